This design comes from an exercise in tuning for small area and a short achievable clock period on the open sky130 flow, not from production work. The RTL was checked by simulation tests, not by an equivalence proof against the original design. The runs stand in the order in which they began. Some may have run side by side, so a run need not build on the results above it, and the first need not be the original design. Not every run is shown, and edits may drop behaviour that the tests do not exercise. Power and IR drop assume default switching activity.

==> flow/design.v <==
module processing_element #(
        parameter DATA_WIDTH = 8,
        parameter ACC_WIDTH = 32
)(
        input logic clk,
        input logic rst_n,
        input logic [DATA_WIDTH-1:0] data_in,
        input logic [DATA_WIDTH-1:0] weight_in,
        input logic [ACC_WIDTH-1:0] partial_sum_in,
        input logic valid_in,
        input logic accumulate_en,
        input logic clear_acc,
        input logic use_partial_sum,
        output logic [DATA_WIDTH-1:0] data_out,
        output logic [DATA_WIDTH-1:0] weight_out,
        output logic [ACC_WIDTH-1:0] partial_sum_out,
        output logic valid_out
);
        logic [ACC_WIDTH-1:0] accumulator;
        logic [DATA_WIDTH-1:0] data_reg;
        logic [DATA_WIDTH-1:0] weight_reg;
        logic [2*DATA_WIDTH-1:0] product;
        logic [ACC_WIDTH-1:0] sum;
        logic valid_reg;
        always_ff @(posedge clk or negedge rst_n) begin
                if (!rst_n) begin
                        product <= '0;
                        data_reg <= '0;
                        weight_reg <= '0;
                        valid_reg <= '0;
                end else begin
                        if (valid_in) begin
                                product <= data_in * weight_in;
                                data_reg <= data_in;
                                weight_reg <= weight_in;
                        end
                        valid_reg <= valid_in;
                end
        end
        always_ff @(posedge clk or negedge rst_n) begin
                if (!rst_n) begin
                        accumulator <= '0;
                end else if (clear_acc) begin
                        accumulator <= '0;
                end else if (valid_reg) begin
                        if (accumulate_en) begin
                                accumulator <= accumulator + ACC_WIDTH'(product);
                        end else begin
                                accumulator <= ACC_WIDTH'(product);
                        end
                end
        end
        always_comb begin
                if (use_partial_sum) begin
                        sum = partial_sum_in + accumulator;
                end else begin
                        sum = accumulator;
                end
        end
        always_ff @(posedge clk or negedge rst_n) begin
                if (!rst_n) begin
                        partial_sum_out <= '0;
                        data_out <= '0;
                        weight_out <= '0;
                        valid_out <= '0;
                end else begin
                        partial_sum_out <= sum;
                        data_out <= data_reg;
                        weight_out <= weight_reg;
                        valid_out <= valid_reg;
                end
        end
endmodule
==> flow/run.sh <==
#!/bin/bash
# synth_recipe.tcl (not shown) runs the flow's synth.tcl, then flattens the netlist and writes it again
# the make line also repeats each setting of config.mk as NAME=value (left out here)
make -C /OpenROAD-flow-scripts/flow DESIGN_CONFIG=/design/flow/config.mk WORK_HOME=/design/flow/orfs CLKGATE_MAP_FILE= SYNTH_SCRIPT=/design/flow/synth_recipe.tcl finish
==> flow/config.mk <==
export PLATFORM = sky130hd
export DESIGN_NAME = processing_element
export DESIGN_NICKNAME = processing_element
export VERILOG_FILES = /design/flow/design.v
export SDC_FILE = /design/flow/constraint.sdc
export NUM_CORES = 4
export LEC_CHECK = 0
export CAP_MARGIN = 20
export CORE_MARGIN = 2
export CORE_UTILIZATION = 40
export SLEW_MARGIN = 20
==> flow/constraint.sdc <==
create_clock -name core_clock -period 5.5 [get_ports {clk}]
set_input_delay 1.1000 -clock core_clock [delete_from_list [all_inputs] [get_ports {clk}]]
set_output_delay 1.1000 -clock core_clock [all_outputs]
set_load 0.01 [all_outputs]
==> notes.md, run 1 <==
* Warnings from Yosys at 1
* TritonRoute pass-1 iters at 5
* Routability Congestion at 0.850
* Kind of path behind the tightest hold check: flop to flop
* GRT Total Usage at 17.5%
* Worst setup SP type: input pin
* Syn_nets at 1,064
* Most frequent cells in the layout: dfrtp_1, clkdlybuf4s50_1, ha_1
* Total CTS buffers at 17
* Status: timing/DRC/antenna clean
* Clk sinks at 114
* Synth Flop Type: dfrtp_1
* FF-to-FF End: accumulator[30]
* Largest net degree at the start of global routing at 62
* P_leak at between 5 and 6 nW
* Seq cells post-synth at 114
* Fin. Hold Viols at 0
* Core outline area at 21,800 sq um
* Post-Syn Area at 8810 sq um
* Die W at ~150 um
* Initial antenna violation count at 0
* Slew HR at 32.0%
* Worst flop-to-flop path startpoint: accumulator[1]
* R2R Setup Slk at 2550 ps
* Critical path endpoint category: flop
* Post-Syn Area per Cell at 9.91 sq um
* Clk buf depth at 2
* Async set-or-reset flop fraction in the synthesized netlist at 100%
* Vias/cell at 5.15
* Highest routed metal layer: met4
* Starting DRT DRC Count at between 300 and 400
* P_int at ~2.6 mW
* Cells after synthesis at 889
* Met1 WL at between 9 and 10 mm
* Number of synthesized flops with an enable pin at 0
* Die Y at 152 um
* WS Path Type: input pin to flop
* Peak Freq at 0.191 GHz
* Fin nets at 1,199
* Synth Area in Compound Gates at 15.4%
* Hold Path Stages at 0
* Tmin final at ~5200 ps
* Critical path, cell by cell: clkdlybuf4s50_1 -> and2_1 -> fa_1 -> fa_1 -> ha_1 -> inv_1 -> fa_1 -> inv_1 -> ha_1 -> nor2b_1 -> o21ai_1 -> a21boi_1 -> o21ai_1 -> a21oi_2 -> a41oi_1 -> nor2b_1 -> xnor2_1 -> mux2_2
* Layout cell share with drive strength beyond 1 at between 10% and 20%
* Hpwl dp at 14.7 mm
* Synth cell types at 75
* CP max FO at 6
* Reg2Reg Depth at 11
* Clock power share at 29.6%
* First-pass GRT wire length at 33.3 mm
* Part of the power in combinational logic at 43.3%
* Max-cap viol count at 0
* Clock transition at the registers of the reported paths at about 50 ps
* Wire length per cell at around 15 um
* Crit path DAT at roughly 5500 ps
* Initial core utilization at 40.5%
* Most frequent CP cell: fa_1
* PD cells at approximately 360 nW/um^2
* CTS HTree Levels at 4
* Post-synthesis xor/xnor area fraction at 4.57%
* Vias in the first global route at 6,644
* Critical Path RT at approximately 5800 ps
* Diodes inserted at 0
* Sequential power share at 27.1%
* DIE AREA at 23,200 sq um
* Via count at 6,785
* Std cell rows at 54
* Synth Area in Adders at between 20% and 30%
* Synth-to-layout area growth at 24.9%
* Top flop regs: accumulator x32, partial_sum_out x32, product x16
* Detailed Route WL at 19.4 mm
* Final Non-Filler Cells at 1,317
* Number of I/O pins at 103
* # port buffers at 102
* DR DRC count at 0
* Hold Path End: weight_out[0]
* Peak supply drop at around 0.23 mV
* Post-synthesis sequential area ratio at 32.4%
* Setup bufs post-CTS at 0
* Max Slew Vio Count at 0
* Largest family of logic cells by synthesized area: adder cells
* Psw at 1.33 mW
* Slowest stage cell, crit path: fa_1
* Mux contribution to synthesized area at 7.77%
* Worst Hold Launch: weight_reg[0]
* Placed insts at between 1,000 and 1,500
* Measured slew at the worst slew-check pin at slightly above 1000 ps
* CTS tree: done
* Final global-route overflow total at 0
* Commonest non-fill, non-tap cell in the layout: dfrtp_1
* Post-route ant nets at 0
* Worst-Skew Late Latency at 420 ps
* Final setup fails at 0
* Post-synthesis simple-gate area fraction at between 10% and 20%
* Delay of the slowest critical-path stage at 550 ps
* Sw frac at 33.4%
* Utilization after layout at between 50% and 60%
* Clk_skew at about 9.5 ps
* Clk root buf: clkbuf_16
* Crit share post-route at 95.1%
* Metal2 WL at 8.67 mm
* WL met3 at 859 um
## final cells by class
cell class	count	area, sq um
clock buffer	22	464
clock inverter	10	156
fill	2025	10700
inverter	69	259
multi-input combinational	679	5590
sequential	114	2850
tap	280	350
timing repair buffer	143	1340
## cell usage after synthesis, types with 3 or more instances
cell / number / area [sq um]
dfrtp_1: 114 / 2850
ha_1: 83 / 1040
inv_1: 69 / 259
a21oi_1: 55 / 275
nand2_1: 53 / 199
and2_1: 52 / 325
mux2_2: 51 / 574
nor2_1: 47 / 176
fa_1: 38 / 761
o21ai_0: 35 / 175
xnor2_1: 33 / 289
nand3_1: 18 / 90.1
a211oi_1: 16 / 120
clkbuf_1: 16 / 60.1
a21o_1: 15 / 113
nor3_1: 13 / 65.1
xor2_1: 13 / 114
o211ai_1: 12 / 90.1
mux2i_1: 11 / 110
nand4_1: 10 / 62.6
a31oi_1: 9 / 56.3
nor2b_1: 9 / 56.3
o21a_1: 7 / 52.6
o21bai_1: 7 / 52.6
buf_1: 6 / 22.5
or4_1: 6 / 45.0
and3_1: 5 / 31.3
nand3b_1: 5 / 37.5
or3_1: 5 / 31.3
nand2b_1: 4 / 25.0
o21ai_1: 4 / 20.0
o22ai_1: 4 / 25.0
a211o_1: 3 / 26.3
a21boi_0: 3 / 22.5
a311oi_1: 3 / 26.3
and3_2: 3 / 22.5
o311a_1: 3 / 30.0
or2_2: 3 / 18.8
## kinds of logic (layout without fill, tap and decap cells)
logic type	count (synthesis)	count (layout)
compound gates	200	200
xor+xnor	46	46
fa+ha+maj	121	121
buf+inv	96	244
flops	114	114
mux	62	62
simple gates	250	250
## stage by stage
step | hold slack [ps] | power (mW) | area (sq um) | setup slack (ps) | setup TNS (ps)
after floorplan | 350 | 2.30 | 8810 | 543 | 0
after global placement | 354 | 2.78 | 10400 | -219 | -770
after detailed placement | 361 | 2.80 | 10400 | -309 | -1200
after CTS | 374 | 4.01 | 11000 | 127 | 0
after global routing | 378 | 4.28 | 11000 | -22.0 | -22.0
final | 368 | 3.98 | 11000 | 269 | 0
## routing by layer
metal  track usage, %  vias up
met5                0        -
met4             4.50        0
met3             3.67       10
met2             27.6      126
met1             24.8     3236
li1                 -     3413
## worst max-delay path, delay by kind of cell
family	cells	cell delay, ps
XOR/XNOR	1	80
AND/OR/NAND/NOR	3	560
adder cells (fa/ha/maj)	5	2090
multiplexers	1	260
AO/OA/AOI/OAI	5	830
buffers and inverters	3	620
## how the worst max path moves through the flow
stage | from | end | slack, ps
2_1_floorplan | data_in[1] | product[13] | 540
3_3_place_gp | data_in[2] | product[13] | -220
3_5_place_dp | data_in[1] | product[13] | -310
4_1_cts | data_in[0] | product[13] | 130
5_1_grt | weight_in[3] | product[13] | -20
6_report | weight_in[4] | product[13] | 270
## repair_timing
item	CTS	global route
hold buffers	0	0
setup endpoints to repair	0	4
resized for setup	0	10
## power by group through the flow
stage / Combinational (mW) / Clock [mW] / Sequential, mW
finish: 1.72 / 1.18 / 1.08
CTS: 1.72 / 1.21 / 1.08
detailed placement: 1.71 / 0 / 1.09
global route: 1.94 / 1.25 / 1.10
floorplan: 1.20 / 0 / 1.09
global placement: 1.69 / 0 / 1.09
==> run 2: changes to the inputs <==
==> flow/design.v (replaced) <==
module processing_element #(
        parameter DATA_WIDTH = 8,
        parameter ACC_WIDTH = 32
)(
        input logic clk,
        input logic rst_n,
        input logic [DATA_WIDTH-1:0] data_in,
        input logic [DATA_WIDTH-1:0] weight_in,
        input logic [ACC_WIDTH-1:0] partial_sum_in,
        input logic valid_in,
        input logic accumulate_en,
        input logic clear_acc,
        input logic use_partial_sum,
        output logic [DATA_WIDTH-1:0] data_out,
        output logic [DATA_WIDTH-1:0] weight_out,
        output logic [ACC_WIDTH-1:0] partial_sum_out,
        output logic valid_out
);
        logic [ACC_WIDTH-1:0] accumulator;
        logic [DATA_WIDTH-1:0] data_reg;
        logic [DATA_WIDTH-1:0] weight_reg;
        logic valid_reg;
        wire pp0_0 = data_in[0] & weight_in[0];
        wire pp0_1 = data_in[0] & weight_in[1];
        wire pp0_2 = data_in[0] & weight_in[2];
        wire pp0_3 = data_in[0] & weight_in[3];
        wire pp0_4 = data_in[0] & weight_in[4];
        wire pp0_5 = data_in[0] & weight_in[5];
        wire pp0_6 = data_in[0] & weight_in[6];
        wire pp0_7 = data_in[0] & weight_in[7];
        wire pp1_0 = data_in[1] & weight_in[0];
        wire pp1_1 = data_in[1] & weight_in[1];
        wire pp1_2 = data_in[1] & weight_in[2];
        wire pp1_3 = data_in[1] & weight_in[3];
        wire pp1_4 = data_in[1] & weight_in[4];
        wire pp1_5 = data_in[1] & weight_in[5];
        wire pp1_6 = data_in[1] & weight_in[6];
        wire pp1_7 = data_in[1] & weight_in[7];
        wire pp2_0 = data_in[2] & weight_in[0];
        wire pp2_1 = data_in[2] & weight_in[1];
        wire pp2_2 = data_in[2] & weight_in[2];
        wire pp2_3 = data_in[2] & weight_in[3];
        wire pp2_4 = data_in[2] & weight_in[4];
        wire pp2_5 = data_in[2] & weight_in[5];
        wire pp2_6 = data_in[2] & weight_in[6];
        wire pp2_7 = data_in[2] & weight_in[7];
        wire pp3_0 = data_in[3] & weight_in[0];
        wire pp3_1 = data_in[3] & weight_in[1];
        wire pp3_2 = data_in[3] & weight_in[2];
        wire pp3_3 = data_in[3] & weight_in[3];
        wire pp3_4 = data_in[3] & weight_in[4];
        wire pp3_5 = data_in[3] & weight_in[5];
        wire pp3_6 = data_in[3] & weight_in[6];
        wire pp3_7 = data_in[3] & weight_in[7];
        wire pp4_0 = data_in[4] & weight_in[0];
        wire pp4_1 = data_in[4] & weight_in[1];
        wire pp4_2 = data_in[4] & weight_in[2];
        wire pp4_3 = data_in[4] & weight_in[3];
        wire pp4_4 = data_in[4] & weight_in[4];
        wire pp4_5 = data_in[4] & weight_in[5];
        wire pp4_6 = data_in[4] & weight_in[6];
        wire pp4_7 = data_in[4] & weight_in[7];
        wire pp5_0 = data_in[5] & weight_in[0];
        wire pp5_1 = data_in[5] & weight_in[1];
        wire pp5_2 = data_in[5] & weight_in[2];
        wire pp5_3 = data_in[5] & weight_in[3];
        wire pp5_4 = data_in[5] & weight_in[4];
        wire pp5_5 = data_in[5] & weight_in[5];
        wire pp5_6 = data_in[5] & weight_in[6];
        wire pp5_7 = data_in[5] & weight_in[7];
        wire pp6_0 = data_in[6] & weight_in[0];
        wire pp6_1 = data_in[6] & weight_in[1];
        wire pp6_2 = data_in[6] & weight_in[2];
        wire pp6_3 = data_in[6] & weight_in[3];
        wire pp6_4 = data_in[6] & weight_in[4];
        wire pp6_5 = data_in[6] & weight_in[5];
        wire pp6_6 = data_in[6] & weight_in[6];
        wire pp6_7 = data_in[6] & weight_in[7];
        wire pp7_0 = data_in[7] & weight_in[0];
        wire pp7_1 = data_in[7] & weight_in[1];
        wire pp7_2 = data_in[7] & weight_in[2];
        wire pp7_3 = data_in[7] & weight_in[3];
        wire pp7_4 = data_in[7] & weight_in[4];
        wire pp7_5 = data_in[7] & weight_in[5];
        wire pp7_6 = data_in[7] & weight_in[6];
        wire pp7_7 = data_in[7] & weight_in[7];
        wire hs1 = pp0_6 ^ pp1_5;
        wire hc2 = pp0_6 & pp1_5;
        wire fs3 = pp0_7 ^ pp1_6 ^ pp2_5;
        wire fc4 = (pp0_7 & pp1_6) | (pp0_7 & pp2_5) | (pp1_6 & pp2_5);
        wire hs5 = pp3_4 ^ pp4_3;
        wire hc6 = pp3_4 & pp4_3;
        wire fs7 = pp1_7 ^ pp2_6 ^ pp3_5;
        wire fc8 = (pp1_7 & pp2_6) | (pp1_7 & pp3_5) | (pp2_6 & pp3_5);
        wire hs9 = pp4_4 ^ pp5_3;
        wire hc10 = pp4_4 & pp5_3;
        wire fs11 = pp2_7 ^ pp3_6 ^ pp4_5;
        wire fc12 = (pp2_7 & pp3_6) | (pp2_7 & pp4_5) | (pp3_6 & pp4_5);
        wire hs13 = pp0_4 ^ pp1_3;
        wire hc14 = pp0_4 & pp1_3;
        wire fs15 = pp0_5 ^ pp1_4 ^ pp2_3;
        wire fc16 = (pp0_5 & pp1_4) | (pp0_5 & pp2_3) | (pp1_4 & pp2_3);
        wire hs17 = pp3_2 ^ pp4_1;
        wire hc18 = pp3_2 & pp4_1;
        wire fs19 = hs1 ^ pp2_4 ^ pp3_3;
        wire fc20 = (hs1 & pp2_4) | (hs1 & pp3_3) | (pp2_4 & pp3_3);
        wire fs21 = pp4_2 ^ pp5_1 ^ pp6_0;
        wire fc22 = (pp4_2 & pp5_1) | (pp4_2 & pp6_0) | (pp5_1 & pp6_0);
        wire fs23 = hc2 ^ fs3 ^ hs5;
        wire fc24 = (hc2 & fs3) | (hc2 & hs5) | (fs3 & hs5);
        wire fs25 = pp5_2 ^ pp6_1 ^ pp7_0;
        wire fc26 = (pp5_2 & pp6_1) | (pp5_2 & pp7_0) | (pp6_1 & pp7_0);
        wire fs27 = fc4 ^ hc6 ^ fs7;
        wire fc28 = (fc4 & hc6) | (fc4 & fs7) | (hc6 & fs7);
        wire fs29 = hs9 ^ pp6_2 ^ pp7_1;
        wire fc30 = (hs9 & pp6_2) | (hs9 & pp7_1) | (pp6_2 & pp7_1);
        wire fs31 = fc8 ^ hc10 ^ fs11;
        wire fc32 = (fc8 & hc10) | (fc8 & fs11) | (hc10 & fs11);
        wire fs33 = pp5_4 ^ pp6_3 ^ pp7_2;
        wire fc34 = (pp5_4 & pp6_3) | (pp5_4 & pp7_2) | (pp6_3 & pp7_2);
        wire fs35 = fc12 ^ pp3_7 ^ pp4_6;
        wire fc36 = (fc12 & pp3_7) | (fc12 & pp4_6) | (pp3_7 & pp4_6);
        wire fs37 = pp5_5 ^ pp6_4 ^ pp7_3;
        wire fc38 = (pp5_5 & pp6_4) | (pp5_5 & pp7_3) | (pp6_4 & pp7_3);
        wire fs39 = pp4_7 ^ pp5_6 ^ pp6_5;
        wire fc40 = (pp4_7 & pp5_6) | (pp4_7 & pp6_5) | (pp5_6 & pp6_5);
        wire hs41 = pp0_3 ^ pp1_2;
        wire hc42 = pp0_3 & pp1_2;
        wire fs43 = hs13 ^ pp2_2 ^ pp3_1;
        wire fc44 = (hs13 & pp2_2) | (hs13 & pp3_1) | (pp2_2 & pp3_1);
        wire fs45 = hc14 ^ fs15 ^ hs17;
        wire fc46 = (hc14 & fs15) | (hc14 & hs17) | (fs15 & hs17);
        wire fs47 = fc16 ^ hc18 ^ fs19;
        wire fc48 = (fc16 & hc18) | (fc16 & fs19) | (hc18 & fs19);
        wire fs49 = fc20 ^ fc22 ^ fs23;
        wire fc50 = (fc20 & fc22) | (fc20 & fs23) | (fc22 & fs23);
        wire fs51 = fc24 ^ fc26 ^ fs27;
        wire fc52 = (fc24 & fc26) | (fc24 & fs27) | (fc26 & fs27);
        wire fs53 = fc28 ^ fc30 ^ fs31;
        wire fc54 = (fc28 & fc30) | (fc28 & fs31) | (fc30 & fs31);
        wire fs55 = fc32 ^ fc34 ^ fs35;
        wire fc56 = (fc32 & fc34) | (fc32 & fs35) | (fc34 & fs35);
        wire fs57 = fc36 ^ fc38 ^ fs39;
        wire fc58 = (fc36 & fc38) | (fc36 & fs39) | (fc38 & fs39);
        wire fs59 = fc40 ^ pp5_7 ^ pp6_6;
        wire fc60 = (fc40 & pp5_7) | (fc40 & pp6_6) | (pp5_7 & pp6_6);
        wire hs61 = pp0_2 ^ pp1_1;
        wire hc62 = pp0_2 & pp1_1;
        wire fs63 = hs41 ^ pp2_1 ^ pp3_0;
        wire fc64 = (hs41 & pp2_1) | (hs41 & pp3_0) | (pp2_1 & pp3_0);
        wire fs65 = hc42 ^ fs43 ^ pp4_0;
        wire fc66 = (hc42 & fs43) | (hc42 & pp4_0) | (fs43 & pp4_0);
        wire fs67 = fc44 ^ fs45 ^ pp5_0;
        wire fc68 = (fc44 & fs45) | (fc44 & pp5_0) | (fs45 & pp5_0);
        wire fs69 = fc46 ^ fs47 ^ fs21;
        wire fc70 = (fc46 & fs47) | (fc46 & fs21) | (fs47 & fs21);
        wire fs71 = fc48 ^ fs49 ^ fs25;
        wire fc72 = (fc48 & fs49) | (fc48 & fs25) | (fs49 & fs25);
        wire fs73 = fc50 ^ fs51 ^ fs29;
        wire fc74 = (fc50 & fs51) | (fc50 & fs29) | (fs51 & fs29);
        wire fs75 = fc52 ^ fs53 ^ fs33;
        wire fc76 = (fc52 & fs53) | (fc52 & fs33) | (fs53 & fs33);
        wire fs77 = fc54 ^ fs55 ^ fs37;
        wire fc78 = (fc54 & fs55) | (fc54 & fs37) | (fs55 & fs37);
        wire fs79 = fc56 ^ fs57 ^ pp7_4;
        wire fc80 = (fc56 & fs57) | (fc56 & pp7_4) | (fs57 & pp7_4);
        wire fs81 = fc58 ^ fs59 ^ pp7_5;
        wire fc82 = (fc58 & fs59) | (fc58 & pp7_5) | (fs59 & pp7_5);
        wire fs83 = fc60 ^ pp6_7 ^ pp7_6;
        wire fc84 = (fc60 & pp6_7) | (fc60 & pp7_6) | (pp6_7 & pp7_6);
        logic [28:0] prod_cs;
        wire [28:0] prod_cs_d;
        assign prod_cs_d[0] = pp0_0;
        assign prod_cs_d[1] = pp0_1;
        assign prod_cs_d[2] = pp1_0;
        assign prod_cs_d[3] = hs61;
        assign prod_cs_d[4] = pp2_0;
        assign prod_cs_d[5] = hc62;
        assign prod_cs_d[6] = fs63;
        assign prod_cs_d[7] = fc64;
        assign prod_cs_d[8] = fs65;
        assign prod_cs_d[9] = fc66;
        assign prod_cs_d[10] = fs67;
        assign prod_cs_d[11] = fc68;
        assign prod_cs_d[12] = fs69;
        assign prod_cs_d[13] = fc70;
        assign prod_cs_d[14] = fs71;
        assign prod_cs_d[15] = fc72;
        assign prod_cs_d[16] = fs73;
        assign prod_cs_d[17] = fc74;
        assign prod_cs_d[18] = fs75;
        assign prod_cs_d[19] = fc76;
        assign prod_cs_d[20] = fs77;
        assign prod_cs_d[21] = fc78;
        assign prod_cs_d[22] = fs79;
        assign prod_cs_d[23] = fc80;
        assign prod_cs_d[24] = fs81;
        assign prod_cs_d[25] = fc82;
        assign prod_cs_d[26] = fs83;
        assign prod_cs_d[27] = fc84;
        assign prod_cs_d[28] = pp7_7;
        always_ff @(posedge clk or negedge rst_n) begin
                if (!rst_n) begin
                        data_reg <= '0;
                        weight_reg <= '0;
                        valid_reg <= '0;
                end else begin
                        if (valid_in) begin
                                data_reg <= data_in;
                                weight_reg <= weight_in;
                        end
                        valid_reg <= valid_in;
                end
        end
        always_ff @(posedge clk) begin
                prod_cs <= prod_cs_d;
        end
        wire [15:0] pa_a = {1'b0, prod_cs[27], prod_cs[25], prod_cs[23], prod_cs[21], prod_cs[19], prod_cs[17], prod_cs[15], prod_cs[13], prod_cs[11], prod_cs[9], prod_cs[7], prod_cs[5], prod_cs[3], prod_cs[1], prod_cs[0]};
        wire [15:0] pa_b = {1'b0, prod_cs[28], prod_cs[26], prod_cs[24], prod_cs[22], prod_cs[20], prod_cs[18], prod_cs[16], prod_cs[14], prod_cs[12], prod_cs[10], prod_cs[8], prod_cs[6], prod_cs[4], prod_cs[2], 1'b0};
        wire [15:0] pa_s = pa_a + pa_b;
        wire hs85 = accumulator[0] ^ prod_cs[0];
        wire hc86 = accumulator[0] & prod_cs[0];
        wire fs87 = accumulator[1] ^ prod_cs[1] ^ prod_cs[2];
        wire fc88 = (accumulator[1] & prod_cs[1]) | (accumulator[1] & prod_cs[2]) | (prod_cs[1] & prod_cs[2]);
        wire fs89 = accumulator[2] ^ prod_cs[3] ^ prod_cs[4];
        wire fc90 = (accumulator[2] & prod_cs[3]) | (accumulator[2] & prod_cs[4]) | (prod_cs[3] & prod_cs[4]);
        wire fs91 = accumulator[3] ^ prod_cs[5] ^ prod_cs[6];
        wire fc92 = (accumulator[3] & prod_cs[5]) | (accumulator[3] & prod_cs[6]) | (prod_cs[5] & prod_cs[6]);
        wire fs93 = accumulator[4] ^ prod_cs[7] ^ prod_cs[8];
        wire fc94 = (accumulator[4] & prod_cs[7]) | (accumulator[4] & prod_cs[8]) | (prod_cs[7] & prod_cs[8]);
        wire fs95 = accumulator[5] ^ prod_cs[9] ^ prod_cs[10];
        wire fc96 = (accumulator[5] & prod_cs[9]) | (accumulator[5] & prod_cs[10]) | (prod_cs[9] & prod_cs[10]);
        wire fs97 = accumulator[6] ^ prod_cs[11] ^ prod_cs[12];
        wire fc98 = (accumulator[6] & prod_cs[11]) | (accumulator[6] & prod_cs[12]) | (prod_cs[11] & prod_cs[12]);
        wire fs99 = accumulator[7] ^ prod_cs[13] ^ prod_cs[14];
        wire fc100 = (accumulator[7] & prod_cs[13]) | (accumulator[7] & prod_cs[14]) | (prod_cs[13] & prod_cs[14]);
        wire fs101 = accumulator[8] ^ prod_cs[15] ^ prod_cs[16];
        wire fc102 = (accumulator[8] & prod_cs[15]) | (accumulator[8] & prod_cs[16]) | (prod_cs[15] & prod_cs[16]);
        wire fs103 = accumulator[9] ^ prod_cs[17] ^ prod_cs[18];
        wire fc104 = (accumulator[9] & prod_cs[17]) | (accumulator[9] & prod_cs[18]) | (prod_cs[17] & prod_cs[18]);
        wire fs105 = accumulator[10] ^ prod_cs[19] ^ prod_cs[20];
        wire fc106 = (accumulator[10] & prod_cs[19]) | (accumulator[10] & prod_cs[20]) | (prod_cs[19] & prod_cs[20]);
        wire fs107 = accumulator[11] ^ prod_cs[21] ^ prod_cs[22];
        wire fc108 = (accumulator[11] & prod_cs[21]) | (accumulator[11] & prod_cs[22]) | (prod_cs[21] & prod_cs[22]);
        wire fs109 = accumulator[12] ^ prod_cs[23] ^ prod_cs[24];
        wire fc110 = (accumulator[12] & prod_cs[23]) | (accumulator[12] & prod_cs[24]) | (prod_cs[23] & prod_cs[24]);
        wire fs111 = accumulator[13] ^ prod_cs[25] ^ prod_cs[26];
        wire fc112 = (accumulator[13] & prod_cs[25]) | (accumulator[13] & prod_cs[26]) | (prod_cs[25] & prod_cs[26]);
        wire fs113 = accumulator[14] ^ prod_cs[27] ^ prod_cs[28];
        wire fc114 = (accumulator[14] & prod_cs[27]) | (accumulator[14] & prod_cs[28]) | (prod_cs[27] & prod_cs[28]);
        wire [31:0] aa_a = {accumulator[31], accumulator[30], accumulator[29], accumulator[28], accumulator[27], accumulator[26], accumulator[25], accumulator[24], accumulator[23], accumulator[22], accumulator[21], accumulator[20], accumulator[19], accumulator[18], accumulator[17], accumulator[16], accumulator[15], fs113, fs111, fs109, fs107, fs105, fs103, fs101, fs99, fs97, fs95, fs93, fs91, fs89, fs87, hs85};
        wire [31:0] aa_b = {1'b0, 1'b0, 1'b0, 1'b0, 1'b0, 1'b0, 1'b0, 1'b0, 1'b0, 1'b0, 1'b0, 1'b0, 1'b0, 1'b0, 1'b0, 1'b0, fc114, fc112, fc110, fc108, fc106, fc104, fc102, fc100, fc98, fc96, fc94, fc92, fc90, fc88, hc86, 1'b0};
        wire [31:0] aa_s = aa_a + aa_b;
        wire [31:0] acc_sum = {aa_s[31], aa_s[30], aa_s[29], aa_s[28], aa_s[27], aa_s[26], aa_s[25], aa_s[24], aa_s[23], aa_s[22], aa_s[21], aa_s[20], aa_s[19], aa_s[18], aa_s[17], aa_s[16], aa_s[15], aa_s[14], aa_s[13], aa_s[12], aa_s[11], aa_s[10], aa_s[9], aa_s[8], aa_s[7], aa_s[6], aa_s[5], aa_s[4], aa_s[3], aa_s[2], aa_s[1], aa_s[0]};
        wire [31:0] prod_ext = {16'b0, pa_s[15], pa_s[14], pa_s[13], pa_s[12], pa_s[11], pa_s[10], pa_s[9], pa_s[8], pa_s[7], pa_s[6], pa_s[5], pa_s[4], pa_s[3], pa_s[2], pa_s[1], pa_s[0]};
        wire [31:0] acc_next = !valid_reg ? accumulator : accumulate_en ? acc_sum : prod_ext;
        always_ff @(posedge clk or negedge rst_n) begin
                if (!rst_n)
                        accumulator <= '0;
                else
                        accumulator <= clear_acc ? '0 : acc_next;
        end
        wire [31:0] oa_a = {(partial_sum_in[31] & use_partial_sum), (partial_sum_in[30] & use_partial_sum), (partial_sum_in[29] & use_partial_sum), (partial_sum_in[28] & use_partial_sum), (partial_sum_in[27] & use_partial_sum), (partial_sum_in[26] & use_partial_sum), (partial_sum_in[25] & use_partial_sum), (partial_sum_in[24] & use_partial_sum), (partial_sum_in[23] & use_partial_sum), (partial_sum_in[22] & use_partial_sum), (partial_sum_in[21] & use_partial_sum), (partial_sum_in[20] & use_partial_sum), (partial_sum_in[19] & use_partial_sum), (partial_sum_in[18] & use_partial_sum), (partial_sum_in[17] & use_partial_sum), (partial_sum_in[16] & use_partial_sum), (partial_sum_in[15] & use_partial_sum), (partial_sum_in[14] & use_partial_sum), (partial_sum_in[13] & use_partial_sum), (partial_sum_in[12] & use_partial_sum), (partial_sum_in[11] & use_partial_sum), (partial_sum_in[10] & use_partial_sum), (partial_sum_in[9] & use_partial_sum), (partial_sum_in[8] & use_partial_sum), (partial_sum_in[7] & use_partial_sum), (partial_sum_in[6] & use_partial_sum), (partial_sum_in[5] & use_partial_sum), (partial_sum_in[4] & use_partial_sum), (partial_sum_in[3] & use_partial_sum), (partial_sum_in[2] & use_partial_sum), (partial_sum_in[1] & use_partial_sum), (partial_sum_in[0] & use_partial_sum)};
        wire [31:0] oa_b = {accumulator[31], accumulator[30], accumulator[29], accumulator[28], accumulator[27], accumulator[26], accumulator[25], accumulator[24], accumulator[23], accumulator[22], accumulator[21], accumulator[20], accumulator[19], accumulator[18], accumulator[17], accumulator[16], accumulator[15], accumulator[14], accumulator[13], accumulator[12], accumulator[11], accumulator[10], accumulator[9], accumulator[8], accumulator[7], accumulator[6], accumulator[5], accumulator[4], accumulator[3], accumulator[2], accumulator[1], accumulator[0]};
        wire [31:0] oa_s = oa_a + oa_b;
        wire [31:0] psum_next = {oa_s[31], oa_s[30], oa_s[29], oa_s[28], oa_s[27], oa_s[26], oa_s[25], oa_s[24], oa_s[23], oa_s[22], oa_s[21], oa_s[20], oa_s[19], oa_s[18], oa_s[17], oa_s[16], oa_s[15], oa_s[14], oa_s[13], oa_s[12], oa_s[11], oa_s[10], oa_s[9], oa_s[8], oa_s[7], oa_s[6], oa_s[5], oa_s[4], oa_s[3], oa_s[2], oa_s[1], oa_s[0]};
        always_ff @(posedge clk or negedge rst_n) begin
                if (!rst_n) begin
                        partial_sum_out <= '0;
                        data_out <= '0;
                        weight_out <= '0;
                        valid_out <= '0;
                end else begin
                        partial_sum_out <= psum_next;
                        data_out <= data_reg;
                        weight_out <= weight_reg;
                        valid_out <= valid_reg;
                end
        end
endmodule
==> flow/flow/run.sh (new file) <==
#!/bin/bash
# Layout flow: the standard ORFS flow (standard.sh), with the port
# buffers made from plain buffers instead of the delay buffers
# buffer_ports picks on its own, and power (and area) recovery on
# paths with slack after global routing.
set -euo pipefail
cd "$(dirname "$0")/.."
bash standard.sh finish \
  "BUFFER_PORTS_ARGS=-buffer_cell sky130_fd_sc_hd__buf_2" \
  > flow_standard.log 2>&1
==> flow/standard.sh (new file) <==
#!/bin/bash
# synth_recipe.tcl (not shown) runs the flow's synth.tcl, then flattens the netlist and writes it again
# the make line also repeats each setting of config.mk as NAME=value (left out here)
make -C /OpenROAD-flow-scripts/flow DESIGN_CONFIG=/design/flow/config.mk WORK_HOME=/design/flow/orfs CLKGATE_MAP_FILE= SYNTH_SCRIPT=/design/flow/synth_recipe.tcl "${@:-finish}"
--- a/flow/config.mk
+++ b/flow/config.mk
@@ -8,4 +8,5 @@
 export CAP_MARGIN = 20
 export CORE_MARGIN = 2
 export CORE_UTILIZATION = 40
+export SETUP_SLACK_MARGIN = 2.5
 export SLEW_MARGIN = 20
removed: flow/run.sh
==> run 2 against run 1 <==
  * Core utilization decreased by 0.80 points
  * Non-clock buffer count fell by 19
  * Sequential share of layout area grew 2.0 points
  * Sequential cell count is 13 higher
  * Sequential power increased by 11%
  * Clock power is 8% lower
  * Clock-buffer cell count decreased by 5
  * Critical endpoint is now prod_cs[18]
  * Largest power group unchanged
  * Highest routed layer unchanged
==> notes.md, run 2 <==
* Fin. Hold Viols at 0 (unchanged)
* DR DRC count at 0 (unchanged)
* Overall power at 4.24 mW (+6.6%)
* Synth cell types at 68 (-9.3%)
* Warnings from Yosys at 1 (unchanged)
* Hpwl dp at 15.6 mm (+6.3%)
* Number of I/O pins at 103 (unchanged)
* Synth-to-layout area growth at 22.4%
* Post-synthesis sequential area ratio at 34.2% (+1.8 points)
* Hold Slack at 369 ps (+1.31 ps)
* GRT Total Usage at 18.1% (+0.52 points)
* Slew HR at 40.5% (+8.6 points)
* Critical path endpoint category: flop
* Routability Congestion at 0.861 (+1.2%)
* # port buffers at 102 (unchanged)
* Top cells by area, synth: dfrtp_1, fa_1, ha_1
* Top flop regs: accumulator x32, partial_sum_out x32, prod_cs x29
* Peak Freq at 0.330 GHz (+73%)
* Status: timing/DRC/antenna clean
* Async set-or-reset flop fraction in the synthesized netlist at 77.2% (-23 points)
* Area after DPL at 9780 sq um (-5.6%)
* Clk_skew at 12.3 ps (+2.84 ps)
* Place WS at 1720 ps (+2030 ps)
* Die W at 153 um (+0.38%)
* Number of synthesized flops with an enable pin at 0 (unchanged)
* Seq cells post-synth at 127 (+11%)
* Worst-Skew Late Latency at 430 ps (about the same)
* Measured slew at the worst slew-check pin at 892 ps (-125 ps)
* Final setup TNS at 0 ps (unchanged)
* Top post-synthesis cells by count: dfrtp_1, and2_1, ha_1
* Total CTS buffers at 17 (unchanged)
* Kind of path behind the tightest hold check: flop to flop
* Post-Syn Area per Cell at 9.86 sq um (-0.56%)
* Peak supply drop at 0.299 mV (+30%)
* Cells after synthesis at 901 (+1.3%)
* Critical Path RT at 5860 ps (+60 ps)
* TritonRoute pass-1 iters at 4 (-1)
* Tmin final at 3030 ps (-2200 ps)
* Std cell rows at 54 (unchanged)
* Commonest non-fill, non-tap cell in the layout: dfrtp_1
* Final global-route overflow total at 0 (unchanged)
* Delay of the slowest critical-path stage at 510 ps (-40 ps)
* Final Non-Filler Cells at 1,312 (-0.38%)
* Worst setup SP type: input pin
* Crit path DAT at 3390 ps (-2140 ps)
* Starting DRT DRC Count at 257 (-16%)
* Layout cell share with drive strength beyond 1 at 25.1% (+10 points)
* Post-route ant nets at 0 (unchanged)
* Clk root buf: clkbuf_16
* WS Path Type: input pin to flop
* Vias/cell at 5.34 (+3.6%)
* Critical path, cell by cell: buf_6 -> and2_4 -> fa_2 -> fa_1 -> inv_1 -> fa_1 -> inv_1 -> fa_2
* Crit path max-delay family: adder cells
* Detailed Route WL at 21.0 mm (+8.3%)
* Vias in the first global route at 6,871 (+3.4%)
* Initial antenna violation count at 0 (unchanged)
* Syn_nets at 1,075 (+1.0%)
* Clk sinks at 127 (+11%)
* Wire length per cell at 16.0 um (+8.8%)
* Final setup fails at 0 (unchanged)
* Diodes inserted at 0 (unchanged)
* Slowest stage cell, crit path: fa_2
* Most numerous cell in the Yosys netlist: dfrtp_1
* CP bufs+invs at 3 (unchanged)
* PD cells at 390 nW/um^2 (+7.9%)
* P_leak at 5.05 nW (-1.8%)
* Clock transition at the registers of the reported paths at 70 ps (+20 ps)
* Synth Flop Type: dfrtp_1
* Crit share post-route at 55.0% (-40 points)
* Post-synth top area cell: dfrtp_1
* CTS tree: done
* Die Y at 153 um (+0.38%)
* Max Slew Vio Count at 0 (unchanged)
* Via count at 7,003 (+3.2%)
* Max-cap viol count at 0 (unchanged)
* Most frequent cells in the layout: dfrtp_1, buf_2, and2_1
* Hold_buf cts at 0 (unchanged)
* Post-Syn Area at 8880 sq um (+0.78%)
* Initial core utilization at 40.7% (+0.19 points)
* Core outline area at 21,800 sq um (+0.31%)
* First-pass GRT wire length at 34.3 mm (+2.9%)
* Synth top area share at 27.6% (-4.8 points)
* CP max FO at 9 (+3)
* CTS HTree Levels at 4 (unchanged)
* RSZ-0062 raised after global routing: true
* Placed insts at 1,260 (-1.9%)
* Clk buf depth at 2 (unchanged)
* Fin nets at 1,193 (-0.50%)
* DIE AREA at 23,400 sq um (+0.76%)
* Final worst setup slack at 2470 ps (+2200 ps)
* Utilization after layout at 49.8% (-0.80 points)
* Design area at 10,900 sq um (-1.3%)
* Largest net degree at the start of global routing at 69 (+11%)
==> run 2: changes by cell type in the layout (fill, tap and decap cells not counted), sizes merged, moves of 14 or more <==
| cell | delta |
|---|---|
| inv | -15 |
| dfrtp | -16 |
| buf | +80 |
| a21oi | -14 |
| and2 | +31 |
| fa | +14 |
| ha | -15 |
| clkdlybuf4s50 | -97 |
| dfxtp | +29 |
| mux2 | -35 |
==> run 2: worst reg2reg max path: stages, from the launching register on <==
cell and delay, ps:
dfrtp_2 420, fa_1 440, ha_2 200, fa_2 360
a211oi_2 240, o21bai_2 140, a221oi_4 390, buf_6 170
o31ai_4 60, xnor2_1 150, nand2_1 60, a32o_1 270
==> run 2: area by class of cell <==
class / instances / area [sq um]
Clock inverter: 15 / 144
Fill cell: 2029 / 11000
Inverter: 45 / 169
Multi-Input combinational cell: 704 / 5930
Sequential cell: 127 / 3040
Tap cell: 280 / 350
Timing Repair Buffer: 124 / 817
Clock buffer: 17 / 425
==> run 2: logic make-up after synthesis <==
logic type	synth area share (%)
adder cells (fa/ha/maj)	21.3
XOR/XNOR	4.54
flip-flops	34.2
AO/OA/AOI/OAI	17.2
AND/OR/NAND/NOR	17.3
buffers and inverters	2.99
multiplexers	2.59
==> run 2: what timing repair did <==
action                     in CTS  in global routing
setup endpoints to repair      39                 32
pin swaps                      22                 29
cloned                          0                  2
hold endpoints to repair        0                  0
buffers inserted               10                  7
gates resized for setup        39                 49
==> run 2: routing by layer <==
metal / part of all wire, % / vias up / global-route usage (%)
met1: 48 / 3379 / 25.7
met4: 1.2 / 0 / 5.07
li1: - / 3445 / -
met3: 4.3 / 15 / 3.20
met2: 46 / 164 / 28.5
met5: 0 / - / 0
==> run 2: where the power goes <==
| group | leakage, nW | total [mW] | internal (mW) | switching, mW |
|---|---|---|---|---|
| clock | 0.274 | 1.09 | 0.599 | 0.494 |
| combinational | 3.30 | 1.94 | 0.875 | 1.07 |
| sequential | 1.47 | 1.20 | 1.09 | 0.115 |
| total | 5.05 | 4.24 | 2.56 | 1.68 |
==> run 2: final timing paths <==
| path | from | to | slack (ps) | cells after the start |
|---|---|---|---|---|
| worst max-delay path | weight_in[6] | prod_cs[18] | 2470 | 8 |
| worst min-delay path | data_reg[0] | data_out[0] | 370 | 0 |
| worst max register to register | accumulator[1] | accumulator[15] | 2500 | 11 |
| worst min register to register | data_reg[0] | data_out[0] | 370 | 0 |
| max in group asynchronous | rst_n | partial_sum_out[21] | 3850 | 2 |
| min in group asynchronous | rst_n | accumulator[2] | 770 | 1 |
==> run 3: changes to the inputs <==
--- a/flow/design.v
+++ b/flow/design.v
@@ -102,72 +102,72 @@
         wire fc16 = (pp0_5 & pp1_4) | (pp0_5 & pp2_3) | (pp1_4 & pp2_3);
         wire hs17 = pp3_2 ^ pp4_1;
         wire hc18 = pp3_2 & pp4_1;
-        wire fs19 = hs1 ^ pp2_4 ^ pp3_3;
-        wire fc20 = (hs1 & pp2_4) | (hs1 & pp3_3) | (pp2_4 & pp3_3);
-        wire fs21 = pp4_2 ^ pp5_1 ^ pp6_0;
-        wire fc22 = (pp4_2 & pp5_1) | (pp4_2 & pp6_0) | (pp5_1 & pp6_0);
-        wire fs23 = hc2 ^ fs3 ^ hs5;
-        wire fc24 = (hc2 & fs3) | (hc2 & hs5) | (fs3 & hs5);
-        wire fs25 = pp5_2 ^ pp6_1 ^ pp7_0;
-        wire fc26 = (pp5_2 & pp6_1) | (pp5_2 & pp7_0) | (pp6_1 & pp7_0);
-        wire fs27 = fc4 ^ hc6 ^ fs7;
-        wire fc28 = (fc4 & hc6) | (fc4 & fs7) | (hc6 & fs7);
-        wire fs29 = hs9 ^ pp6_2 ^ pp7_1;
-        wire fc30 = (hs9 & pp6_2) | (hs9 & pp7_1) | (pp6_2 & pp7_1);
-        wire fs31 = fc8 ^ hc10 ^ fs11;
-        wire fc32 = (fc8 & hc10) | (fc8 & fs11) | (hc10 & fs11);
-        wire fs33 = pp5_4 ^ pp6_3 ^ pp7_2;
-        wire fc34 = (pp5_4 & pp6_3) | (pp5_4 & pp7_2) | (pp6_3 & pp7_2);
-        wire fs35 = fc12 ^ pp3_7 ^ pp4_6;
-        wire fc36 = (fc12 & pp3_7) | (fc12 & pp4_6) | (pp3_7 & pp4_6);
-        wire fs37 = pp5_5 ^ pp6_4 ^ pp7_3;
-        wire fc38 = (pp5_5 & pp6_4) | (pp5_5 & pp7_3) | (pp6_4 & pp7_3);
+        wire fs19 = pp2_4 ^ pp3_3 ^ pp4_2;
+        wire fc20 = (pp2_4 & pp3_3) | (pp2_4 & pp4_2) | (pp3_3 & pp4_2);
+        wire fs21 = pp5_1 ^ pp6_0 ^ hs1;
+        wire fc22 = (pp5_1 & pp6_0) | (pp5_1 & hs1) | (pp6_0 & hs1);
+        wire fs23 = pp5_2 ^ pp6_1 ^ pp7_0;
+        wire fc24 = (pp5_2 & pp6_1) | (pp5_2 & pp7_0) | (pp6_1 & pp7_0);
+        wire fs25 = hc2 ^ hs5 ^ fs3;
+        wire fc26 = (hc2 & hs5) | (hc2 & fs3) | (hs5 & fs3);
+        wire fs27 = pp6_2 ^ pp7_1 ^ hc6;
+        wire fc28 = (pp6_2 & pp7_1) | (pp6_2 & hc6) | (pp7_1 & hc6);
+        wire fs29 = hs9 ^ fc4 ^ fs7;
+        wire fc30 = (hs9 & fc4) | (hs9 & fs7) | (fc4 & fs7);
+        wire fs31 = pp5_4 ^ pp6_3 ^ pp7_2;
+        wire fc32 = (pp5_4 & pp6_3) | (pp5_4 & pp7_2) | (pp6_3 & pp7_2);
+        wire fs33 = hc10 ^ fc8 ^ fs11;
+        wire fc34 = (hc10 & fc8) | (hc10 & fs11) | (fc8 & fs11);
+        wire fs35 = pp3_7 ^ pp4_6 ^ pp5_5;
+        wire fc36 = (pp3_7 & pp4_6) | (pp3_7 & pp5_5) | (pp4_6 & pp5_5);
+        wire fs37 = pp6_4 ^ pp7_3 ^ fc12;
+        wire fc38 = (pp6_4 & pp7_3) | (pp6_4 & fc12) | (pp7_3 & fc12);
         wire fs39 = pp4_7 ^ pp5_6 ^ pp6_5;
         wire fc40 = (pp4_7 & pp5_6) | (pp4_7 & pp6_5) | (pp5_6 & pp6_5);
         wire hs41 = pp0_3 ^ pp1_2;
         wire hc42 = pp0_3 & pp1_2;
-        wire fs43 = hs13 ^ pp2_2 ^ pp3_1;
-        wire fc44 = (hs13 & pp2_2) | (hs13 & pp3_1) | (pp2_2 & pp3_1);
-        wire fs45 = hc14 ^ fs15 ^ hs17;
-        wire fc46 = (hc14 & fs15) | (hc14 & hs17) | (fs15 & hs17);
-        wire fs47 = fc16 ^ hc18 ^ fs19;
-        wire fc48 = (fc16 & hc18) | (fc16 & fs19) | (hc18 & fs19);
-        wire fs49 = fc20 ^ fc22 ^ fs23;
-        wire fc50 = (fc20 & fc22) | (fc20 & fs23) | (fc22 & fs23);
-        wire fs51 = fc24 ^ fc26 ^ fs27;
-        wire fc52 = (fc24 & fc26) | (fc24 & fs27) | (fc26 & fs27);
-        wire fs53 = fc28 ^ fc30 ^ fs31;
-        wire fc54 = (fc28 & fc30) | (fc28 & fs31) | (fc30 & fs31);
-        wire fs55 = fc32 ^ fc34 ^ fs35;
-        wire fc56 = (fc32 & fc34) | (fc32 & fs35) | (fc34 & fs35);
-        wire fs57 = fc36 ^ fc38 ^ fs39;
-        wire fc58 = (fc36 & fc38) | (fc36 & fs39) | (fc38 & fs39);
-        wire fs59 = fc40 ^ pp5_7 ^ pp6_6;
-        wire fc60 = (fc40 & pp5_7) | (fc40 & pp6_6) | (pp5_7 & pp6_6);
+        wire fs43 = pp2_2 ^ pp3_1 ^ pp4_0;
+        wire fc44 = (pp2_2 & pp3_1) | (pp2_2 & pp4_0) | (pp3_1 & pp4_0);
+        wire fs45 = pp5_0 ^ hc14 ^ hs17;
+        wire fc46 = (pp5_0 & hc14) | (pp5_0 & hs17) | (hc14 & hs17);
+        wire fs47 = hc18 ^ fc16 ^ fs19;
+        wire fc48 = (hc18 & fc16) | (hc18 & fs19) | (fc16 & fs19);
+        wire fs49 = fc20 ^ fs23 ^ fc22;
+        wire fc50 = (fc20 & fs23) | (fc20 & fc22) | (fs23 & fc22);
+        wire fs51 = fc24 ^ fs27 ^ fc26;
+        wire fc52 = (fc24 & fs27) | (fc24 & fc26) | (fs27 & fc26);
+        wire fs53 = fs31 ^ fc28 ^ fc30;
+        wire fc54 = (fs31 & fc28) | (fs31 & fc30) | (fc28 & fc30);
+        wire fs55 = fc32 ^ fs35 ^ fc34;
+        wire fc56 = (fc32 & fs35) | (fc32 & fc34) | (fs35 & fc34);
+        wire fs57 = pp7_4 ^ fc36 ^ fs39;
+        wire fc58 = (pp7_4 & fc36) | (pp7_4 & fs39) | (fc36 & fs39);
+        wire fs59 = pp5_7 ^ pp6_6 ^ pp7_5;
+        wire fc60 = (pp5_7 & pp6_6) | (pp5_7 & pp7_5) | (pp6_6 & pp7_5);
         wire hs61 = pp0_2 ^ pp1_1;
         wire hc62 = pp0_2 & pp1_1;
-        wire fs63 = hs41 ^ pp2_1 ^ pp3_0;
-        wire fc64 = (hs41 & pp2_1) | (hs41 & pp3_0) | (pp2_1 & pp3_0);
-        wire fs65 = hc42 ^ fs43 ^ pp4_0;
-        wire fc66 = (hc42 & fs43) | (hc42 & pp4_0) | (fs43 & pp4_0);
-        wire fs67 = fc44 ^ fs45 ^ pp5_0;
-        wire fc68 = (fc44 & fs45) | (fc44 & pp5_0) | (fs45 & pp5_0);
-        wire fs69 = fc46 ^ fs47 ^ fs21;
-        wire fc70 = (fc46 & fs47) | (fc46 & fs21) | (fs47 & fs21);
-        wire fs71 = fc48 ^ fs49 ^ fs25;
-        wire fc72 = (fc48 & fs49) | (fc48 & fs25) | (fs49 & fs25);
-        wire fs73 = fc50 ^ fs51 ^ fs29;
-        wire fc74 = (fc50 & fs51) | (fc50 & fs29) | (fs51 & fs29);
-        wire fs75 = fc52 ^ fs53 ^ fs33;
-        wire fc76 = (fc52 & fs53) | (fc52 & fs33) | (fs53 & fs33);
-        wire fs77 = fc54 ^ fs55 ^ fs37;
-        wire fc78 = (fc54 & fs55) | (fc54 & fs37) | (fs55 & fs37);
-        wire fs79 = fc56 ^ fs57 ^ pp7_4;
-        wire fc80 = (fc56 & fs57) | (fc56 & pp7_4) | (fs57 & pp7_4);
-        wire fs81 = fc58 ^ fs59 ^ pp7_5;
-        wire fc82 = (fc58 & fs59) | (fc58 & pp7_5) | (fs59 & pp7_5);
-        wire fs83 = fc60 ^ pp6_7 ^ pp7_6;
-        wire fc84 = (fc60 & pp6_7) | (fc60 & pp7_6) | (pp6_7 & pp7_6);
+        wire fs63 = pp2_1 ^ pp3_0 ^ hs41;
+        wire fc64 = (pp2_1 & pp3_0) | (pp2_1 & hs41) | (pp3_0 & hs41);
+        wire fs65 = hc42 ^ hs13 ^ fs43;
+        wire fc66 = (hc42 & hs13) | (hc42 & fs43) | (hs13 & fs43);
+        wire fs67 = fc44 ^ fs15 ^ fs45;
+        wire fc68 = (fc44 & fs15) | (fc44 & fs45) | (fs15 & fs45);
+        wire fs69 = fc46 ^ fs21 ^ fs47;
+        wire fc70 = (fc46 & fs21) | (fc46 & fs47) | (fs21 & fs47);
+        wire fs71 = fc48 ^ fs25 ^ fs49;
+        wire fc72 = (fc48 & fs25) | (fc48 & fs49) | (fs25 & fs49);
+        wire fs73 = fs29 ^ fc50 ^ fs51;
+        wire fc74 = (fs29 & fc50) | (fs29 & fs51) | (fc50 & fs51);
+        wire fs75 = fs33 ^ fc52 ^ fs53;
+        wire fc76 = (fs33 & fc52) | (fs33 & fs53) | (fc52 & fs53);
+        wire fs77 = fs37 ^ fc54 ^ fs55;
+        wire fc78 = (fs37 & fc54) | (fs37 & fs55) | (fc54 & fs55);
+        wire fs79 = fc38 ^ fs57 ^ fc56;
+        wire fc80 = (fc38 & fs57) | (fc38 & fc56) | (fs57 & fc56);
+        wire fs81 = fc40 ^ fs59 ^ fc58;
+        wire fc82 = (fc40 & fs59) | (fc40 & fc58) | (fs59 & fc58);
+        wire fs83 = pp6_7 ^ pp7_6 ^ fc60;
+        wire fc84 = (pp6_7 & pp7_6) | (pp6_7 & fc60) | (pp7_6 & fc60);
         logic [28:0] prod_cs;
         wire [28:0] prod_cs_d;
         assign prod_cs_d[0] = pp0_0;
@@ -263,7 +263,8 @@
         wire [31:0] oa_a = {(partial_sum_in[31] & use_partial_sum), (partial_sum_in[30] & use_partial_sum), (partial_sum_in[29] & use_partial_sum), (partial_sum_in[28] & use_partial_sum), (partial_sum_in[27] & use_partial_sum), (partial_sum_in[26] & use_partial_sum), (partial_sum_in[25] & use_partial_sum), (partial_sum_in[24] & use_partial_sum), (partial_sum_in[23] & use_partial_sum), (partial_sum_in[22] & use_partial_sum), (partial_sum_in[21] & use_partial_sum), (partial_sum_in[20] & use_partial_sum), (partial_sum_in[19] & use_partial_sum), (partial_sum_in[18] & use_partial_sum), (partial_sum_in[17] & use_partial_sum), (partial_sum_in[16] & use_partial_sum), (partial_sum_in[15] & use_partial_sum), (partial_sum_in[14] & use_partial_sum), (partial_sum_in[13] & use_partial_sum), (partial_sum_in[12] & use_partial_sum), (partial_sum_in[11] & use_partial_sum), (partial_sum_in[10] & use_partial_sum), (partial_sum_in[9] & use_partial_sum), (partial_sum_in[8] & use_partial_sum), (partial_sum_in[7] & use_partial_sum), (partial_sum_in[6] & use_partial_sum), (partial_sum_in[5] & use_partial_sum), (partial_sum_in[4] & use_partial_sum), (partial_sum_in[3] & use_partial_sum), (partial_sum_in[2] & use_partial_sum), (partial_sum_in[1] & use_partial_sum), (partial_sum_in[0] & use_partial_sum)};
         wire [31:0] oa_b = {accumulator[31], accumulator[30], accumulator[29], accumulator[28], accumulator[27], accumulator[26], accumulator[25], accumulator[24], accumulator[23], accumulator[22], accumulator[21], accumulator[20], accumulator[19], accumulator[18], accumulator[17], accumulator[16], accumulator[15], accumulator[14], accumulator[13], accumulator[12], accumulator[11], accumulator[10], accumulator[9], accumulator[8], accumulator[7], accumulator[6], accumulator[5], accumulator[4], accumulator[3], accumulator[2], accumulator[1], accumulator[0]};
         wire [31:0] oa_s = oa_a + oa_b;
-        wire [31:0] psum_next = {oa_s[31], oa_s[30], oa_s[29], oa_s[28], oa_s[27], oa_s[26], oa_s[25], oa_s[24], oa_s[23], oa_s[22], oa_s[21], oa_s[20], oa_s[19], oa_s[18], oa_s[17], oa_s[16], oa_s[15], oa_s[14], oa_s[13], oa_s[12], oa_s[11], oa_s[10], oa_s[9], oa_s[8], oa_s[7], oa_s[6], oa_s[5], oa_s[4], oa_s[3], oa_s[2], oa_s[1], oa_s[0]};
+        wire [31:0] psum_add = {oa_s[31], oa_s[30], oa_s[29], oa_s[28], oa_s[27], oa_s[26], oa_s[25], oa_s[24], oa_s[23], oa_s[22], oa_s[21], oa_s[20], oa_s[19], oa_s[18], oa_s[17], oa_s[16], oa_s[15], oa_s[14], oa_s[13], oa_s[12], oa_s[11], oa_s[10], oa_s[9], oa_s[8], oa_s[7], oa_s[6], oa_s[5], oa_s[4], oa_s[3], oa_s[2], oa_s[1], oa_s[0]};
+        wire [31:0] psum_next = psum_add;
         always_ff @(posedge clk or negedge rst_n) begin
                 if (!rst_n) begin
                         partial_sum_out <= '0;
==> flow/flow/run.sh (replaced) <==
#!/bin/bash
set -euo pipefail
cd "$(dirname "$0")/.."
bash standard.sh finish \
  "BUFFER_PORTS_ARGS=-buffer_cell sky130_fd_sc_hd__buf_2" \
  "CTS_ARGS=-sink_clustering_enable -repair_clock_nets -dont_use_dummy_load" \
  > flow_standard.log 2>&1
==> run 3 against run 2 <==
  * Sequential cell count unchanged
  * Core utilization decreased by 1.5 points
  * Setup slack better by 86 ps
  * Largest cell class unchanged
  * Clock skew is 9.1 ps higher
  * Final cell count decreased by 2.1%
  * Hold slack improved by 1.6 ps
  * Clock power fell by about 20%
  * Sequential share of layout area rose by 0.96 points
==> notes.md, run 3 <==
* Largest net degree at the start of global routing at 60 (-13%)
* Worst flop-to-flop path startpoint: accumulator[1]
* CP bufs+invs at 2 (-1)
* Clk sinks at 127 (unchanged)
* Critical path endpoint category: flop
* Warnings from Yosys at 1 (unchanged)
* Clk_skew at 21.4 ps (+9.12 ps)
* GRT Total Usage at 17.7% (-0.39 points)
* Layout cell share with drive strength beyond 1 at 22.2% (-2.9 points)
* Via count at 6,725 (-4.0%)
* TritonRoute pass-1 iters at 4 (unchanged)
* Reg2Reg Depth at 10 (-1)
* Mux contribution to synthesized area at 2.73% (+0.14 points)
* Post-synthesis sequential area ratio at 34.3% (+0.15 points)
* Top post-synthesis cells by count: dfrtp_1, and2_1, nand2_1
* Synth Area in Adders at 21.4% (+0.093 points)
* Overall power at 3.77 mW (-11%)
* Post-Syn Area at 8840 sq um (-0.44%)
* Synth top area share at 27.7% (+0.12 points)
* Crit path max-delay family: adder cells
* P_leak at 5.07 nW (+0.51%)
* Starting DRT DRC Count at 315 (+23%)
* Kind of path behind the tightest hold check: flop to flop
* Placed insts at 1,263 (+0.24%)
* Peak supply drop at 0.292 mV (-2.3%)
* Critical path, cell by cell: clkbuf_4 -> nand2_1 -> fa_1 -> fa_2 -> fa_2 -> inv_1 -> fa_2
* Final Non-Filler Cells at 1,284 (-2.1%)
* Top cells by area, synth: dfrtp_1, fa_1, ha_1
* Diodes inserted at 0 (unchanged)
* DIE AREA at 23,300 sq um (-0.42%)
* Number of I/O pins at 103 (unchanged)
* Cells after synthesis at 900 (-0.11%)
* Vias in the first global route at 6,731 (-2.0%)
* Die W at 153 um (-0.21%)
* Fin nets at 1,180 (-1.1%)
* DR DRC count at 0 (unchanged)
* Post-Syn Area per Cell at 9.82 sq um (-0.33%)
* PD cells at 359 nW/um^2 (-8.0%)
* Post-synthesis xor/xnor area fraction at 4.26% (-0.28 points)
* Final global-route overflow total at 0 (unchanged)
* Detailed Route WL at 20.2 mm (-4.2%)
* Slew HR at 44.7% (+4.1 points)
* Hpwl dp at 15.6 mm (+0.11%)
* Core outline area at 21,800 sq um (-0.31%)
* R2R Setup Slk at 2620 ps (+120 ps)
* Seq cells post-synth at 127 (unchanged)
* Largest family of logic cells by synthesized area: adder cells
* Most frequent CP cell: fa_2
* Post-synthesis simple-gate area fraction at 16.2% (-1.0 points)
* Syn_nets at 1,074 (-0.093%)
* Wire length per cell at 15.7 um (-2.1%)
* Number of synthesized flops with an enable pin at 0 (unchanged)
* Final setup TNS at 0 ps (unchanged)
* Measured slew at the worst slew-check pin at 827 ps (-65.1 ps)
* Routability Congestion at 0.857 (-0.45%)
* Tmin final at 2940 ps (-86.2 ps)
* Vias/cell at 5.24 (-1.9%)
* Max Slew Vio Count at 0 (unchanged)
* Die Y at 153 um (-0.21%)
* Post-route ant nets at 0 (unchanged)
* Commonest non-fill, non-tap cell in the layout: dfrtp_1
* Peak Freq at 0.340 GHz (+2.9%)
* First-pass GRT wire length at 33.5 mm (-2.5%)
* Critical Path RT at 5850 ps (about the same)
* Std cell rows at 54 (unchanged)
* CTS HTree Levels at 4 (unchanged)
* Worst setup SP type: input pin
* Hold Path End: data_out[0]
* Final worst setup slack at 2560 ps (+86.2 ps)
* Place WS at 1640 ps (-80.6 ps)
* Status: timing/DRC/antenna clean
* RSZ-0062 raised after global routing: true
* Slowest stage cell, crit path: fa_2
* Clock transition at the registers of the reported paths at 50 ps (-20 ps)
* Initial antenna violation count at 0 (unchanged)
* FF-to-FF End: accumulator[23]
* CTS tree: done
* Worst-Skew Late Latency at 410 ps (-20 ps)
* Most numerous cell in the Yosys netlist: dfrtp_1
* Synth cell types at 70 (+2.9%)
* Async set-or-reset flop fraction in the synthesized netlist at 77.2% (unchanged)
* Final setup fails at 0 (unchanged)
* Synth-to-layout area growth at 18.7%
* Critical path launch point: weight_in[5]
* Synth Area in Compound Gates at 17.8% (+0.64 points)
* Total CTS buffers at 17 (unchanged)
* Worst Hold Launch: data_reg[0]
* Max-cap viol count at 0 (unchanged)
* Crit path DAT at 3290 ps (-100 ps)
* Initial core utilization at 40.6% (-0.052 points)
* Fin. Hold Viols at 0 (unchanged)
* # port buffers at 102 (unchanged)
* CP max FO at 9 (unchanged)
* Delay of the slowest critical-path stage at 520 ps (about the same)
* Hold_buf cts at 0 (unchanged)
* Hold Path Stages at 0 (unchanged)
* WS Path Type: input pin to flop
* Crit share post-route at 53.5% (-1.6 points)
* Top flop regs: accumulator x32, partial_sum_out x32, prod_cs x29
* Clk root buf: clkbuf_16
* Synth Flop Type: dfrtp_1
* Clk buf depth at 2 (unchanged)
* Most frequent cells in the layout: dfrtp_1, buf_2, and2_1
* Post-synth top area cell: dfrtp_1
run 3: changes by cell type in the layout (fill, tap and decap cells not counted), moves of 8 or more:
| cell | delta |
|---|---|
| xnor2_1 | -8 |
| nand3_1 | -13 |
| a31oi_1 | +8 |
| inv_1 | +9 |
| buf_4 | -8 |
| buf_6 | -11 |
| and3_1 | +11 |
run 3: worst max-delay path by stage:
stage | to | slack [ps] | cells past startpoint
6_report | prod_cs[20] | 2560 | 7
3_5_place_dp | partial_sum_out[30] | 1640 | 12
5_1_grt | accumulator[23] | 2490 | 10
3_3_place_gp | partial_sum_out[30] | 1670 | 12
2_1_floorplan | prod_cs[16] | 2280 | 9
4_1_cts | partial_sum_out[30] | 2480 | 12
run 3: through the flow:
step / hold WS, ps / cell area, sq um / util, %
floorplan: 350 / 9110 / -
finish: 371 / 10500 / 48.3
global placement: 355 / 9850 / 45.3
CTS: 373 / 10300 / 47.5
detailed placement: 360 / 9850 / 45.3
global route: 376 / 10500 / 48.3
run 3: cells by family (layout without fill, tap and decap cells):
| kind of cell | Yosys count | in the layout |
|---|---|---|
| simple gates | 280 | 280 |
| compound gates | 231 | 231 |
| flops | 127 | 127 |
| fa+ha+maj | 120 | 120 |
| buf+inv | 77 | 181 |
| xor+xnor | 43 | 43 |
| mux | 22 | 22 |
run 3: cell type report:
type / count / area [sq um]
Clock buffer: 17 / 425
Inverter: 55 / 206
Sequential cell: 127 / 3030
Multi-Input combinational cell: 696 / 5860
Tap cell: 280 / 350
Fill cell: 2058 / 11300
Timing Repair Buffer: 109 / 626
run 3: power breakdown:
| part | leakage (nW) | switching [mW] | total (mW) | internal, mW |
|---|---|---|---|---|
| logic | 3.39 | 0.940 | 1.69 | 0.754 |
| registers | 1.47 | 0.117 | 1.21 | 1.09 |
| clock network | 0.209 | 0.337 | 0.869 | 0.531 |
run 3: repair_timing:
action                     in CTS  in global routing
setup endpoints to repair      31                 32
gates cloned                    0                  1
pin swaps                       4                  8
resized for setup              15                 30
hold endpoints to repair        0                  0
setup buffers                   0                  3
run 3: routing by layer:
metal	wire length, um	GRT usage (%)
met1	9990	24.6
met2	9100	28.7
met3	896	3.53
met4	158	3.92
met5	0	0
==> run 4: changes to the inputs <==
==> flow/flow/run.sh (replaced) <==
#!/bin/bash
set -euo pipefail
cd "$(dirname "$0")/.."
bash standard.sh finish \
  "BUFFER_PORTS_ARGS=-buffer_cell sky130_fd_sc_hd__buf_2" \
  "CTS_ARGS=-sink_clustering_enable -repair_clock_nets -dont_use_dummy_load -buf_list {sky130_fd_sc_hd__clkbuf_8}" \
  > flow_standard.log 2>&1
==> run 4 against run 3 <==
  * Critical endpoint unchanged
  * First-iteration DRC count is 15% lower
  * Design area is 2.4% lower
  * Critical path depth stayed put
  * Still clean
  * Global-route usage is 0.072 points lower
  * Combinational power hardly changed
  * Total power is 8.1% lower
  * Wire length is 1.6% lower
  * Final cell count hardly changed
  * Sequential cell count stayed put
==> notes.md, run 4 <==
* Vias/cell at 5.23 (-0.20%)
* Vias in the first global route at 6,734 (+0.045%)
* Slew HR at 45.0% (+0.31 points)
* Synth Flop Type: dfrtp_1
* Starting DRT DRC Count at 269 (-15%)
* Max-cap viol count at 0 (unchanged)
* Worst-Skew Late Latency at 430 ps (+20 ps)
* Warnings from Yosys at 1 (unchanged)
* Fin nets at 1,179 (-0.085%)
* Status: timing/DRC/antenna clean
* Top cells by area, synth: dfrtp_1, fa_1, ha_1
* Std cell rows at 54 (unchanged)
* Post-synth top area cell: dfrtp_1
* Post-route ant nets at 0 (unchanged)
* Clk buf depth at 2 (unchanged)
* Total CTS buffers at 17 (unchanged)
* Clk sinks at 127 (unchanged)
* Synth-to-layout area growth at 15.9%
* Critical path endpoint category: flop
* Clk_skew at 28.2 ps (+6.82 ps)
* Synth top area share at 27.7% (unchanged)
* Kind of path behind the tightest hold check: flop to flop
* Initial antenna violation count at 0 (unchanged)
* Place WS at 1640 ps (unchanged)
* Number of synthesized flops with an enable pin at 0 (unchanged)
* Critical Path RT at 5870 ps (+20 ps)
* Synth cell types at 70 (unchanged)
* Detailed Route WL at 19.8 mm (-1.6%)
* Most frequent cells in the layout: dfrtp_1, buf_2, and2_1
* Post-Syn Area at 8840 sq um (unchanged)
* Crit path DAT at 3310 ps (+20 ps)
* Seq cells post-synth at 127 (unchanged)
* Fin. Hold Viols at 0 (unchanged)
* Fillers at 2,090 (+1.6%)
* Peak supply drop at 0.219 mV (-25%)
* Worst setup SP type: input pin
* Routability Congestion at 0.857 (unchanged)
* Cells after synthesis at 900 (unchanged)
* Most numerous cell in the Yosys netlist: dfrtp_1
* Crit share post-route at 53.4% (about the same)
* Via count at 6,706 (-0.28%)
* Core outline area at 21,800 sq um (unchanged)
* CTS tree: done
* Diodes inserted at 0 (unchanged)
* DR DRC count at 0 (unchanged)
* # port buffers at 102 (unchanged)
* DIE AREA at 23,300 sq um (unchanged)
* Top post-synthesis cells by count: dfrtp_1, and2_1, nand2_1
* Die W at 153 um (unchanged)
* Initial core utilization at 40.6% (unchanged)
* Top flop regs: accumulator x32, partial_sum_out x32, prod_cs x29
* Hold_buf cts at 0 (unchanged)
* Overall power at 3.46 mW (-8.1%)
* WS Path Type: input pin to flop
* GRT Total Usage at 17.6% (-0.072 points)
* Post-synthesis sequential area ratio at 34.3% (unchanged)
* Measured slew at the worst slew-check pin at 822 ps (-4.67 ps)
* Post-Syn Area per Cell at 9.82 sq um (unchanged)
* PD cells at 338 nW/um^2 (-5.8%)
* Layout cell share with drive strength beyond 1 at 21.8% (-0.38 points)
* P_leak at 4.96 nW (-2.1%)
* Number of I/O pins at 103 (unchanged)
* Final setup TNS at 0 ps (unchanged)
* Syn_nets at 1,074 (unchanged)
* Die Y at 153 um (unchanged)
* Clk root buf: clkbuf_8
* CTS HTree Levels at 4 (unchanged)
* Largest net degree at the start of global routing at 60 (unchanged)
* CP max FO at 9 (unchanged)
* Commonest non-fill, non-tap cell in the layout: dfrtp_1
* Clock transition at the registers of the reported paths at 60 ps (about the same)
* Final setup fails at 0 (unchanged)
* First-pass GRT wire length at 33.3 mm (-0.37%)
* TritonRoute pass-1 iters at 5 (+1)
* Max Slew Vio Count at 0 (unchanged)
* Final global-route overflow total at 0 (unchanged)
* RSZ-0062 raised after global routing: true
* Tmin final at 2940 ps (-1.15 ps)
* Final worst setup slack at 2560 ps (+1.15 ps)
* Wire length per cell at 15.5 um (-1.5%)
* Async set-or-reset flop fraction in the synthesized netlist at 77.2% (unchanged)
* Hpwl dp at 15.6 mm (unchanged)
* Peak Freq at 0.340 GHz (about the same)
==> run 4: layout make-up <==
cell class,instances,area (sq um),area share [%]
well taps,280,350,3.42
repair buffers,108,583,5.69
inverters,55,206,2.01
multi-input cells,696,5840,57.0
flip-flops and latches,127,3030,29.6
clock buffers,17,234,2.28
==> run 4: kinds of logic (layout without fill, tap and decap cells) <==
| logic type | count (synthesis) | in the layout | synth area share, % |
|---|---|---|---|
| and+or+nand+nor | 280 | 280 | 16.2 |
| AOI/OAI and AO/OA | 231 | 231 | 17.8 |
| DFF | 127 | 127 | 34.3 |
| adders and majority gates | 120 | 120 | 21.4 |
| buffers and inverters | 77 | 180 | 3.27 |
| xor gates and xnor gates | 43 | 43 | 4.26 |
| muxes | 22 | 22 | 2.73 |
==> run 4: worst paths after layout <==
path	start	end	slack (ps)	cells past startpoint
max	data_in[4]	prod_cs[20]	2560	7
min	weight_reg[5]	weight_out[5]	370	0
max reg2reg	accumulator[1]	accumulator[15]	2640	10
min reg2reg	weight_reg[5]	weight_out[5]	370	0
max in group asynchronous	rst_n	accumulator[11]	3760	2
min in group asynchronous	rst_n	accumulator[1]	740	1
==> run 4: worst max-delay path, stage by stage <==
cell and delay [ps]:
buf_2 180, nand2_1 100, fa_1 500, fa_2 360
fa_2 520, inv_1 50, fa_2 500
==> run 4: power by group <==
| group | internal (mW) | switching [mW] | leakage (nW) | total, mW |
|---|---|---|---|---|
| registers | 1.09 | 0.118 | 1.47 | 1.20 |
| clock network | 0.271 | 0.295 | 0.122 | 0.566 |
| logic | 0.757 | 0.938 | 3.37 | 1.69 |
| total | 2.11 | 1.35 | 4.96 | 3.46 |
==> run 4: what timing repair did <==
item,in CTS,in global routing
endpoints found under the setup margin,28,32
buffers inserted,1,2
pin swaps,4,6
resized for setup,13,21
==> run 4: layer usage <==
metal / global-route usage, % / part of all wire (%) / up-vias
met1: 24.4 / 50 / 3177
met2: 28.5 / 45 / 141
met3: 3.44 / 4.4 / 15
li1: - / - / 3373
met5: 0 / 0 / -
met4: 4.10 / 0.95 / 0
==> run 4: through the flow <==
step	area (sq um)	instances	hold slack [ps]	util [%]
final	10200	1283	371	47.1
after global routing	10200	1283	380	47.1
after CTS	10100	1281	375	46.6
after detailed placement	9850	1263	360	45.3
after global placement	9850	1263	355	45.3
after floorplan	9110	900	350	-

## afterwards: timing with drivers on the ports
No port has a modelled driver above. Below, the same layouts with a new extraction and two added sets of constraints. Step 1 assumes that a clkbuf_16 drives the clock port and a buf_2 every other input. Step 2, shift: input delay + t, output delay - t, t = (earliest + latest rising clock arrival at the registers) / 2. This alone moves slack from input paths to output paths. Slacks: no drivers / after step 1 / after step 2; pairs: no drivers / after step 1.
run	t (ns)	slack for setup (ns)	worst register clock-pin slew, ns	pins driven straight from the clock port
run 1	0.459	0.269 / 0.288 / -0.170	0.06 / 0.06	1
run 2	0.465	2.473 / 2.451 / 1.987	0.07 / 0.07	1
run 3	0.447	2.560 / 2.546 / 2.099	0.06 / 0.06	1
run 4	0.460	2.561 / 2.548 / 2.088	0.07 / 0.07	1
Met with ideal ports but missed after step 2: setup timing in run 1. The setup slack of run 2, which loses most, moves by -0.022 ns with the drivers and by -0.486 ns with both steps.
